Context: an optimization exercise on an open-source flow, tuned for small area. The choices shown serve that exercise and are no tape-out recipe.
Only simulation tests tie the RTL to the original design; equivalence was not proved.
The runs stand in the order in which they began. Some may have run side by side, so a run need not build on the results above it, and the first need not be the original design.
Some runs may be left out. An edit can pass the tests and still lose a function that they never use.
Power is estimated from default activity; no workload was simulated.

$ cat flow/run.sh
#!/bin/bash
# synth_recipe.tcl (not shown) runs the flow's synth.tcl, then flattens the netlist and writes it again
# the make line also repeats each setting of config.mk as NAME=value (left out here)
make -C /OpenROAD-flow-scripts/flow DESIGN_CONFIG=/design/flow/config.mk WORK_HOME=/design/flow/orfs CLKGATE_MAP_FILE= SYNTH_SCRIPT=/design/flow/synth_recipe.tcl finish
$ cat flow/config.mk
export PLATFORM = sky130hd
export DESIGN_NAME = QA
export DESIGN_NICKNAME = QA
export VERILOG_FILES = /design/flow/design.v
export SDC_FILE = /design/flow/constraint.sdc
export NUM_CORES = 4
export LEC_CHECK = 0
export CAP_MARGIN = 20
export CORE_MARGIN = 2
export CORE_UTILIZATION = 40
export SLEW_MARGIN = 20
$ cat flow/design.v
`timescale 1ns / 1ps
module multiply(
    input wire [31:0] in0,
    input wire [2:0] c,
    output wire [31:0] out0
    );
    wire [1:0] i, j, k; 
    assign i = (c[2])? 2'd1 : 2'd0;  
    assign j = (c[1])? 2'd2 : 2'd0;  
    assign k = (c[0])? 2'd3 : 2'd0;  
    wire [31:0] w0, w1, w2, w3, w4;
    r_shift s0(.in0(in0),   .step(i),   .out0(w0));
    r_shift s1(.in0(in0),   .step(j),   .out0(w1));
    r_shift s3(.in0(in0),   .step(k),   .out0(w2));
    assign w3 = w0 + w1;
    assign w4 = w2 + w3;
    assign out0 = w4;
endmodule
module r_shift(
    input wire [31:0] in0,
    input wire [1:0] step,
    output wire [31:0] out0
    );
    assign out0 =
        (step == 2'd0)                      ? 32'd0 :
        (step == 2'd1) && (in0[31] == 1'b1) ? (in0 >> step)|32'h8000_0000 :
        (step == 2'd2) && (in0[31] == 1'b1) ? (in0 >> step)|32'hc000_0000 :
        (step == 2'd3) && (in0[31] == 1'b1) ? (in0 >> step)|32'he000_0000 :
        (in0 >> step) ;
endmodule
module lsfr_16bit(
    input wire  [15:0] in0,
    output wire [15:0] out0
    );
    wire w0;
    assign w0 = in0[15] ^ in0[13] ^ in0[12] ^ in0[10];
    assign out0 = {in0[14:0],w0};
endmodule
module lsfr_12bit(
    input wire  [11:0] in0,
    output wire [11:0] out0
    );
    wire w0;
    assign w0 = in0[11] ^ in0[10] ^ in0[9] ^ in0[3];
    assign out0 = {in0[10:0],w0};
endmodule
module lsfr_32bit(
    input wire  [31:0] in0,
    output wire [31:0] out0
    );
    wire w0, temp0;
    assign w0 = in0[31] ^~ in0[21] ^~ in0[1] ^~ in0[0];
    assign out0 = {in0[30:0],w0};
endmodule
`timescale 1ns / 1ps
module mux4to1_32bit(
    input   wire [31:0] in0, in1, in2, in3,
    input   wire [1:0] sel,
    output  wire [31:0] out0
    );
    assign  out0 =  (sel==2'd0)? in0:
                    (sel==2'd1)? in1:
                    (sel==2'd2)? in2:
                                 in3;
endmodule
`timescale 1ns / 1ps
module QA(
    input wire clk, rst,
    input wire [31:0] Q0_A, Q1_A, Q2_A, Q3_A,
    input wire [31:0] Q0_B, Q1_B, Q2_B, Q3_B,
    input wire [31:0] R,
    input wire [1:0] A_A, Amax_A, A_B, Amax_B,
    input wire [2:0] alpha, gamma,
    output reg [31:0] Qnew_A,Qnew_B
    );
    reg [31:0] Q0_reg0_A, Q1_reg0_A, Q2_reg0_A, Q3_reg0_A;
    reg [31:0] Q0_reg1_A, Q1_reg1_A, Q2_reg1_A, Q3_reg1_A;
    reg [1:0] Amax_reg0_A, A_reg0_A;
    reg [31:0] Q0_reg0_B, Q1_reg0_B, Q2_reg0_B, Q3_reg0_B;
    reg [31:0] Q0_reg1_B, Q1_reg1_B, Q2_reg1_B, Q3_reg1_B;
    reg [1:0] Amax_reg0_B, A_reg0_B;
    reg [31:0] R_reg0_A, R_reg0_B;
    always @(posedge clk) begin 
        Q0_reg0_A <= Q0_A;
        Q1_reg0_A <= Q1_A;
        Q2_reg0_A <= Q2_A;
        Q3_reg0_A <= Q3_A;
        Q0_reg1_A <= Q0_reg0_A;
        Q1_reg1_A <= Q1_reg0_A;
        Q2_reg1_A <= Q2_reg0_A;
        Q3_reg1_A <= Q3_reg0_A;
        Amax_reg0_A <= Amax_A;
        A_reg0_A <= A_A;
        R_reg0_A <= R;
        Q0_reg0_B <= Q0_B;
        Q1_reg0_B <= Q1_B;
        Q2_reg0_B <= Q2_B;
        Q3_reg0_B <= Q3_B;
        Q0_reg1_B <= Q0_reg0_B;
        Q1_reg1_B <= Q1_reg0_B;
        Q2_reg1_B <= Q2_reg0_B;
        Q3_reg1_B <= Q3_reg0_B;
        Amax_reg0_B <= Amax_B;
        A_reg0_B <= A_B;
        R_reg0_B <= R;
    end
    wire [31:0] Qmax_A;
    mux4to1_32bit max0_A( .in0(Q0_reg0_A),   .in1(Q1_reg0_A),   .in2(Q2_reg0_A),   .in3(Q3_reg0_A),
                       .sel(Amax_reg0_A),  .out0(Qmax_A)
                        );
    wire [31:0] Qsel_A;
    mux4to1_32bit mux0_A( .in0(Q0_reg1_A),   .in1(Q1_reg1_A),   .in2(Q2_reg1_A),   .in3(Q3_reg1_A),
                       .sel(A_reg0_A),    .out0(Qsel_A)
                        );
    wire [31:0] Qmax_B;
    mux4to1_32bit max0_B( .in0(Q0_reg0_B),   .in1(Q1_reg0_B),   .in2(Q2_reg0_B),   .in3(Q3_reg0_B),
                       .sel(Amax_reg0_B),  .out0(Qmax_B)
                        );
    wire [31:0] Qsel_B;
    mux4to1_32bit mux0_B( .in0(Q0_reg1_B),   .in1(Q1_reg1_B),   .in2(Q2_reg1_B),   .in3(Q3_reg1_B),
                       .sel(A_reg0_B),    .out0(Qsel_B)
                        );
    reg [31:0] Qsel_reg0_A, Qsel_reg1_A, Qsel_reg2_A, Qsel_reg3_A;  
    always @(posedge clk) begin
        Qsel_reg0_A <= Qsel_A;
        Qsel_reg1_A <= Qsel_reg0_A;
        Qsel_reg2_A <= Qsel_reg1_A;
        Qsel_reg3_A <= Qsel_reg2_A;
    end              
    reg [31:0] Qsel_reg0_B, Qsel_reg1_B, Qsel_reg2_B, Qsel_reg3_B;  
    always @(posedge clk) begin
        Qsel_reg0_B <= Qsel_B;
        Qsel_reg1_B <= Qsel_reg0_B;
        Qsel_reg2_B <= Qsel_reg1_B;
        Qsel_reg3_B <= Qsel_reg2_B;
    end
    wire [31:0] Gm_A, Gm_B;
    reg [31:0] Gm_reg0_A, Gm_reg0_B;
    multiply mul0_A(.in0(Qmax_A), .c(gamma), .out0(Gm_A));
    multiply mul0_B(.in0(Qmax_B), .c(gamma), .out0(Gm_B));
    always @(posedge clk) begin
        Gm_reg0_A <= Gm_A;
        Gm_reg0_B <= Gm_B;
    end
    wire [31:0] RQ_A, RQg_A, Ap_A;
    reg [31:0] Ap_reg0_A;
    wire [31:0] RQ_B, RQg_B, Ap_B;
    reg [31:0] Ap_reg0_B;
    assign RQ_A  = R_reg0_A - Qsel_reg1_A;
    assign RQg_A = RQ_A + Gm_reg0_A;
    assign RQ_B  = R_reg0_B - Qsel_reg1_B;
    assign RQg_B = RQ_B + Gm_reg0_B;
    reg [31:0] RQg_reg0_A, RQg_reg0_B;
    always @(posedge clk) begin
        RQg_reg0_A <= RQg_A;
        RQg_reg0_B <= RQg_B;
    end
    multiply mul1_A(.in0(RQg_reg0_A), .c(alpha), .out0(Ap_A));
    multiply mul1_B(.in0(RQg_reg0_B), .c(alpha), .out0(Ap_B));
    always @(posedge clk) begin
        Ap_reg0_A <= Ap_A;
        Ap_reg0_B <= Ap_B;
    end
    wire [31:0] Qnew_temp0_A, Qnew_temp0_B;
    assign Qnew_temp0_A = Ap_reg0_A + Qsel_reg3_A;
    assign Qnew_temp0_B = Ap_reg0_B + Qsel_reg3_B;
    always @(posedge clk) begin
        Qnew_A <= Qnew_temp0_A;
        Qnew_B <= Qnew_temp0_B;
    end
endmodule
$ cat flow/constraint.sdc
create_clock -name core_clock -period 6.0 [get_ports {clk}]
set_input_delay 1.2000 -clock core_clock [delete_from_list [all_inputs] [get_ports {clk}]]
set_output_delay 1.2000 -clock core_clock [all_outputs]
set_load 0.01 [all_outputs]
==> results.ini, run 1 <==
[status]
status = no timing/DRC/antenna violations

[yosys]
ys_seq_elements = 1062
synth_ff_type = dfxtp_1
synth.top_cell.area_share_pct = 49.60
synth.avg_cell_area_sq_um = 11.04
synth_cells = 3883
synth-seq-area-share_pct = 49.60
synthArstFlopShare_pct = 0
syn_area_sq_um = 42860
ys_types = 64
synth_edf_count = 0
netlist_top_cells_area = dfxtp_1, fa_1, ha_1
synth_top_cell_by_area = dfxtp_1
syn-num-nets = 4624
yosys_warnings = 1

[power]
comb_power_share_pct = 40.5
power_leakage_nw = 23.83
powerDensity_nw_per_um2 = 519.0
power.total_mw = 27.00
p_int_mw = 17.64
power.share.sequential_pct = 33.6
p_sw_mw = 9.358
p_sw_share_pct = 34.66
clkPwrFrac_pct = 25.9
peakVddDrop_mv = 0.2544

[clock_tree]
insertion_delay_ns = 0.70
cts.sink_count = 1062
root_buffer = clkbuf_16
cts_max_level = 3
cts.clk_slew.worst_paths_ns = 0.07
cts_buffer_depth = 3
cts_resized = 0
cts_tree = yes
cts_made_buffers = 107
hold_buffers = 0
post_cts_buffers = 0

[setup_path]
cp.arrival_ns = 5.54
critPathCaptureType = register
critPathRequiredTime_ns = 6.60
regToRegSetupSlack_ns = 1.07
startpoint_type = register
crit_start = Amax_reg0_B[1]
cp_max_fo = 12
crit_type = register to register
r2r-start = Amax_reg0_B[1]

[global_routing]
grt_pass1_vias = 26510
grt_max_degree = 62
grt_pass1_wl_mm = 147.1
grt_overflow_total = 0
track_usage_pct = 17.21
antenna_found_initial = 12

[placed_design]
place_congestion = 0.8592
io_buffer_count = 366
place_hpwl_mm = 75.78
pre_cts_ws_ns = 0.3727
dpl_cell_area_sq_um = 48170

[route]
ant_nets = 0
wl_mm = 95.41
firstDrtPassIters = 5
drt_iter0_drc = 957
via_per_inst = 4.586
vias = 26620
drc = 0
wl_per_cell_microns = 16.44

[timing]
tightest_slew_ns = 0.8196
fin_tns_setup_ns = 0
whs_ns = 0.3024
clock_skew_ns = 0.03350
min_period_ns = 4.935
finalHoldViolCount = 0
setup_violations = 0
worst_slack_ns = 1.065
clock.fmax_mhz = 202.6
rsz0062_at_grt = false
min_period_over_period_pct = 82.25
maxSlewHeadroom_pct = 45.36
drv_slew = 0

[finish]
area_delta_synth_final_pct = 21.37
final_common_cell = dfxtp_1
nNetsFinal = 5048
design_area_sq_um = 52020
final_cell_mix = dfxtp_1, inv_1, nand2_1
drive_gt1_share_pct = 8.458
fill_cells = 9705

[floorplan]
initial_core_util_pct = 40.21
rows = 120
die-width_microns = 331.4
fp.dieH_microns = 331.4
coreArea_sq_um = 106600
dieArea_sq_um = 109800
io_pins = 368

[min_path]
worstHoldStart = Qsel_reg2_B[17]
hp-class = register to register

[job]
drv_cap = 0

[cell type report]
cell class                 count  area [sq um]  share of cell area [%]
clock buffer                 139          2988                   5.743
inverter                     506          1899                   3.651
tap                         1403          1755                   3.374
sequential                  1062         21270                   40.88
multi-input combinational   2242         19430                   37.35
timing repair buffer         388          3836                   7.374
antenna                        2         5.005                0.009620
clock inverter                61         843.3                   1.621
[synth_stat cells (14+ instances only)]
cell,number
fa_1,192
a21oi_1,219
o21ai_0,111
o31ai_1,14
nand2_1,442
nor2b_1,25
nand2b_1,34
a21o_1,114
a211oi_1,18
and3_1,25
o21bai_1,33
xor2_1,66
a31oi_1,19
nor3_1,25
inv_1,506
dfxtp_1,1062
clkbuf_1,56
nor2_1,123
buf_1,17
o21a_1,24
mux4_2,126
nand4_1,23
o211ai_1,16
ha_1,245
nand3_1,37
xnor2_1,156
and2_1,42
[cell families after synthesis]
logic type | share of synthesized area, %
flip-flops | 49.60
multiplexers | 6.690
buffers and inverters | 5.070
AO/OA/AOI/OAI | 9.504
AND/OR/NAND/NOR | 8.480
adder cells (fa/ha/maj) | 16.12
XOR/XNOR | 4.536
[power groups by stage]
stage	registers, mW	clock network, mW	logic [mW]
after detailed placement	9.23	0	10.9
after floorplan	9.12	0	8.21
final	9.06	7.00	10.9
after global placement	9.20	0	10.8
after global routing	9.19	7.48	12.4
after CTS	9.08	7.20	11.0
[path summary, 6_finish.rpt]
path | end | depth (start not counted)
max | Gm_reg0_B[21] | 15
min | Qsel_reg3_B[17] | 0
max reg2reg | Gm_reg0_B[21] | 15
min reg2reg | Qsel_reg3_B[17] | 0
[worst max-delay path, cell delays in order (launching register included)]
cell	delay, ns
dfxtp_1	0.74
mux4_2	0.44
and2_1	0.20
fa_1	0.43
ha_1	0.25
fa_1	0.46
a21oi_1	0.19
o21ai_0	0.15
nand3_1	0.13
a31oi_1	0.11
o21a_1	0.25
o21ai_0	0.21
a21oi_1	0.13
o41ai_2	0.40
or4b_2	0.64
o211ai_1	0.12
[layer usage]
metal	part of all wire (%)	up-vias	track usage [%]
li1	-	13720	-
met1	49	12260	24.26
met2	45	522	27.38
met3	4.3	105	2.771
met4	1.9	8	4.780
met5	0.055	-	0
[through the flow]
stage | util, % | cells
after detailed placement | 45.18 | 5600
after floorplan | - | 3883
after global routing | 48.80 | 5801
final | 48.80 | 5803
after global placement | 45.18 | 5600
after CTS | 48.78 | 5800
==> run 2, diff against run 1 <==
==> flow/design.v (replaced) <==
`timescale 1ns / 1ps
module QA(
    input wire clk, rst,
    input wire [31:0] Q0_A, Q1_A, Q2_A, Q3_A,
    input wire [31:0] Q0_B, Q1_B, Q2_B, Q3_B,
    input wire [31:0] R,
    input wire [1:0] A_A, Amax_A, A_B, Amax_B,
    input wire [2:0] alpha, gamma,
    output wire [31:0] Qnew_A, Qnew_B
    );
    qa_agent agA(.clk(clk), .Q0(Q0_A), .Q1(Q1_A), .Q2(Q2_A), .Q3(Q3_A),
                 .A(A_A), .Amax(Amax_A), .R(R), .alpha(alpha), .gamma(gamma),
                 .Qnew(Qnew_A));
    qa_agent agB(.clk(clk), .Q0(Q0_B), .Q1(Q1_B), .Q2(Q2_B), .Q3(Q3_B),
                 .A(A_B), .Amax(Amax_B), .R(R), .alpha(alpha), .gamma(gamma),
                 .Qnew(Qnew_B));
endmodule
module qa_agent(
    input wire clk,
    input wire [31:0] Q0, Q1, Q2, Q3,
    input wire [1:0] A, Amax,
    input wire [31:0] R,
    input wire [2:0] alpha, gamma,
    output reg [31:0] Qnew
    );
    reg [31:0] q0, q1, q2, q3;
    reg [31:0] qsel1, qsel2, qsel3, qsel4;
    reg [1:0]  amax1;
    reg [31:1] td3, td4;
    reg [31:0] res5;
    wire [31:0] qsel = (A == 2'd0) ? q0 : (A == 2'd1) ? q1 : (A == 2'd2) ? q2 : q3;
    wire [31:0] qmax = (amax1 == 2'd0) ? q0 : (amax1 == 2'd1) ? q1 : (amax1 == 2'd2) ? q2 : q3;
    wire [31:0] gq = (gamma[2] ? {qmax[31], qmax[31:1]} : 32'd0)
                   + (gamma[1] ? {{2{qmax[31]}}, qmax[31:2]} : 32'd0)
                   + (gamma[0] ? {{3{qmax[31]}}, qmax[31:3]} : 32'd0);
    wire [31:0] td = R - qsel2 + gq;
    wire [31:0] at = (alpha[2] ? {td4[31], td4[31:1]} : 32'd0)
                   + (alpha[1] ? {{2{td4[31]}}, td4[31:2]} : 32'd0)
                   + (alpha[0] ? {{3{td4[31]}}, td4[31:3]} : 32'd0);
    always @(posedge clk) begin
        q0 <= Q0; q1 <= Q1; q2 <= Q2; q3 <= Q3;
        qsel1 <= qsel;
        qsel2 <= qsel1;
        amax1 <= Amax;
        td3   <= td[31:1];
        qsel3 <= qsel2;
        td4   <= td3;
        qsel4 <= qsel3;
        res5  <= qsel4 + at;
        Qnew  <= res5;
    end
endmodule
==> results.ini, run 2 <==
[route]
firstDrtPassIters = 5  ; unchanged
ant_nets = 0  ; unchanged
wl_per_cell_microns = 17.73  ; was 16.44 microns
wl_mm = 79.91  ; was 95.41 mm
drc = 0  ; unchanged
vias = 20550  ; was 26,620
drt_iter0_drc = 1072  ; was 957
via_per_inst = 4.560  ; was 4.586

[yosys]
synth_cells = 2863  ; was 3,883
yosys_warnings = 1  ; unchanged
synth-seq-area-share_pct = 45.43  ; was 49.60%
netlist_top_cells_area = dfxtp_1, fa_1, mux4_2  ; was dfxtp_1, fa_1, ha_1
synth_top_cell_by_area = dfxtp_1  ; unchanged
ys_seq_elements = 768  ; was 1,062
synth.top_cell.area_share_pct = 45.43  ; was 49.60%
ys_types = 66  ; was 64
synth_commonest_cells = dfxtp_1, inv_1, fa_1  ; was dfxtp_1, inv_1, nand2_1
syn_area_sq_um = 33840  ; was 42,860 sq um
synth.most_common_cell = dfxtp_1  ; unchanged
synth_edf_count = 0  ; unchanged
synthArstFlopShare_pct = 0  ; unchanged
synth.avg_cell_area_sq_um = 11.82  ; was 11.04 sq um
syn-num-nets = 3599  ; was 4,624
synth_ff_type = dfxtp_1  ; unchanged

[finish]
multi_input_area_sq_um = 16580  ; was 19,430 sq um
final_cell_mix = dfxtp_1, inv_1, clkdlybuf4s50_1  ; was dfxtp_1, inv_1, nand2_1
final_common_cell = dfxtp_1  ; unchanged
fill_cells = 7366  ; was 9,705
design_area_sq_um = 41940  ; was 52,020 sq um
area.sequential_sq_um = 15380  ; was 21,270 sq um
drive_gt1_share_pct = 10.28  ; was 8.458%
nNetsFinal = 4039  ; was 5,048
area_delta_synth_final_pct = 23.92  ; was 21.37%

[clock_tree]
cts_resized = 0  ; unchanged
cts_made_buffers = 82  ; was 107
insertion_delay_ns = 0.63  ; was 0.70 ns
post_cts_buffers = 0  ; unchanged
cts.sink_count = 768  ; was 1,062
cts_max_level = 3  ; unchanged
hold_buffers = 0  ; unchanged
root_buffer = clkbuf_16  ; unchanged
cts.clk_slew.worst_paths_ns = 0.06  ; was 0.07 ns
cts_buffer_depth = 3  ; unchanged
cts_tree = yes  ; unchanged

[power]
power.share.sequential_pct = 28.6  ; was 33.6%
powerDensity_nw_per_um2 = 583.9  ; was 519.0 nW/um^2
p_sw_share_pct = 37.63  ; was 34.66%
peakVddDrop_mv = 0.2379  ; was 0.2544 mV
p_int_mw = 15.27  ; was 17.64 mW
power.total_mw = 24.49  ; was 27.00 mW
p_sw_mw = 9.214  ; was 9.358 mW
clkPwrFrac_pct = 20.9  ; was 25.9%
power_leakage_nw = 18.75  ; was 23.83 nW
comb_power_share_pct = 50.5  ; was 40.5%

[placed_design]
pre_cts_ws_ns = -0.03971  ; was 0.3727 ns
place_hpwl_mm = 65.15  ; was 75.78 mm
dpl_cell_area_sq_um = 39140  ; was 48,170 sq um
place_congestion = 0.8548  ; was 0.8592
io_buffer_count = 366  ; unchanged

[global_routing]
grt_pass1_wl_mm = 123.2  ; was 147.1 mm
grt_max_degree = 59  ; was 62
grt_overflow_total = 0  ; unchanged
track_usage_pct = 18.79  ; was 17.21%
grt_pass1_vias = 21240  ; was 26,510
antenna_found_initial = 10  ; was 12

[floorplan]
initial_core_util_pct = 40.44  ; was 40.21%
dieArea_sq_um = 86950  ; was 109,800 sq um
fp.dieH_microns = 294.9  ; was 331.4 microns
io_pins = 368  ; unchanged
die-width_microns = 294.9  ; was 331.4 microns
rows = 106  ; was 120
coreArea_sq_um = 83690  ; was 106,600 sq um

[min_path]
hp-class = register to register  ; unchanged

[setup_path]
crit_end = agA.td3[30]  ; was Gm_reg0_B[21]
critPathRequiredTime_ns = 6.48  ; was 6.60 ns
cp.arrival_ns = 6.03  ; was 5.54 ns
r2r-start = agA.amax1[0]  ; was Amax_reg0_B[1]
regToRegSetupSlack_ns = 0.45  ; was 1.07 ns
crit_start = agA.amax1[0]  ; was Amax_reg0_B[1]
startpoint_type = register  ; unchanged
crit_type = register to register  ; unchanged
worstRegToRegCells = 17  ; was 15
cp_max_fo = 10  ; was 12
critPathCaptureType = register  ; unchanged
reg2reg_to = agA.td3[30]  ; was Gm_reg0_B[21]

[job]
drv_cap = 0  ; unchanged

[timing]
setup_violations = 0  ; unchanged
drv_slew = 0  ; unchanged
fin_tns_setup_ns = 0  ; unchanged
rsz0062_at_grt = false  ; unchanged
clock.fmax_mhz = 180.2  ; was 202.6 MHz
tightest_slew_ns = 0.6928  ; was 0.8196 ns
min_period_over_period_pct = 92.48  ; was 82.25%
finalHoldViolCount = 0  ; unchanged
min_period_ns = 5.549  ; was 4.935 ns
worst_slack_ns = 0.4510  ; was 1.065 ns
clock_skew_ns = 0.01948  ; was 0.03350 ns
maxSlewHeadroom_pct = 53.81  ; was 45.36%

[status]
status = no timing/DRC/antenna violations  ; unchanged

[run 2: cell types whose count changed in the layout (fill, tap and decap cells not counted), moves of 69 or more]
cell     change
a21o_1      -69
a21oi_1    -125
and2_1      +96
dfxtp_1    -292
fa_1       +116
ha_1       -121
inv_1       -74
nand2_1    -170
[run 2: cells by family (layout without fill, tap and decap cells)]
kind of cell / after synthesis / in the layout / share of synthesized area (%)
and+or+nand+nor: 599 / 599 / 8.448
xor gates and xnor gates: 120 / 120 / 3.105
other: 0 / 7 / 0
buffers and inverters: 503 / 1005 / 5.582
muxes: 127 / 127 / 8.340
adders and majority gates: 432 / 432 / 22.80
AOI/OAI and AO/OA: 314 / 314 / 6.292
DFF: 768 / 768 / 45.43
[run 2: layout make-up]
cell class / instances / share of cell area (%)
Multi-Input combinational cell: 1592 / 39.53
Sequential cell: 768 / 36.67
Timing Repair Buffer: 427 / 9.881
Clock buffer: 114 / 5.713
Inverter: 432 / 3.867
Tap cell: 1134 / 3.383
Clock inverter: 32 / 0.9129
Antenna cell: 7 / 0.04177
[run 2: worst min-delay path by stage]
stage,endpoint,cells past startpoint,startpoint
finish,agB.qsel2[21],0,agB.qsel1[21]
global route,agA.qsel2[1],0,agA.qsel1[1]
CTS,agA.qsel2[16],0,agA.qsel1[16]
detailed placement,agA.qsel2[2],0,agA.qsel1[2]
global placement,agA.qsel2[22],0,agA.qsel1[22]
floorplan,agA.Qnew[0],0,agA.res5[0]
[run 2: power by group through the flow]
| stage | combinational [mW] | sequential (mW) | clock, mW |
|---|---|---|---|
| after floorplan | 9.04 | 7.02 | 0 |
| after global placement | 12.3 | 7.13 | 0 |
| after detailed placement | 12.4 | 7.14 | 0 |
| after CTS | 12.5 | 7.03 | 5.26 |
| after global routing | 14.0 | 7.15 | 5.47 |
| final | 12.4 | 7.01 | 5.11 |
[run 2: metrics by stage]
stage | util, % | hold WS [ns] | std cells
6_report | 50.11 | 0.3204 | 4506
5_1_grt | 50.11 | 0.3273 | 4504
4_1_cts | 50.09 | 0.3196 | 4499
3_5_place_dp | 46.77 | 0.3121 | 4353
3_3_place_gp | 46.77 | 0.3103 | 4353
2_1_floorplan | - | 0.3096 | 2863
[run 2: metal layers]
layer / part of all wire [%] / up-vias / global-route usage (%)
met5: 0.038 / - / 0
met4: 2.5 / 6 / 6.757
met3: 5.0 / 118 / 3.273
met2: 45 / 477 / 28.98
met1: 48 / 9777 / 26.55
li1: - / 10170 / -
[run 2: worst max-delay path, stage by stage, from the launching register on]
cell and delay, ns:
dfxtp_2 0.53, buf_4 0.24, mux4_2 0.57, and2_1 0.19, fa_1 0.45, fa_1 0.49
inv_1 0.05, fa_1 0.52, inv_1 0.06, ha_1 0.28, a211oi_1 0.25, o21bai_1 0.18
o2111a_1 0.32, o21ai_0 0.39, nand4_1 0.21, a31o_2 0.27, a21oi_1 0.22, o311ai_0 0.16
==> run 3, diff against run 2 <==
--- a/flow/design.v
+++ b/flow/design.v
@@ -30,13 +30,22 @@
     reg [31:0] res5;
     wire [31:0] qsel = (A == 2'd0) ? q0 : (A == 2'd1) ? q1 : (A == 2'd2) ? q2 : q3;
     wire [31:0] qmax = (amax1 == 2'd0) ? q0 : (amax1 == 2'd1) ? q1 : (amax1 == 2'd2) ? q2 : q3;
-    wire [31:0] gq = (gamma[2] ? {qmax[31], qmax[31:1]} : 32'd0)
-                   + (gamma[1] ? {{2{qmax[31]}}, qmax[31:2]} : 32'd0)
-                   + (gamma[0] ? {{3{qmax[31]}}, qmax[31:3]} : 32'd0);
-    wire [31:0] td = R - qsel2 + gq;
-    wire [31:0] at = (alpha[2] ? {td4[31], td4[31:1]} : 32'd0)
-                   + (alpha[1] ? {{2{td4[31]}}, td4[31:2]} : 32'd0)
-                   + (alpha[0] ? {{3{td4[31]}}, td4[31:3]} : 32'd0);
+    wire [31:0] gp1, gp0;
+    wire [1:0]  gb;
+    mul_pp mg(.x(qmax), .c(gamma), .pp1(gp1), .pp0(gp0), .b(gb));
+    wire [31:0] s1, c1, s2, c2;
+    csa3 r1(.x(R), .y(~qsel2), .z(gp0), .s(s1), .c(c1));
+    csa3 r2(.x(gp1), .y(s1), .z({c1[30:0], 1'b1}), .s(s2), .c(c2));
+    wire [31:0] td;
+    cpa ad(.a(s2), .b({c2[30:0], gb[0]}), .ci(gb[1]), .s(td));
+    wire [31:0] tdx = {td4, 1'b0};   
+    wire [31:0] ap1, ap0;
+    wire [1:0]  ab;
+    mul_pp ma(.x(tdx), .c(alpha), .pp1(ap1), .pp0(ap0), .b(ab));
+    wire [31:0] s3, c3;
+    csa3 r3(.x(qsel4), .y(ap1), .z(ap0), .s(s3), .c(c3));
+    wire [31:0] res;
+    cpa ar(.a(s3), .b({c3[30:0], ab[0]}), .ci(ab[1]), .s(res));
     always @(posedge clk) begin
         q0 <= Q0; q1 <= Q1; q2 <= Q2; q3 <= Q3;
         qsel1 <= qsel;
@@ -46,7 +55,65 @@
         qsel3 <= qsel2;
         td4   <= td3;
         qsel4 <= qsel3;
-        res5  <= qsel4 + at;
+        res5  <= res;
         Qnew  <= res5;
     end
 endmodule
+module mul_pp(
+    input wire [31:0] x,
+    input wire [2:0] c,
+    output wire [31:0] pp1, pp0,
+    output wire [1:0] b
+    );
+    wire d1one = c[2] ^ c[1];
+    wire d1two = c[2] & c[1];
+    wire one = c[0];
+    wire two = c[1] & ~c[0];
+    wire neg = c[1];
+    wire [31:0] h  = {{3{x[31]}}, x[31:3]};
+    wire [31:0] h2 = {{2{x[31]}}, x[31:3], 1'b0};
+    wire [31:0] xs1 = {x[31], x[31:2], 1'b0};
+    wire [31:0] xs0 = {x[31:2], 2'b00};
+    assign pp1 = ({32{d1one}} & xs1) | ({32{d1two}} & xs0);
+    assign pp0 = (({32{one}} & h) | ({32{two}} & h2)) ^ {32{neg}};
+    assign b = {c[2] & x[1], c[1] & ~x[2]};
+endmodule
+module csa3(
+    input wire [31:0] x, y, z,
+    output wire [31:0] s, c
+    );
+    assign s = x ^ y ^ z;
+    assign c = (x & y) | (x & z) | (y & z);
+endmodule
+module cpa(
+    input wire [31:0] a, b,
+    input wire ci,
+    output wire [31:0] s
+    );
+    wire [31:0] p0 = a ^ b;
+    wire [31:0] g0 = {a[31:1] & b[31:1], (a[0] & b[0]) | (p0[0] & ci)};
+    wire [31:0] g1, p1, g2, p2, g3, p3, g4, p4, g5, p5;
+    sk_level #(.L(0)) l0(.gi(g0), .pi(p0), .go(g1), .po(p1));
+    sk_level #(.L(1)) l1(.gi(g1), .pi(p1), .go(g2), .po(p2));
+    sk_level #(.L(2)) l2(.gi(g2), .pi(p2), .go(g3), .po(p3));
+    sk_level #(.L(3)) l3(.gi(g3), .pi(p3), .go(g4), .po(p4));
+    sk_level #(.L(4)) l4(.gi(g4), .pi(p4), .go(g5), .po(p5));
+    assign s = p0 ^ {g5[30:0], ci};
+endmodule
+module sk_level #(parameter L = 0) (
+    input wire [31:0] gi, pi,
+    output wire [31:0] go, po
+    );
+    genvar i;
+    generate
+        for (i = 0; i < 32; i = i + 1) begin : bt
+            if (((i >> L) & 1) == 1) begin : m
+                assign go[i] = gi[i] | (pi[i] & gi[((i >> L) << L) - 1]);
+                assign po[i] = pi[i] & pi[((i >> L) << L) - 1];
+            end else begin : k
+                assign go[i] = gi[i];
+                assign po[i] = pi[i];
+            end
+        end
+    endgenerate
+endmodule
==> results.ini, run 3 <==
[status]
status = no timing/DRC/antenna violations  ; unchanged

[route]
via_per_inst = 4.705  ; was 4.560
wl_per_cell_microns = 19.04  ; was 17.73 microns
drc = 0  ; unchanged
drt_iter0_drc = 1111  ; was 1,072
firstDrtPassIters = 5  ; unchanged
wl_mm = 78.38  ; was 79.91 mm
vias = 19370  ; was 20,550
ant_nets = 0  ; unchanged

[yosys]
synth.top_cell.area_share_pct = 48.46  ; was 45.43%
syn_area_sq_um = 31730  ; was 33,840 sq um
synth_cells = 2612  ; was 2,863
synth_ff_type = dfxtp_1  ; unchanged
synth_top_cell_by_area = dfxtp_1  ; unchanged
synth.most_common_cell = dfxtp_1  ; unchanged
synth_commonest_cells = dfxtp_1, inv_1, fa_1  ; unchanged
synth-seq-area-share_pct = 48.46  ; was 45.43%
synthArstFlopShare_pct = 0  ; unchanged
netlist_top_cells_area = dfxtp_1, fa_1, mux4_2  ; unchanged
synth_edf_count = 0  ; unchanged
synth.avg_cell_area_sq_um = 12.15  ; was 11.82 sq um
yosys_warnings = 1  ; unchanged
syn-num-nets = 3242  ; was 3,599
ys_types = 60  ; was 66
ys_seq_elements = 768  ; unchanged

[setup_path]
startpoint_type = register  ; unchanged
worstRegToRegCells = 17  ; unchanged
cp_max_fo = 14  ; was 10
critPathCaptureType = register  ; unchanged
cp.arrival_ns = 5.67  ; was 6.03 ns
critPathRequiredTime_ns = 6.50  ; was 6.48 ns
reg2reg_to = agA.td3[31]  ; was agA.td3[30]
r2r-start = agA.amax1[0]  ; unchanged
regToRegSetupSlack_ns = 0.83  ; was 0.45 ns
crit_end = agA.td3[31]  ; was agA.td3[30]
crit_start = agA.amax1[0]  ; unchanged
crit_type = register to register  ; unchanged

[timing]
min_period_over_period_pct = 86.19  ; was 92.48%
clock_skew_ns = 0.02515  ; was 0.01948 ns
rsz0062_at_grt = false  ; unchanged
clock.fmax_mhz = 193.4  ; was 180.2 MHz
finalHoldViolCount = 0  ; unchanged
fin_tns_setup_ns = 0  ; unchanged
maxSlewHeadroom_pct = 49.23  ; was 53.81%
min_period_ns = 5.172  ; was 5.549 ns
worst_slack_ns = 0.8283  ; was 0.4510 ns
setup_violations = 0  ; unchanged
tightest_slew_ns = 0.7615  ; was 0.6928 ns
drv_slew = 0  ; unchanged

[clock_tree]
cts_made_buffers = 80  ; was 82
cts_tree = yes  ; unchanged
cts.clk_slew.worst_paths_ns = 0.07  ; was 0.06 ns
cts.sink_count = 768  ; unchanged
cts_max_level = 3  ; unchanged
cts_buffer_depth = 3  ; unchanged
cts_resized = 0  ; unchanged
root_buffer = clkbuf_16  ; unchanged
hold_buffers = 0  ; unchanged
post_cts_buffers = 0  ; unchanged
insertion_delay_ns = 0.62  ; was 0.63 ns

[global_routing]
grt_pass1_wl_mm = 119.2  ; was 123.2 mm
grt_overflow_total = 0  ; unchanged
antenna_found_initial = 12  ; was 10
grt_max_degree = 61  ; was 59
track_usage_pct = 19.23  ; was 18.79%
grt_pass1_vias = 19990  ; was 21,240

[placed_design]
place_hpwl_mm = 63.36  ; was 65.15 mm
dp.cells = 3960  ; was 4,353
place_congestion = 0.8768  ; was 0.8548
io_buffer_count = 366  ; unchanged
pre_cts_ws_ns = 0.3633  ; was -0.03971 ns

[floorplan]
coreArea_sq_um = 78740  ; was 83,690 sq um
die-width_microns = 285.6  ; was 294.9 microns
fp.dieH_microns = 285.6  ; was 294.9 microns
io_pins = 368  ; unchanged
rows = 103  ; was 106
initial_core_util_pct = 40.29  ; was 40.44%
dieArea_sq_um = 81580  ; was 86,950 sq um

[power]
power_leakage_nw = 16.94  ; was 18.75 nW
powerDensity_nw_per_um2 = 506.6  ; was 583.9 nW/um^2
power.total_mw = 19.95  ; was 24.49 mW
peakVddDrop_mv = 0.2212  ; was 0.2379 mV

[finish]
drive_gt1_share_pct = 11.23  ; was 10.28%
final_cells = 4117  ; was 4,506
nNetsFinal = 3622  ; was 4,039
area_delta_synth_final_pct = 24.10  ; was 23.92%
final_cell_mix = dfxtp_1, clkdlybuf4s50_1, inv_1  ; was dfxtp_1, inv_1, clkdlybuf4s50_1
final_common_cell = dfxtp_1  ; unchanged

[min_path]
hp-class = register to register  ; unchanged
worstHoldStart = agA.td3[19]  ; was agB.qsel1[21]
min_path_cells = 0  ; unchanged

[job]
drv_cap = 0  ; unchanged

[run 3: critical path: stages (launching register included)]
cell,delay [ns]
dfxtp_2,0.68
buf_4,0.27
mux4_2,0.59
nand2_1,0.12
o21ai_0,0.11
fa_1,0.51
inv_1,0.05
fa_1,0.49
inv_1,0.04
ha_1,0.31
a21oi_1,0.19
o21ai_0,0.15
a221oi_2,0.34
o211ai_1,0.24
a41oi_2,0.33
o21ai_2,0.15
o41ai_2,0.26
xnor2_1,0.22
[run 3: metrics by stage]
stage / utilization, % / hold slack, ns / cell area (sq um)
2_1_floorplan: - / 0.3096 / 31730
3_3_place_gp: 46.47 / 0.3116 / 36590
3_5_place_dp: 46.47 / 0.3121 / 36590
4_1_cts: 49.97 / 0.3160 / 39340
5_1_grt: 50.00 / 0.3253 / 39370
6_report: 50.00 / 0.3180 / 39370
[run 3: how the worst min path moves through the flow]
stage | end | slack [ns]
floorplan | agA.Qnew[0] | 0.31
global placement | agB.qsel2[29] | 0.31
detailed placement | agA.qsel2[7] | 0.31
CTS | agA.td4[19] | 0.32
global route | agB.qsel2[21] | 0.33
finish | agA.td4[19] | 0.32
[run 3: layout make-up]
type / instances / area [sq um]
Inverter: 331 / 1242
Tap cell: 1050 / 1314
Clock inverter: 37 / 503.0
Fill cell: 6849 / 39370
Timing Repair Buffer: 403 / 3946
Clock buffer: 108 / 2248
Multi-Input combinational cell: 1408 / 14710
Antenna cell: 12 / 30.03
Sequential cell: 768 / 15380
[run 3: kinds of logic after synthesis]
logic type,count (synthesis),synth area share (%)
XOR/XNOR,162,4.472
buffers and inverters,436,5.182
AND/OR/NAND/NOR,313,4.807
multiplexers,152,9.780
AO/OA/AOI/OAI,455,9.615
adder cells (fa/ha/maj),326,17.68
flip-flops,768,48.46
[run 3: where the power goes]
part	internal, mW	switching [mW]
Clock	3.04	2.02
Sequential	6.43	0.639
Combinational	3.77	4.04
[run 3: metal layers]
layer / vias to the layer above / routed length (microns) / global-route usage (%)
li1: 9562 / - / -
met1: 9183 / 38240 / 27.86
met2: 500 / 34160 / 28.88
met3: 123 / 3433 / 2.943
met4: 2 / 2541 / 7.696
met5: - / 13 / 0
==> run 4, diff against run 3 <==
--- a/flow/config.mk
+++ b/flow/config.mk
@@ -8,4 +8,6 @@
 export CAP_MARGIN = 20
 export CORE_MARGIN = 2
 export CORE_UTILIZATION = 40
+export CTS_BUF_LIST = sky130_fd_sc_hd__clkbuf_4
+export CTS_CLUSTER_SIZE = 30
 export SLEW_MARGIN = 20
==> results.ini, run 4 <==
[status]
status = no timing/DRC/antenna violations  ; unchanged

[min_path]
worstHoldStart = agB.qsel1[14]  ; was agA.td3[19]
min_path_cells = 0  ; unchanged
hp-class = register to register  ; unchanged
min_to = agB.qsel2[14]  ; was agA.td4[19]

[yosys]
syn-num-nets = 3242  ; unchanged
ys_types = 60  ; unchanged
syn_area_sq_um = 31730  ; unchanged
synth_commonest_cells = dfxtp_1, inv_1, fa_1  ; unchanged
synth.top_cell.area_share_pct = 48.46  ; unchanged
synth-seq-area-share_pct = 48.46  ; unchanged
synth_compound_area_share_pct = 9.615  ; unchanged
synth.avg_cell_area_sq_um = 12.15  ; unchanged
synth_cells = 2612  ; unchanged
yosys_warnings = 1  ; unchanged
synth_top_family_by_area = adder cells  ; unchanged
synth_xor_xnor_area_share_pct = 4.472  ; unchanged
netlist_top_cells_area = dfxtp_1, fa_1, mux4_2  ; unchanged
synth_edf_count = 0  ; unchanged
synth_ff_type = dfxtp_1  ; unchanged
synth.most_common_cell = dfxtp_1  ; unchanged
synthMuxAreaShare_pct = 9.780  ; unchanged
synth-simple-area-share_pct = 4.807  ; unchanged
ys_seq_elements = 768  ; unchanged
synthArstFlopShare_pct = 0  ; unchanged
synth_top_cell_by_area = dfxtp_1  ; unchanged
synth_adder_area_share_pct = 17.68  ; unchanged

[finish]
final_common_cell = dfxtp_1  ; unchanged
area_delta_synth_final_pct = 23.04  ; was 24.10%
final_cells = 4304  ; was 4,117
drive_gt1_share_pct = 15.55  ; was 11.23%
final_cell_mix = dfxtp_1, clkdlybuf4s50_1, inv_1  ; unchanged
finish.utilization_pct = 49.57  ; was 50.00%
nNetsFinal = 3732  ; was 3,622
design_area_sq_um = 39040  ; was 39,370 sq um

[timing]
setup_violations = 0  ; unchanged
clock_skew_ns = 0.08979  ; was 0.02515 ns
drv_slew = 0  ; unchanged
clock.fmax_mhz = 190.7  ; was 193.4 MHz
fin_tns_setup_ns = 0  ; unchanged
finalHoldViolCount = 0  ; unchanged
rsz0062_at_grt = false  ; unchanged
min_period_over_period_pct = 87.42  ; was 86.19%
tightest_slew_ns = 0.7672  ; was 0.7615 ns
min_period_ns = 5.245  ; was 5.172 ns
maxSlewHeadroom_pct = 48.85  ; was 49.23%

[job]
drv_cap = 0  ; unchanged

[global_routing]
grt_max_degree = 61  ; unchanged
grt_pass1_wl_mm = 121.1  ; was 119.2 mm
antenna_found_initial = 13  ; was 12
track_usage_pct = 19.63  ; was 19.23%
grt_overflow_total = 0  ; unchanged
grt_pass1_vias = 20980  ; was 19,990

[clock_tree]
post_cts_buffers = 0  ; unchanged
cts.sink_count = 768  ; unchanged
cts_buffer_depth = 3  ; unchanged
insertion_delay_ns = 1.01  ; was 0.62 ns
hold_buffers = 0  ; unchanged
cts_made_buffers = 190  ; was 80
cts_tree = yes  ; unchanged
cts_resized = 0  ; unchanged
root_buffer = clkbuf_4  ; was clkbuf_16
cts_max_level = 4  ; was 3
cts.clk_slew.worst_paths_ns = 0.06  ; was 0.07 ns

[setup_path]
regToRegSetupSlack_ns = 0.76  ; was 0.83 ns
cp.arrival_ns = 6.08  ; was 5.67 ns
r2r-start = agA.amax1[0]  ; unchanged
critPathCaptureType = register  ; unchanged
critPathRequiredTime_ns = 6.83  ; was 6.50 ns
cp_max_fo = 14  ; unchanged
crit_type = register to register  ; unchanged
startpoint_type = register  ; unchanged
reg2reg_to = agA.td3[31]  ; unchanged
worstRegToRegCells = 17  ; unchanged

[floorplan]
dieArea_sq_um = 81580  ; unchanged
fp.dieH_microns = 285.6  ; unchanged
initial_core_util_pct = 40.29  ; unchanged
die-width_microns = 285.6  ; unchanged
rows = 103  ; unchanged
io_pins = 368  ; unchanged
coreArea_sq_um = 78740  ; unchanged

[route]
vias = 20100  ; was 19,370
firstDrtPassIters = 7  ; was 5
via_per_inst = 4.670  ; was 4.705
wl_per_cell_microns = 18.45  ; was 19.04 microns
drt_iter0_drc = 1197  ; was 1,111
wl_mm = 79.41  ; was 78.38 mm
drc = 0  ; unchanged
ant_nets = 0  ; unchanged

[placed_design]
dpl_cell_area_sq_um = 36590  ; unchanged
io_buffer_count = 366  ; unchanged
place_hpwl_mm = 63.36  ; unchanged
dp.cells = 3960  ; unchanged
place_congestion = 0.8768  ; unchanged

[power]
p_sw_mw = 6.698  ; was 6.702 mW
comb_power_share_pct = 40.8  ; was 39.2%
clkPwrFrac_pct = 22.3  ; was 25.4%
powerDensity_nw_per_um2 = 490.3  ; was 506.6 nW/um^2
p_sw_share_pct = 35.00  ; was 33.60%
power.share.sequential_pct = 36.9  ; was 35.4%
power.total_mw = 19.14  ; was 19.95 mW
peakVddDrop_mv = 0.1690  ; was 0.2212 mV
power_leakage_nw = 17.02  ; was 16.94 nW
p_int_mw = 12.44  ; was 13.24 mW

[run 4: changes by cell type in the layout (fill, tap and decap cells not counted), moves of 5 or more]
cell / previous run / this run
clkbuf_4: 0 / 269
clkinv_1: 0 / 40
clkbuf_16: 81 / 0
clkbuf_1: 15 / 0
bufinv_16: 9 / 4
clkbuf_8: 12 / 0
[run 4: worst max path at each step]
stage,cells after the start,from,to
5_1_grt,16,agA.amax1[0],agA.td3[31]
3_3_place_gp,14,R[0],agA.td3[31]
4_1_cts,17,agA.amax1[0],agA.td3[31]
2_1_floorplan,17,gamma[0],agB.td3[19]
6_report,17,agA.amax1[0],agA.td3[31]
3_5_place_dp,15,alpha[2],agB.res5[29]
[run 4: kinds of logic after synthesis]
| group | count (synthesis) |
|---|---|
| AO/OA/AOI/OAI | 455 |
| XOR/XNOR | 162 |
| adder cells (fa/ha/maj) | 326 |
| buffers and inverters | 436 |
| flip-flops | 768 |
| multiplexers | 152 |
| AND/OR/NAND/NOR | 313 |
[run 4: layout make-up]
cell class              instances  area (sq um)
repair buffers                403          3946
well taps                    1050          1314
fillers                      7033         39710
flip-flops and latches        768         15380
clock inverters                62         391.6
multi-input cells            1408         14710
diodes                         13         32.53
inverters                     331          1242
clock buffers                 269          2019
[run 4: critical path, stage by stage (launching register included)]
cell,delay [ns]
dfxtp_2,0.69
buf_4,0.27
mux4_2,0.60
nand2_1,0.12
o21ai_0,0.11
fa_1,0.51
inv_1,0.05
fa_1,0.49
inv_1,0.04
ha_1,0.31
a21oi_1,0.19
o21ai_0,0.15
a221oi_2,0.33
o211ai_1,0.24
a41oi_2,0.33
o21ai_2,0.15
o41ai_2,0.26
xnor2_1,0.22
[run 4: layer usage]
layer	share of wire (%)	vias up	wire, microns	global-route usage, %
li1	-	9890	-	-
met4	3.0	2	2374	8.809
met1	48	9503	38070	27.46
met5	0.014	-	11	0
met2	44	586	35090	29.33
met3	4.9	118	3870	4.099
[run 4: power groups by stage]
| stage | Clock [mW] | Sequential, mW | Combinational, mW |
|---|---|---|---|
| after floorplan | 0 | 7.04 | 5.59 |
| after global placement | 0 | 7.16 | 7.68 |
| after detailed placement | 0 | 7.20 | 7.84 |
| after CTS | 4.44 | 7.08 | 7.89 |
| after global routing | 4.71 | 7.20 | 8.85 |
| final | 4.26 | 7.07 | 7.81 |
[run 4: stage by stage]
| stage | worst slack [ns] | hold WS (ns) |
|---|---|---|
| 6_report | 0.7550 | 0.2575 |
| 5_1_grt | 0.3971 | 0.2622 |
| 4_1_cts | 0.6994 | 0.2399 |
| 3_5_place_dp | 0.3633 | 0.3121 |
| 3_3_place_gp | 0.4173 | 0.3116 |
| 2_1_floorplan | 0.7763 | 0.3096 |
==> run 5, diff against run 4 <==
==> flow/flow/run.sh (new file) <==
#!/bin/bash
# The standard flow, with 1x buffers on the ports and a clock tree without dummy loads.
set -euo pipefail
bash standard.sh synth > synth.log 2>&1
bash standard.sh \
  "BUFFER_PORTS_ARGS=-buffer_cell sky130_fd_sc_hd__buf_1" \
  "CTS_ARGS=-sink_clustering_enable -repair_clock_nets -dont_use_dummy_load" \
  finish > finish.log 2>&1
==> flow/standard.sh (new file) <==
#!/bin/bash
# synth_recipe.tcl (not shown) runs the flow's synth.tcl, then flattens the netlist and writes it again
# the make line also repeats each setting of config.mk as NAME=value (left out here)
make -C /OpenROAD-flow-scripts/flow DESIGN_CONFIG=/design/flow/config.mk WORK_HOME=/design/flow/orfs CLKGATE_MAP_FILE= SYNTH_SCRIPT=/design/flow/synth_recipe.tcl "${@:-finish}"
--- a/flow/config.mk
+++ b/flow/config.mk
@@ -8,6 +8,4 @@
 export CAP_MARGIN = 20
 export CORE_MARGIN = 2
 export CORE_UTILIZATION = 40
-export CTS_BUF_LIST = sky130_fd_sc_hd__clkbuf_4
-export CTS_CLUSTER_SIZE = 30
 export SLEW_MARGIN = 20
removed: flow/run.sh
==> results.ini, run 5 <==
[yosys]
synth_compound_area_share_pct = 9.615  ; unchanged
synth_xor_xnor_area_share_pct = 4.472  ; unchanged
synth.avg_cell_area_sq_um = 12.15  ; unchanged
synth.most_common_cell = dfxtp_1  ; unchanged
synth_ff_type = dfxtp_1  ; unchanged
ys_types = 60  ; unchanged
synth-simple-area-share_pct = 4.807  ; unchanged
synth_adder_area_share_pct = 17.68  ; unchanged
synth_commonest_cells = dfxtp_1, inv_1, fa_1  ; unchanged
synth_top_family_by_area = adder cells  ; unchanged
netlist_top_cells_area = dfxtp_1, fa_1, mux4_2  ; unchanged
synth_cells = 2612  ; unchanged
syn-num-nets = 3242  ; unchanged
syn_area_sq_um = 31730  ; unchanged
ys_seq_elements = 768  ; unchanged
synth_edf_count = 0  ; unchanged
synthMuxAreaShare_pct = 9.780  ; unchanged
yosys_warnings = 1  ; unchanged
synth-seq-area-share_pct = 48.46  ; unchanged
synthArstFlopShare_pct = 0  ; unchanged
synth_top_cell_by_area = dfxtp_1  ; unchanged
synth.top_cell.area_share_pct = 48.46  ; unchanged

[power]
power_leakage_nw = 15.60  ; was 17.02 nW
peakVddDrop_mv = 0.2403  ; was 0.1690 mV
powerDensity_nw_per_um2 = 508.7  ; was 490.3 nW/um^2

[timing]
maxSlewHeadroom_pct = 33.66  ; was 48.85%
finalHoldViolCount = 0  ; unchanged
setup_violations = 0  ; unchanged
min_period_ns = 5.294  ; was 5.245 ns
clock_skew_ns = 0.04849  ; was 0.08979 ns
min_period_over_period_pct = 88.23  ; was 87.42%
fin_tns_setup_ns = 0  ; unchanged
drv_slew = 0  ; unchanged
tightest_slew_ns = 0.9951  ; was 0.7672 ns
rsz0062_at_grt = false  ; unchanged
clock.fmax_mhz = 188.9  ; was 190.7 MHz

[setup_path]
cp.arrival_ns = 5.75  ; was 6.08 ns
crit_path_top_delay_cell = dfxtp_2  ; unchanged
regToRegSetupSlack_ns = 0.71  ; was 0.76 ns
critPathCaptureType = register  ; unchanged
slowest_delay_ns = 0.66  ; was 0.69 ns
crit_type = register to register  ; unchanged
startpoint_type = register  ; unchanged
critPathMostFrequentCell = a21oi_1
cp_max_fo = 15  ; was 14
crit_path_cell_trace = buf_4, mux4_2, nand2_1, nor2_1, a21oi_1, fa_1, fa_1, inv_1, ha_1, o21ai_0, a21oi_1, a21boi_2, o21ai_0, a21oi_1, nor2b_1, o21a_1, nor2_1, xnor2_1  ; was buf_4, mux4_2, nand2_1, o21ai_0, fa_1, inv_1, fa_1, inv_1, ha_1, a21oi_1, o21ai_0, a221oi_2, o211ai_1, a41oi_2, o21ai_2, o41ai_2, xnor2_1
critPathRequiredTime_ns = 6.45  ; was 6.83 ns

[placed_design]
dp.cells = 3962  ; was 3,960
place_hpwl_mm = 62.68  ; was 63.36 mm
place_congestion = 0.8541  ; was 0.8768
io_buffer_count = 366  ; unchanged

[clock_tree]
post_cts_buffers = 0  ; unchanged
root_buffer = clkbuf_16  ; was clkbuf_4
cts_max_level = 3  ; was 4
cts_buffer_depth = 3  ; unchanged
cts.sink_count = 768  ; unchanged
cts_made_buffers = 79  ; was 190
hold_buffers = 0  ; unchanged
cts_tree = yes  ; unchanged
cts.clk_slew.worst_paths_ns = 0.06  ; about the same
cts_resized = 0  ; unchanged
insertion_delay_ns = 0.60  ; was 1.01 ns

[global_routing]
track_usage_pct = 18.85  ; was 19.63%
antenna_found_initial = 9  ; was 13
grt_pass1_wl_mm = 117.7  ; was 121.1 mm
grt_overflow_total = 0  ; unchanged
grt_pass1_vias = 20030  ; was 20,980
grt_max_degree = 77  ; was 61

[floorplan]
rows = 103  ; unchanged
io_pins = 368  ; unchanged
initial_core_util_pct = 40.29  ; unchanged
dieArea_sq_um = 81580  ; unchanged
coreArea_sq_um = 78740  ; unchanged
die-width_microns = 285.6  ; unchanged
fp.dieH_microns = 285.6  ; unchanged

[finish]
area_delta_synth_final_pct = 14.50  ; was 23.04%
drive_gt1_share_pct = 9.896  ; was 15.55%
final_cell_mix = dfxtp_1, buf_1, inv_1  ; was dfxtp_1, clkdlybuf4s50_1, inv_1
final_common_cell = dfxtp_1  ; unchanged
final_cells = 4043  ; was 4,304
fill_cells = 7133  ; was 7,033
nNetsFinal = 3623  ; was 3,732

[route]
firstDrtPassIters = 6  ; was 7
via_per_inst = 4.820  ; was 4.670
wl_per_cell_microns = 19.10  ; was 18.45 microns
drt_iter0_drc = 1451  ; was 1,197
ant_nets = 0  ; unchanged
vias = 19490  ; was 20,100
drc = 0  ; unchanged
wl_mm = 77.23  ; was 79.41 mm

[job]
drv_cap = 0  ; unchanged

[min_path]
hp-class = register to register  ; unchanged

[status]
status = no timing/DRC/antenna violations  ; unchanged

run 5: area by class of cell:
cell class	count	area [sq um]	share of cell area [%]
inverter	331	1242	3.420
antenna	2	5.005	0.01378
multi-input combinational	1408	14710	40.50
tap	1050	1314	3.616
clock buffer	79	1977	5.442
sequential	768	15380	42.33
timing repair buffer	405	1699	4.677
run 5: metrics by stage:
stage | utilization, % | setup slack [ns] | hold WS [ns] | total power [mW] | cell area (sq um)
final | 46.13 | 0.7063 | 0.3018 | 18.48 | 36330
after global routing | 46.13 | 0.3806 | 0.3095 | 19.96 | 36320
after CTS | 46.13 | 0.7132 | 0.3041 | 18.70 | 36320
after detailed placement | 43.62 | 0.4550 | 0.3121 | 14.60 | 34350
after global placement | 43.62 | 0.5006 | 0.3107 | 14.39 | 34350
after floorplan | - | 0.7763 | 0.3096 | 12.63 | 31730
run 5: worst paths after layout:
kind | cells past startpoint | from | to
worst max register to register | 18 | agB.amax1[0] | agB.td3[15]
worst min-delay path | 0 | agA.qsel1[14] | agA.qsel2[14]
worst min register to register | 0 | agA.qsel1[14] | agA.qsel2[14]
worst max-delay path | 18 | agB.amax1[0] | agB.td3[15]
run 5: cells by family after synthesis:
family / Yosys count
simple gates: 313
compound gates: 455
buf+inv: 436
flops: 768
mux: 152
fa+ha+maj: 326
xor+xnor: 162
run 5: power by group:
| part | switching (mW) | internal (mW) | total [mW] |
|---|---|---|---|
| clock network | 1.72 | 2.30 | 4.02 |
| registers | 0.645 | 6.43 | 7.08 |
| logic | 4.03 | 3.35 | 7.38 |
run 5: metal layers:
layer	part of all wire, %	global-route usage (%)	routed length [microns]	vias up
met5	0.084	0	65	-
met4	3.3	7.068	2533	10
met3	5.7	3.102	4380	114
met2	43	28.53	33550	587
met1	48	27.16	36700	9297
li1	-	-	-	9479
run 5: critical path, delay by kind of cell, from the launching register on:
| family | cells | cell delay (ns) |
|---|---|---|
| mux | 1 | 0.64 |
| compound gates | 7 | 1.46 |
| buf+inv | 2 | 0.33 |
| flops | 1 | 0.66 |
| fa+ha+maj | 3 | 1.34 |
| xor+xnor | 1 | 0.31 |
| simple gates | 4 | 0.38 |
==> run 6, diff against run 5 <==
==> flow/flow/run.sh (replaced) <==
#!/bin/bash
# The standard flow, with 1x buffers on the ports and a clock tree of larger
# sink clusters without dummy loads.
set -euo pipefail
bash standard.sh synth > synth.log 2>&1
bash standard.sh \
  "BUFFER_PORTS_ARGS=-buffer_cell sky130_fd_sc_hd__buf_1" \
  "CTS_ARGS=-sink_clustering_enable -repair_clock_nets -dont_use_dummy_load -buf_list sky130_fd_sc_hd__clkbuf_8 -sink_clustering_size 18 -sink_clustering_max_diameter 50" \
  finish > finish.log 2>&1
==> results.ini, run 6 <==
[status]
status = no timing/DRC/antenna violations  ; unchanged

[yosys]
ys_types = 60  ; unchanged
synth_top_cell_by_area = dfxtp_1  ; unchanged
synthArstFlopShare_pct = 0  ; unchanged
synth-seq-area-share_pct = 48.46  ; unchanged
synth.top_cell.area_share_pct = 48.46  ; unchanged
synth_cells = 2612  ; unchanged
syn-num-nets = 3242  ; unchanged
ys_seq_elements = 768  ; unchanged
yosys_warnings = 1  ; unchanged
synth_edf_count = 0  ; unchanged
netlist_top_cells_area = dfxtp_1, fa_1, mux4_2  ; unchanged
synth.avg_cell_area_sq_um = 12.15  ; unchanged
synth_commonest_cells = dfxtp_1, inv_1, fa_1  ; unchanged
synth.most_common_cell = dfxtp_1  ; unchanged
syn_area_sq_um = 31730  ; unchanged
synth_ff_type = dfxtp_1  ; unchanged

[floorplan]
fp.dieH_microns = 285.6  ; unchanged
dieArea_sq_um = 81580  ; unchanged
rows = 103  ; unchanged
initial_core_util_pct = 40.29  ; unchanged
io_pins = 368  ; unchanged
coreArea_sq_um = 78740  ; unchanged
die-width_microns = 285.6  ; unchanged

[finish]
nNetsFinal = 3616  ; was 3,623
design_area_sq_um = 35350  ; was 36,330 sq um
drive_gt1_share_pct = 9.685  ; was 9.896%
final_common_cell = dfxtp_1  ; unchanged
area_delta_synth_final_pct = 11.41  ; was 14.50%
finish.utilization_pct = 44.89  ; was 46.13%
multi_input_area_sq_um = 14710  ; unchanged
final_cell_mix = dfxtp_1, buf_1, inv_1  ; unchanged
area.sequential_sq_um = 15380  ; unchanged
fill_cells = 7243  ; was 7,133

[global_routing]
grt_max_degree = 77  ; unchanged
grt_pass1_vias = 19940  ; was 20,030
antenna_found_initial = 11  ; was 9
grt_overflow_total = 0  ; unchanged
grt_pass1_wl_mm = 117.4  ; was 117.7 mm
track_usage_pct = 18.82  ; was 18.85%

[clock_tree]
insertion_delay_ns = 0.68  ; was 0.60 ns
cts_tree = yes  ; unchanged
post_cts_buffers = 0  ; unchanged
cts_buffer_depth = 3  ; unchanged
root_buffer = clkbuf_8  ; was clkbuf_16
cts_resized = 0  ; unchanged
cts_made_buffers = 72  ; was 79
hold_buffers = 0  ; unchanged
cts_max_level = 3  ; unchanged
cts.clk_slew.worst_paths_ns = 0.10  ; was 0.06 ns
cts.sink_count = 768  ; unchanged

[placed_design]
place_congestion = 0.8541  ; unchanged
place_hpwl_mm = 62.68  ; unchanged
dpl_cell_area_sq_um = 34350  ; unchanged
pre_cts_ws_ns = 0.4550  ; unchanged
io_buffer_count = 366  ; unchanged

[timing]
setup_violations = 0  ; unchanged
clock.fmax_mhz = 188.6  ; was 188.9 MHz
rsz0062_at_grt = false  ; unchanged
finalHoldViolCount = 0  ; unchanged
maxSlewHeadroom_pct = 33.64  ; was 33.66%
drv_slew = 0  ; unchanged
tightest_slew_ns = 0.9954  ; was 0.9951 ns
min_period_ns = 5.302  ; was 5.294 ns
whs_ns = 0.2620  ; was 0.3018 ns
worst_slack_ns = 0.6978  ; was 0.7063 ns
min_period_over_period_pct = 88.37  ; was 88.23%
clock_skew_ns = 0.08907  ; was 0.04849 ns
fin_tns_setup_ns = 0  ; unchanged

[power]
powerDensity_nw_per_um2 = 482.5  ; was 508.7 nW/um^2
power_leakage_nw = 15.15  ; was 15.60 nW
peakVddDrop_mv = 0.1797  ; was 0.2403 mV

[route]
ant_nets = 0  ; unchanged
firstDrtPassIters = 6  ; unchanged
vias = 19280  ; was 19,490
via_per_inst = 4.774  ; was 4.820
wl_per_cell_microns = 19.02  ; was 19.10 microns
drt_iter0_drc = 1492  ; was 1,451
drc = 0  ; unchanged
wl_mm = 76.81  ; was 77.23 mm

[setup_path]
critPathCaptureType = register  ; unchanged
critPathRequiredTime_ns = 6.54  ; was 6.45 ns
crit_type = register to register  ; unchanged
cp_max_fo = 16  ; was 15
regToRegSetupSlack_ns = 0.70  ; was 0.71 ns
startpoint_type = register  ; unchanged
cp.arrival_ns = 5.84  ; was 5.75 ns

[min_path]
hp-class = register to register  ; unchanged

[job]
drv_cap = 0  ; unchanged

[run 6: cell counts after synthesis]
No cell type changed its count.
[run 6: metrics by stage]
| step | power [mW] | cells |
|---|---|---|
| global placement | 14.39 | 3962 |
| finish | 17.06 | 4038 |
| CTS | 17.26 | 4034 |
| detailed placement | 14.60 | 3962 |
| global route | 18.54 | 4037 |
| floorplan | 12.63 | 2612 |
[run 6: path summary, 6_finish.rpt]
kind,start,to,depth (start not counted)
setup / recovery,agA.amax1[0],agA.td3[30],17
hold / removal,agB.qsel1[25],agB.qsel2[25],0
setup reg to reg,agA.amax1[0],agA.td3[30],17
hold reg to reg,agB.qsel1[25],agB.qsel2[25],0
[run 6: final cells by class]
class	instances	share of cell area, %
sequential	768	43.50
multi-input combinational	1408	41.62
timing repair buffer	405	4.807
tap	1050	3.717
inverter	331	3.515
clock buffer	72	2.804
antenna	4	0.02832
[run 6: kinds of logic (layout without fill, tap and decap cells)]
group                      after synthesis  after routing  synth area share, %
DFF                                    768            768                48.46
other                                    0              4                    0
adders and majority gates              326            326                17.68
muxes                                  152            152                9.780
AOI/OAI and AO/OA                      455            455                9.615
buffers and inverters                  436            808                5.182
xor gates and xnor gates               162            162                4.472
and+or+nand+nor                        313            313                4.807
[run 6: critical path, stage by stage, from the launching register on]
cell,delay (ns)
dfxtp_2,0.72
mux4_2,0.71
nand2_1,0.11
nor2_1,0.04
a21oi_1,0.36
fa_1,0.53
fa_1,0.57
inv_1,0.06
ha_1,0.29
a211oi_1,0.29
o211ai_1,0.24
nand4_1,0.14
o211ai_1,0.18
a41oi_2,0.34
o21ai_2,0.15
o21a_1,0.21
nor2_1,0.11
xnor2_1,0.12
[run 6: power breakdown]
group          switching, mW  total [mW]  internal, mW
sequential             0.641        7.06          6.42
clock                   1.54        2.61          1.07
combinational           4.03        7.38          3.35
total                   6.21        17.1          10.8
[run 6: routing by layer]
| metal | track usage [%] | up-vias | part of all wire (%) |
|---|---|---|---|
| met5 | 0 | - | 0.085 |
| met4 | 6.780 | 10 | 3.0 |
| met3 | 3.214 | 101 | 5.2 |
| met2 | 28.39 | 524 | 43 |
| met1 | 27.24 | 9190 | 48 |
| li1 | - | 9452 | - |
==> run 7, diff against run 6 <==
==> flow/flow/run.sh (replaced) <==
#!/bin/bash
# The standard flow, with 1x buffers on the ports and a clock tree of larger
# sink clusters without dummy loads.
set -euo pipefail
bash standard.sh synth > synth.log 2>&1
bash standard.sh \
  "BUFFER_PORTS_ARGS=-buffer_cell sky130_fd_sc_hd__buf_1" \
  "CTS_ARGS=-sink_clustering_enable -repair_clock_nets -dont_use_dummy_load -buf_list sky130_fd_sc_hd__clkbuf_16 -sink_clustering_size 32 -sink_clustering_max_diameter 60" \
  finish > finish.log 2>&1
==> results.ini, run 7 <==
[status]
status = no timing/DRC/antenna violations  ; unchanged

[setup_path]
crit_start = agB.amax1[0]  ; was agA.amax1[0]
cp_max_fo = 15  ; was 16
startpoint_type = register  ; unchanged
cp.arrival_ns = 5.78  ; was 5.84 ns
critPathCaptureType = register  ; unchanged
crit_type = register to register  ; unchanged
critPathRequiredTime_ns = 6.44  ; was 6.54 ns
r2r-start = agB.amax1[0]  ; was agA.amax1[0]

[yosys]
synth_edf_count = 0  ; unchanged
synth_cells = 2612  ; unchanged
synth.top_cell.area_share_pct = 48.46  ; unchanged
synth.most_common_cell = dfxtp_1  ; unchanged
synth.avg_cell_area_sq_um = 12.15  ; unchanged
ys_seq_elements = 768  ; unchanged
ys_types = 60  ; unchanged
synth_top_cell_by_area = dfxtp_1  ; unchanged
yosys_warnings = 1  ; unchanged
synthArstFlopShare_pct = 0  ; unchanged
netlist_top_cells_area = dfxtp_1, fa_1, mux4_2  ; unchanged
synth-seq-area-share_pct = 48.46  ; unchanged
syn_area_sq_um = 31730  ; unchanged
synth_commonest_cells = dfxtp_1, inv_1, fa_1  ; unchanged
synth_ff_type = dfxtp_1  ; unchanged
syn-num-nets = 3242  ; unchanged

[power]
power.total_mw = 17.33  ; was 17.06 mW
power_leakage_nw = 15.18  ; was 15.15 nW
peakVddDrop_mv = 0.2756  ; was 0.1797 mV
powerDensity_nw_per_um2 = 488.3  ; was 482.5 nW/um^2

[placed_design]
dp.cells = 3962  ; unchanged
place_congestion = 0.8541  ; unchanged
place_hpwl_mm = 62.68  ; unchanged
io_buffer_count = 366  ; unchanged

[finish]
nNetsFinal = 3589  ; was 3,616
final_cells = 4011  ; was 4,038
final_cell_mix = dfxtp_1, buf_1, inv_1  ; unchanged
final_common_cell = dfxtp_1  ; unchanged
drive_gt1_share_pct = 8.860  ; was 9.685%
area_delta_synth_final_pct = 11.83  ; was 11.41%

[clock_tree]
cts_max_level = 2  ; was 3
post_cts_buffers = 0  ; unchanged
hold_buffers = 0  ; unchanged
root_buffer = clkbuf_16  ; was clkbuf_8
cts_resized = 0  ; unchanged
cts.clk_slew.worst_paths_ns = 0.11  ; was 0.10 ns
cts_made_buffers = 45  ; was 72
cts_buffer_depth = 3  ; unchanged
cts.sink_count = 768  ; unchanged
insertion_delay_ns = 0.62  ; was 0.68 ns
cts_tree = yes  ; unchanged

[timing]
finalHoldViolCount = 0  ; unchanged
drv_slew = 0  ; unchanged
min_period_over_period_pct = 88.99  ; was 88.37%
rsz0062_at_grt = false  ; unchanged
clock_skew_ns = 0.07699  ; was 0.08907 ns
setup_violations = 0  ; unchanged
whs_ns = 0.2621  ; was 0.2620 ns
fin_tns_setup_ns = 0  ; unchanged
tightest_slew_ns = 0.9733  ; was 0.9954 ns
min_period_ns = 5.339  ; was 5.302 ns
clock.fmax_mhz = 187.3  ; was 188.6 MHz
maxSlewHeadroom_pct = 35.11  ; was 33.64%

[route]
wl_per_cell_microns = 19.09  ; was 19.02 microns
via_per_inst = 4.789  ; was 4.774
drc = 0  ; unchanged
drt_iter0_drc = 1541  ; was 1,492
wl_mm = 76.56  ; was 76.81 mm
ant_nets = 0  ; unchanged
vias = 19210  ; was 19,280
firstDrtPassIters = 6  ; unchanged

[job]
drv_cap = 0  ; unchanged

[min_path]
worstHoldStart = agA.td3[20]  ; was agB.qsel1[25]
hp-class = register to register  ; unchanged

[floorplan]
rows = 103  ; unchanged
io_pins = 368  ; unchanged
fp.dieH_microns = 285.6  ; unchanged
dieArea_sq_um = 81580  ; unchanged
coreArea_sq_um = 78740  ; unchanged
initial_core_util_pct = 40.29  ; unchanged
die-width_microns = 285.6  ; unchanged

[global_routing]
grt_overflow_total = 0  ; unchanged
antenna_found_initial = 9  ; was 11
grt_pass1_vias = 19640  ; was 19,940
track_usage_pct = 18.65  ; was 18.82%
grt_max_degree = 77  ; unchanged
grt_pass1_wl_mm = 116.7  ; was 117.4 mm

-- run 7: cell types whose count changed in the layout (fill, tap and decap cells not counted) --
cell	before	now
clkbuf_16	0	45
clkbuf_8	72	0
-- run 7: final cells by class --
type	instances	area (sq um)
well taps	1050	1314
clock buffers	45	1126
repair buffers	405	1699
diodes	4	10.01
flip-flops and latches	768	15380
inverters	331	1242
fillers	7211	43260
multi-input cells	1408	14710
-- run 7: power by group --
group          internal, mW  leakage, nW  switching, mW
registers              6.42         6.48          0.643
clock network          1.33        0.555           1.54
logic                  3.35         8.15           4.04
total                  11.1         15.2           6.22
-- run 7: worst paths after layout --
kind	to	slack, ns	cells past startpoint
worst max-delay path	agB.td3[15]	0.66	18
worst min-delay path	agA.td4[20]	0.26	0
worst max register to register	agB.td3[15]	0.66	18
worst min register to register	agA.td4[20]	0.26	0
-- run 7: cells by family after synthesis --
kind of cell               after synthesis  share of synthesized area (%)
DFF                                    768                          48.46
AOI/OAI and AO/OA                      455                          9.615
muxes                                  152                          9.780
adders and majority gates              326                          17.68
buffers and inverters                  436                          5.182
xor gates and xnor gates               162                          4.472
and+or+nand+nor                        313                          4.807
-- run 7: per-stage QoR --
step	cell area (sq um)	util, %	worst slack (ns)
5_1_grt	35480	45.05	0.3679
2_1_floorplan	31730	-	0.7763
6_report	35480	45.06	0.6607
3_3_place_gp	34350	43.62	0.5006
3_5_place_dp	34350	43.62	0.4550
4_1_cts	35470	45.05	0.6868
-- run 7: per-layer routing --
layer / track usage [%] / wire length, microns
met2: 28.64 / 33650
met1: 27.45 / 37340
met5: 0 / 65
met3: 2.560 / 3389
met4: 5.458 / 2110
-- run 7: worst max-delay path, stage by stage (launching register included) --
cell and delay (ns):
dfxtp_2 0.67, buf_4 0.29, mux4_2 0.64, nand2_1 0.12
nor2_1 0.05, a21oi_1 0.22, fa_1 0.50, fa_1 0.53
inv_1 0.04, ha_1 0.31, o21ai_0 0.09, a21oi_1 0.25
a21boi_2 0.11, o21ai_0 0.44, a21oi_1 0.19, nor2b_1 0.17
o21a_1 0.13, nor2_1 0.05, xnor2_1 0.36
==> run 8, diff against run 7 <==
--- a/flow/design.v
+++ b/flow/design.v
@@ -26,7 +26,7 @@
     reg [31:0] q0, q1, q2, q3;
     reg [31:0] qsel1, qsel2, qsel3, qsel4;
     reg [1:0]  amax1;
-    reg [31:1] td3, td4;
+    reg [31:1] tdn3, tdn4;    
     reg [31:0] res5;
     wire [31:0] qsel = (A == 2'd0) ? q0 : (A == 2'd1) ? q1 : (A == 2'd2) ? q2 : q3;
     wire [31:0] qmax = (amax1 == 2'd0) ? q0 : (amax1 == 2'd1) ? q1 : (amax1 == 2'd2) ? q2 : q3;
@@ -34,11 +34,11 @@
     wire [1:0]  gb;
     mul_pp mg(.x(qmax), .c(gamma), .pp1(gp1), .pp0(gp0), .b(gb));
     wire [31:0] s1, c1, s2, c2;
-    csa3 r1(.x(R), .y(~qsel2), .z(gp0), .s(s1), .c(c1));
-    csa3 r2(.x(gp1), .y(s1), .z({c1[30:0], 1'b1}), .s(s2), .c(c2));
-    wire [31:0] td;
-    cpa ad(.a(s2), .b({c2[30:0], gb[0]}), .ci(gb[1]), .s(td));
-    wire [31:0] tdx = {td4, 1'b0};   
+    csa3 r1(.x(~R), .y(qsel2), .z(~gp0), .s(s1), .c(c1));
+    csa3 r2(.x(~gp1), .y(s1), .z({c1[30:0], 1'b0}), .s(s2), .c(c2));
+    wire [31:0] tdn;
+    cpa ad(.a(s2), .b({c2[30:0], ~gb[0]}), .ci(~gb[1]), .s(tdn));
+    wire [31:0] tdx = {~tdn4, 1'b0};   
     wire [31:0] ap1, ap0;
     wire [1:0]  ab;
     mul_pp ma(.x(tdx), .c(alpha), .pp1(ap1), .pp0(ap0), .b(ab));
@@ -51,9 +51,9 @@
         qsel1 <= qsel;
         qsel2 <= qsel1;
         amax1 <= Amax;
-        td3   <= td[31:1];
+        tdn3  <= tdn[31:1];
         qsel3 <= qsel2;
-        td4   <= td3;
+        tdn4  <= tdn3;
         qsel4 <= qsel3;
         res5  <= res;
         Qnew  <= res5;
==> flow/flow/run.sh (replaced) <==
#!/bin/bash
# The standard flow, with 1x buffers on the ports and a clock tree of larger
# sink clusters without dummy loads.
set -euo pipefail
bash standard.sh synth > synth.log 2>&1
bash standard.sh \
  "BUFFER_PORTS_ARGS=-buffer_cell sky130_fd_sc_hd__buf_1" \
  "CTS_ARGS=-sink_clustering_enable -repair_clock_nets -dont_use_dummy_load -buf_list sky130_fd_sc_hd__clkbuf_8 -sink_clustering_size 22 -sink_clustering_max_diameter 45" \
  finish > finish.log 2>&1
==> results.ini, run 8 <==
[status]
status = no timing/DRC/antenna violations  ; unchanged

[floorplan]
initial_core_util_pct = 40.54  ; was 40.29%
fp.dieH_microns = 281.9  ; was 285.6 microns
coreArea_sq_um = 76200  ; was 78,740 sq um
die-width_microns = 281.9  ; was 285.6 microns
dieArea_sq_um = 79480  ; was 81,580 sq um
io_pins = 368  ; unchanged
rows = 101  ; was 103

[route]
wl_mm = 74.54  ; was 76.56 mm
firstDrtPassIters = 5  ; was 6
drc = 0  ; unchanged
drt_iter0_drc = 1143  ; was 1,541
ant_nets = 0  ; unchanged
vias = 18250  ; was 19,210
via_per_inst = 4.807  ; was 4.789
wl_per_cell_microns = 19.63  ; was 19.09 microns

[yosys]
synth_ff_type = dfxtp_1  ; unchanged
synth_commonest_cells = dfxtp_1, fa_1, inv_1  ; was dfxtp_1, inv_1, fa_1
synthArstFlopShare_pct = 0  ; unchanged
synth_xor_xnor_area_share_pct = 6.237  ; was 4.472%
synth-seq-area-share_pct = 49.76  ; was 48.46%
synth.most_common_cell = dfxtp_1  ; unchanged
ys_types = 57  ; was 60
synth_top_cell_by_area = dfxtp_1  ; unchanged
ys_seq_elements = 768  ; unchanged
netlist_top_cells_area = dfxtp_1, fa_1, mux4_2  ; unchanged
syn-num-nets = 3016  ; was 3,242
synth_compound_area_share_pct = 9.533  ; was 9.615%
synth-simple-area-share_pct = 3.491  ; was 4.807%
synth.top_cell.area_share_pct = 49.76  ; was 48.46%
synth_cells = 2386  ; was 2,612
synth_adder_area_share_pct = 18.16  ; was 17.68%
synthMuxAreaShare_pct = 9.258  ; was 9.780%
synth_edf_count = 0  ; unchanged
syn_area_sq_um = 30900  ; was 31,730 sq um
synth.avg_cell_area_sq_um = 12.95  ; was 12.15 sq um
yosys_warnings = 1  ; unchanged
synth_top_family_by_area = adder cells  ; unchanged

[setup_path]
regToRegSetupSlack_ns = 0.66  ; about the same
cp_max_fo = 12  ; was 15
slowest_delay_ns = 0.67  ; about the same
crit_path_cell_trace = buf_4, mux4_2, xor2_1, nand2_1, o21ai_0, fa_1, fa_1, inv_1, ha_1, o21ai_0, a21oi_1, o2111ai_2, a21o_1, a2111o_1, a21oi_1, nor3_1, a311o_1  ; was buf_4, mux4_2, nand2_1, nor2_1, a21oi_1, fa_1, fa_1, inv_1, ha_1, o21ai_0, a21oi_1, a21boi_2, o21ai_0, a21oi_1, nor2b_1, o21a_1, nor2_1, xnor2_1
cp.arrival_ns = 5.85  ; was 5.78 ns
critPathRequiredTime_ns = 6.51  ; was 6.44 ns
critPathCaptureType = register  ; unchanged
critPathBufInv = 2  ; unchanged
path_delay_family = compound AO/OA/AOI/OAI gates  ; unchanged
crit_type = register to register  ; unchanged
startpoint_type = register  ; unchanged
crit_path_top_delay_cell = dfxtp_2  ; unchanged

[timing]
maxSlewHeadroom_pct = 33.89  ; was 35.11%
rsz0062_at_grt = false  ; unchanged
clock.fmax_mhz = 187.4  ; was 187.3 MHz
drv_slew = 0  ; unchanged
setup_violations = 0  ; unchanged
fin_tns_setup_ns = 0  ; unchanged
clock_skew_ns = 0.1270  ; was 0.07699 ns
min_period_ns = 5.337  ; was 5.339 ns
tightest_slew_ns = 0.9916  ; was 0.9733 ns
min_period_over_period_pct = 88.95  ; was 88.99%
finalHoldViolCount = 0  ; unchanged

[global_routing]
track_usage_pct = 18.83  ; was 18.65%
grt_pass1_vias = 19060  ; was 19,640
grt_max_degree = 70  ; was 77
antenna_found_initial = 12  ; was 9
grt_pass1_wl_mm = 112.9  ; was 116.7 mm
grt_overflow_total = 0  ; unchanged

[finish]
final_cell_mix = dfxtp_1, buf_1, fa_1  ; was dfxtp_1, buf_1, inv_1
nNetsFinal = 3396  ; was 3,589
area.sequential_sq_um = 15380  ; unchanged
finish.utilization_pct = 45.37  ; was 45.06%
drive_gt1_share_pct = 9.334  ; was 8.860%
final_cells = 3797  ; was 4,011
multi_input_area_sq_um = 14430  ; was 14,710 sq um
final_common_cell = dfxtp_1  ; unchanged
area_delta_synth_final_pct = 11.90  ; was 11.83%
fill_cells = 6878  ; was 7,211

[placed_design]
io_buffer_count = 366  ; unchanged
place_congestion = 0.8725  ; was 0.8541
dp.cells = 3720  ; was 3,962
place_hpwl_mm = 61.11  ; was 62.68 mm

[clock_tree]
cts_made_buffers = 74  ; was 45
root_buffer = clkbuf_8  ; was clkbuf_16
cts_buffer_depth = 3  ; unchanged
cts.clk_slew.worst_paths_ns = 0.11  ; about the same
hold_buffers = 0  ; unchanged
post_cts_buffers = 0  ; unchanged
cts_max_level = 3  ; was 2
insertion_delay_ns = 0.72  ; was 0.62 ns
cts_resized = 0  ; unchanged
cts_tree = yes  ; unchanged
cts.sink_count = 768  ; unchanged

[min_path]
hp-class = register to register  ; unchanged

[power]
power_leakage_nw = 14.28  ; was 15.18 nW
peakVddDrop_mv = 0.2007  ; was 0.2756 mV
powerDensity_nw_per_um2 = 500.2  ; was 488.3 nW/um^2

[job]
drv_cap = 0  ; unchanged

==> run 8: metrics by stage <==
step	hold slack, ns	area [sq um]	setup slack [ns]	total power, mW
floorplan	0.3096	30900	0.6050	12.80
global placement	0.3122	33550	0.4543	14.67
detailed placement	0.3121	33550	0.3827	14.82
CTS	0.2626	34560	0.6393	17.48
global route	0.2558	34570	0.3191	18.78
finish	0.2607	34570	0.6631	17.29
==> run 8: final cells by class <==
type,instances,area share [%]
sequential,768,44.48
multi-input combinational,1327,41.74
timing repair buffer,396,4.922
tap,1030,3.728
clock buffer,74,2.946
inverter,199,2.161
antenna,3,0.02171
==> run 8: worst register-to-register path, cell delays in order, from the launching register on <==
cell and delay [ns]:
dfxtp_2 0.67, buf_4 0.31, mux4_2 0.62, xor2_1 0.18, nand2_1 0.08, o21ai_0 0.10, fa_1 0.47, fa_1 0.52
inv_1 0.04, ha_1 0.31, o21ai_0 0.11, a21oi_1 0.22, o2111ai_2 0.22, a21o_1 0.26, a2111o_1 0.46, a21oi_1 0.23
nor3_1 0.09, a311o_1 0.33
==> run 8: cells by family (layout without fill, tap and decap cells) <==
logic type | Yosys count | count (layout)
adder cells (fa/ha/maj) | 326 | 326
AND/OR/NAND/NOR | 227 | 227
XOR/XNOR | 220 | 220
other | 0 | 3
buffers and inverters | 291 | 669
multiplexers | 128 | 128
AO/OA/AOI/OAI | 426 | 426
flip-flops | 768 | 768
==> run 8: path summary, 6_finish.rpt <==
kind | from | endpoint | depth (start not counted)
min | agB.qsel3[26] | agB.qsel4[26] | 0
min reg2reg | agB.qsel3[26] | agB.qsel4[26] | 0
max | agB.amax1[0] | agB.tdn3[31] | 17
max reg2reg | agB.amax1[0] | agB.tdn3[31] | 17
==> run 8: per-layer routing <==
layer	vias up	wire length, microns	global-route usage, %
li1	8879	-	-
met1	8749	35170	26.56
met2	488	32880	28.75
met3	124	3951	3.422
met4	14	2455	7.338
met5	-	86	0
==> run 8: power breakdown <==
| group | internal [mW] | leakage, nW | switching, mW |
|---|---|---|---|
| Combinational | 3.48 | 7.27 | 4.09 |
| Clock | 1.09 | 0.532 | 1.53 |
| Sequential | 6.44 | 6.48 | 0.658 |
==> run 9, diff against run 8 <==
--- a/flow/config.mk
+++ b/flow/config.mk
@@ -7,5 +7,5 @@
 export LEC_CHECK = 0
 export CAP_MARGIN = 20
 export CORE_MARGIN = 2
-export CORE_UTILIZATION = 40
+export CORE_UTILIZATION = 65
 export SLEW_MARGIN = 20
==> results.ini, run 9 <==
[route]
ant_nets = 0  ; unchanged
firstDrtPassIters = 6  ; was 5
drc = 0  ; unchanged
vias = 18680  ; was 18,250
wl_per_cell_microns = 20.73  ; was 19.63 microns
drt_iter0_drc = 1431  ; was 1,143
wl_mm = 69.60  ; was 74.54 mm
via_per_inst = 5.564  ; was 4.807

[yosys]
synth_adder_area_share_pct = 18.16  ; unchanged
synth_commonest_cells = dfxtp_1, fa_1, inv_1  ; unchanged
synthArstFlopShare_pct = 0  ; unchanged
netlist_top_cells_area = dfxtp_1, fa_1, mux4_2  ; unchanged
synth_edf_count = 0  ; unchanged
synth_top_cell_by_area = dfxtp_1  ; unchanged
synth_cells = 2386  ; unchanged
synth_top_family_by_area = adder cells  ; unchanged
synth_compound_area_share_pct = 9.533  ; unchanged
ys_types = 57  ; unchanged
synth.top_cell.area_share_pct = 49.76  ; unchanged
synth.avg_cell_area_sq_um = 12.95  ; unchanged
synth-simple-area-share_pct = 3.491  ; unchanged
synthMuxAreaShare_pct = 9.258  ; unchanged
synth_ff_type = dfxtp_1  ; unchanged
syn-num-nets = 3016  ; unchanged
ys_seq_elements = 768  ; unchanged
synth_xor_xnor_area_share_pct = 6.237  ; unchanged
synth.most_common_cell = dfxtp_1  ; unchanged
synth-seq-area-share_pct = 49.76  ; unchanged
yosys_warnings = 1  ; unchanged
syn_area_sq_um = 30900  ; unchanged

[clock_tree]
cts_resized = 0  ; unchanged
cts.sink_count = 768  ; unchanged
cts.clk_slew.worst_paths_ns = 0.11  ; about the same
cts_max_level = 2  ; was 3
root_buffer = clkbuf_8  ; unchanged
cts_buffer_depth = 3  ; unchanged
cts_made_buffers = 56  ; was 74
cts_tree = yes  ; unchanged
post_cts_buffers = 0  ; unchanged
hold_buffers = 0  ; unchanged
insertion_delay_ns = 0.70  ; was 0.72 ns

[timing]
min_period_over_period_pct = 89.40  ; was 88.95%
tightest_slew_ns = 0.9918  ; was 0.9916 ns
rsz0062_at_grt = false  ; unchanged
min_period_ns = 5.364  ; was 5.337 ns
fin_tns_setup_ns = 0  ; unchanged
drv_slew = 0  ; unchanged
clock_skew_ns = 0.09094  ; was 0.1270 ns
setup_violations = 0  ; unchanged
clock.fmax_mhz = 186.4  ; was 187.4 MHz
worst_slack_ns = 0.6358  ; was 0.6631 ns
maxSlewHeadroom_pct = 33.88  ; was 33.89%
finalHoldViolCount = 0  ; unchanged

[finish]
area_delta_synth_final_pct = 9.302  ; was 11.90%
final_cells = 3357  ; was 3,797
design_area_sq_um = 33770  ; was 34,570 sq um
final_cell_mix = dfxtp_1, buf_1, fa_1  ; unchanged
finish.utilization_pct = 72.23  ; was 45.37%
nNetsFinal = 3378  ; was 3,396
final_common_cell = dfxtp_1  ; unchanged
drive_gt1_share_pct = 8.667  ; was 9.334%

[floorplan]
rows = 79  ; was 101
io_pins = 368  ; unchanged
dieArea_sq_um = 49290  ; was 79,480 sq um
die-width_microns = 222.0  ; was 281.9 microns
fp.dieH_microns = 222.0  ; was 281.9 microns
coreArea_sq_um = 46750  ; was 76,200 sq um
initial_core_util_pct = 66.08  ; was 40.54%

[placed_design]
place_congestion = 0.9279  ; was 0.8725
place_hpwl_mm = 56.79  ; was 61.11 mm
io_buffer_count = 366  ; unchanged
dpl_cell_area_sq_um = 32990  ; was 33,550 sq um
pre_cts_ws_ns = 0.4156  ; was 0.3827 ns
dp.cells = 3297  ; was 3,720

[setup_path]
r2r-start = agA.amax1[0]  ; was agB.amax1[0]
crit_end = agA.tdn3[31]  ; was agB.tdn3[31]
cp_max_fo = 16  ; was 12
reg2reg_to = agA.tdn3[31]  ; was agB.tdn3[31]
slowest_delay_ns = 0.70  ; was 0.67 ns
crit_path_cell_trace = buf_4, mux4_2, xor2_1, nand2_1, o21ai_0, fa_1, fa_1, inv_1, ha_1, a21o_1, a21oi_1, nor2b_1, or3_1, o211ai_2, a21oi_2, or2_1, a311o_1  ; was buf_4, mux4_2, xor2_1, nand2_1, o21ai_0, fa_1, fa_1, inv_1, ha_1, o21ai_0, a21oi_1, o2111ai_2, a21o_1, a2111o_1, a21oi_1, nor3_1, a311o_1
critPathCaptureType = register  ; unchanged
crit_type = register to register  ; unchanged
crit_start = agA.amax1[0]  ; was agB.amax1[0]
regToRegSetupSlack_ns = 0.64  ; was 0.66 ns
critPathMostFrequentCell = fa_1
crit_path_top_delay_cell = dfxtp_2  ; unchanged
critPathRequiredTime_ns = 6.52  ; was 6.51 ns
worstRegToRegCells = 17  ; unchanged
startpoint_type = register  ; unchanged
cp.arrival_ns = 5.88  ; was 5.85 ns

[global_routing]
antenna_found_initial = 5  ; was 12
grt_overflow_total = 0  ; unchanged
track_usage_pct = 28.36  ; was 18.83%
grt_max_degree = 64  ; was 70
grt_pass1_wl_mm = 106.0  ; was 112.9 mm
grt_pass1_vias = 18640  ; was 19,060

[min_path]
hp-class = register to register  ; unchanged

[power]
peakVddDrop_mv = 0.2921  ; was 0.2007 mV
power_leakage_nw = 14.13  ; was 14.28 nW
powerDensity_nw_per_um2 = 499.4  ; was 500.2 nW/um^2

[status]
status = no timing/DRC/antenna violations  ; unchanged

[job]
drv_cap = 0  ; unchanged

[run 9: final cells by class]
| class | count | area [sq um] |
|---|---|---|
| antenna | 4 | 10.01 |
| clock buffer | 56 | 770.7 |
| fill | 3161 | 12980 |
| inverter | 199 | 747.0 |
| multi-input combinational | 1327 | 14430 |
| sequential | 768 | 15380 |
| tap | 607 | 759.5 |
| timing repair buffer | 396 | 1674 |
[run 9: where the power goes]
group	internal [mW]	switching [mW]	leakage, nW	total, mW
logic	3.50	4.10	7.25	7.60
registers	6.43	0.607	6.48	7.04
clock network	0.831	1.40	0.403	2.23
total	10.8	6.10	14.1	16.9
[run 9: cells by family (layout without fill, tap and decap cells)]
| logic type | Yosys count | count (layout) |
|---|---|---|
| buffers and inverters | 291 | 651 |
| other | 0 | 4 |
| and+or+nand+nor | 227 | 227 |
| xor gates and xnor gates | 220 | 220 |
| muxes | 128 | 128 |
| adders and majority gates | 326 | 326 |
| AOI/OAI and AO/OA | 426 | 426 |
| DFF | 768 | 768 |
[run 9: worst min-delay path by stage]
| stage | startpoint | to | slack, ns | cells after the start |
|---|---|---|---|---|
| final | agB.res5[18] | agB.Qnew[18] | 0.28 | 0 |
| after global routing | agB.res5[18] | agB.Qnew[18] | 0.28 | 0 |
| after CTS | agB.res5[14] | agB.Qnew[14] | 0.29 | 0 |
| after detailed placement | agA.res5[11] | agA.Qnew[11] | 0.31 | 0 |
| after global placement | agA.res5[5] | agA.Qnew[5] | 0.31 | 0 |
| after floorplan | agA.res5[0] | agA.Qnew[0] | 0.31 | 0 |
[run 9: per-stage QoR]
| step | hold WS, ns | power [mW] |
|---|---|---|
| floorplan | 0.3096 | 12.80 |
| global placement | 0.3096 | 14.39 |
| detailed placement | 0.3121 | 14.70 |
| CTS | 0.2854 | 16.90 |
| global route | 0.2801 | 18.17 |
| finish | 0.2784 | 16.86 |
[run 9: per-layer routing]
metal,share of wire (%),vias up,GRT usage [%]
met5,0,-,0
met4,3.4,0,10.64
met3,6.4,112,4.320
met2,43,793,41.21
met1,47,8921,43.29
li1,-,8852,-
[run 9: worst max-delay path: cells and delay by family (launching register included)]
family | cells | cell delay [ns]
fa+ha+maj | 3 | 1.32
flops | 1 | 0.70
simple gates | 4 | 0.81
xor+xnor | 1 | 0.17
buf+inv | 2 | 0.38
mux | 1 | 0.61
compound gates | 6 | 1.21
==> run 10, diff against run 9 <==
==> flow/flow/run.sh (replaced) <==
#!/bin/bash
# The standard flow, with 1x buffers on the ports and a clock tree of larger
# sink clusters without dummy loads.
set -euo pipefail
bash standard.sh synth > synth.log 2>&1
bash standard.sh \
  "BUFFER_PORTS_ARGS=-buffer_cell sky130_fd_sc_hd__buf_1" \
  "CTS_ARGS=-sink_clustering_enable -repair_clock_nets -dont_use_dummy_load -buf_list sky130_fd_sc_hd__clkbuf_16 -sink_clustering_size 36 -sink_clustering_max_diameter 50" \
  finish > finish.log 2>&1
==> results.ini, run 10 <==
[power]
comb_power_share_pct = 43.5  ; was 45.0%
p_int_mw = 11.29  ; was 10.76 mW
power.share.sequential_pct = 40.3  ; was 41.7%
p_sw_mw = 6.208  ; was 6.102 mW
powerDensity_nw_per_um2 = 512.5  ; was 499.4 nW/um^2
p_sw_share_pct = 35.47  ; was 36.18%
peakVddDrop_mv = 0.3196  ; was 0.2921 mV
power.total_mw = 17.50  ; was 16.86 mW
power_leakage_nw = 14.30  ; was 14.13 nW
clkPwrFrac_pct = 16.2  ; was 13.2%

[finish]
drive_gt1_share_pct = 8.333  ; was 8.667%
final_common_cell = dfxtp_1  ; unchanged
nNetsFinal = 3368  ; was 3,378
design_area_sq_um = 34150  ; was 33,770 sq um
final_cell_mix = dfxtp_1, buf_1, fa_1  ; unchanged
finish.utilization_pct = 73.04  ; was 72.23%
area_delta_synth_final_pct = 10.53  ; was 9.302%

[timing]
setup_violations = 0  ; unchanged
min_period_over_period_pct = 88.92  ; was 89.40%
worst_slack_ns = 0.6648  ; was 0.6358 ns
tightest_slew_ns = 0.9879  ; was 0.9918 ns
clock.fmax_mhz = 187.4  ; was 186.4 MHz
drv_slew = 0  ; unchanged
fin_tns_setup_ns = 0  ; unchanged
maxSlewHeadroom_pct = 34.14  ; was 33.88%
min_period_ns = 5.335  ; was 5.364 ns
finalHoldViolCount = 0  ; unchanged
rsz0062_at_grt = false  ; unchanged
clock_skew_ns = 0.07775  ; was 0.09094 ns

[setup_path]
startpoint_type = register  ; unchanged
path_delay_family = adder cells  ; unchanged
cp.arrival_ns = 5.80  ; was 5.88 ns
crit_path_top_delay_cell = dfxtp_2  ; unchanged
worstRegToRegCells = 17  ; unchanged
r2r-start = agA.amax1[0]  ; unchanged
regToRegSetupSlack_ns = 0.66  ; was 0.64 ns
crit_path_cell_trace = buf_4, mux4_2, xor2_1, nand2_1, o21ai_0, fa_1, fa_1, inv_1, ha_1, a21o_1, a21oi_1, nor2b_1, or3_1, o211ai_2, a21oi_2, or2_1, a311o_1  ; unchanged
crit_type = register to register  ; unchanged
crit_cells = 17  ; unchanged
critPathCaptureType = register  ; unchanged
cp_max_fo = 16  ; unchanged
slowest_delay_ns = 0.69  ; was 0.70 ns
critPathMostFrequentCell = fa_1  ; unchanged
critPathRequiredTime_ns = 6.46  ; was 6.52 ns
critPathBufInv = 2  ; unchanged
reg2reg_to = agA.tdn3[31]  ; unchanged

[yosys]
synth_top_family_by_area = adder cells  ; unchanged
synth_top_cell_by_area = dfxtp_1  ; unchanged
synth-seq-area-share_pct = 49.76  ; unchanged
synth_edf_count = 0  ; unchanged
syn-num-nets = 3016  ; unchanged
synth.most_common_cell = dfxtp_1  ; unchanged
synth_xor_xnor_area_share_pct = 6.237  ; unchanged
ys_seq_elements = 768  ; unchanged
synth_adder_area_share_pct = 18.16  ; unchanged
yosys_warnings = 1  ; unchanged
synth_compound_area_share_pct = 9.533  ; unchanged
synth-simple-area-share_pct = 3.491  ; unchanged
syn_area_sq_um = 30900  ; unchanged
synth_ff_type = dfxtp_1  ; unchanged
synth_cells = 2386  ; unchanged
synth_commonest_cells = dfxtp_1, fa_1, inv_1  ; unchanged
synth.top_cell.area_share_pct = 49.76  ; unchanged
netlist_top_cells_area = dfxtp_1, fa_1, mux4_2  ; unchanged
ys_types = 57  ; unchanged
synthArstFlopShare_pct = 0  ; unchanged
synthMuxAreaShare_pct = 9.258  ; unchanged
synth.avg_cell_area_sq_um = 12.95  ; unchanged

[global_routing]
grt_overflow_total = 0  ; unchanged
track_usage_pct = 28.87  ; was 28.36%
grt_pass1_vias = 18710  ; was 18,640
grt_max_degree = 64  ; unchanged
grt_pass1_wl_mm = 108.1  ; was 106.0 mm
antenna_found_initial = 4  ; was 5

[clock_tree]
cts_tree = yes  ; unchanged
cts_made_buffers = 46  ; was 56
cts_buffer_depth = 3  ; unchanged
cts.sink_count = 768  ; unchanged
root_buffer = clkbuf_16  ; was clkbuf_8
hold_buffers = 0  ; unchanged
cts_max_level = 2  ; unchanged
insertion_delay_ns = 0.61  ; was 0.70 ns
cts.clk_slew.worst_paths_ns = 0.10  ; was 0.11 ns
cts_resized = 0  ; unchanged
post_cts_buffers = 0  ; unchanged

[floorplan]
die-width_microns = 222.0  ; unchanged
io_pins = 368  ; unchanged
dieArea_sq_um = 49290  ; unchanged
initial_core_util_pct = 66.08  ; unchanged
rows = 79  ; unchanged
fp.dieH_microns = 222.0  ; unchanged
coreArea_sq_um = 46750  ; unchanged

[min_path]
hp-class = register to register  ; unchanged
worstHoldStart = agB.tdn3[21]  ; was agB.res5[18]
min_path_cells = 0  ; unchanged
min_to = agB.tdn4[21]  ; was agB.Qnew[18]

[placed_design]
dpl_cell_area_sq_um = 32990  ; unchanged
place_congestion = 0.9279  ; unchanged
place_hpwl_mm = 56.79  ; unchanged
pre_cts_ws_ns = 0.4156  ; unchanged
io_buffer_count = 366  ; unchanged

[route]
drt_iter0_drc = 1437  ; was 1,431
drc = 0  ; unchanged
via_per_inst = 5.589  ; was 5.564
ant_nets = 0  ; unchanged
firstDrtPassIters = 7  ; was 6
wl_per_cell_microns = 21.16  ; was 20.73 microns
vias = 18700  ; was 18,680
wl_mm = 70.80  ; was 69.60 mm

[job]
drv_cap = 0  ; unchanged

[status]
status = no timing/DRC/antenna violations  ; unchanged

run 10: final cells by class:
class	instances	area, sq um
diodes	3	7.507
well taps	607	759.5
fillers	3088	12610
flip-flops and latches	768	15380
multi-input cells	1327	14430
clock buffers	46	1151
inverters	199	747.0
repair buffers	396	1674
run 10: cell families after synthesis:
| kind of cell | count (synthesis) |
|---|---|
| AND/OR/NAND/NOR | 227 |
| AO/OA/AOI/OAI | 426 |
| XOR/XNOR | 220 |
| flip-flops | 768 |
| adder cells (fa/ha/maj) | 326 |
| buffers and inverters | 291 |
| multiplexers | 128 |
run 10: worst max-delay path by stage:
stage	startpoint	end
floorplan	gamma[0]	agB.tdn3[31]
global placement	gamma[1]	agB.tdn3[31]
detailed placement	gamma[1]	agB.tdn3[31]
CTS	agA.amax1[0]	agA.tdn3[31]
global route	agB.amax1[0]	agB.tdn3[31]
finish	agA.amax1[0]	agA.tdn3[31]
run 10: layer usage:
| metal | track usage (%) | part of all wire [%] | wire (microns) | vias up |
|---|---|---|---|---|
| met1 | 44.28 | 47 | 33500 | 8984 |
| met5 | 0 | 0 | 0 | - |
| met2 | 43.30 | 43 | 30730 | 778 |
| met3 | 4.029 | 6.4 | 4528 | 94 |
| met4 | 7.999 | 2.9 | 2039 | 0 |
| li1 | - | - | - | 8844 |
run 10: power groups by stage:
stage	registers (mW)	logic, mW	clock network [mW]
final	7.05	7.61	2.84
after detailed placement	7.15	7.54	0
after global placement	7.10	7.29	0
after CTS	7.04	7.60	2.89
after floorplan	7.05	5.74	0
after global routing	7.16	8.55	3.07
run 10: per-stage QoR:
step                      instances  hold WS, ns
after floorplan                2386       0.3096
after global placement         3297       0.3096
after detailed placement       3297       0.3121
after CTS                      3343       0.2713
after global routing           3346       0.2687
final                          3346       0.2691
==> run 11, diff against run 10 <==
==> flow/flow/run.sh (replaced) <==
#!/bin/bash
# The standard flow, with 1x buffers on the ports and a clock tree of larger
# sink clusters without dummy loads.
set -euo pipefail
bash standard.sh synth > synth.log 2>&1
bash standard.sh \
  "BUFFER_PORTS_ARGS=-buffer_cell sky130_fd_sc_hd__buf_1" \
  "CTS_ARGS=-sink_clustering_enable -repair_clock_nets -dont_use_dummy_load -buf_list sky130_fd_sc_hd__clkbuf_4 -sink_clustering_size 12 -sink_clustering_max_diameter 30" \
  finish > finish.log 2>&1
==> results.ini, run 11 <==
[status]
status = no timing/DRC/antenna violations  ; unchanged

[timing]
clock.fmax_mhz = 187.0  ; was 187.4 MHz
tightest_slew_ns = 0.9896  ; was 0.9879 ns
min_period_ns = 5.346  ; was 5.335 ns
rsz0062_at_grt = false  ; unchanged
min_period_over_period_pct = 89.10  ; was 88.92%
fin_tns_setup_ns = 0  ; unchanged
drv_slew = 0  ; unchanged
whs_ns = 0.2579  ; was 0.2691 ns
setup_violations = 0  ; unchanged
clock_skew_ns = 0.08655  ; was 0.07775 ns
finalHoldViolCount = 0  ; unchanged
maxSlewHeadroom_pct = 34.03  ; was 34.14%

[clock_tree]
cts_max_level = 3  ; was 2
cts_tree = yes  ; unchanged
root_buffer = clkbuf_4  ; was clkbuf_16
cts_buffer_depth = 3  ; unchanged
hold_buffers = 0  ; unchanged
cts.clk_slew.worst_paths_ns = 0.11  ; was 0.10 ns
cts.sink_count = 768  ; unchanged
insertion_delay_ns = 0.84  ; was 0.61 ns
post_cts_buffers = 0  ; unchanged
cts_made_buffers = 100  ; was 46
cts_resized = 0  ; unchanged

[finish]
final_cells = 3400  ; was 3,346
drive_gt1_share_pct = 10.11  ; was 8.333%
area_delta_synth_final_pct = 9.229  ; was 10.53%
final_common_cell = dfxtp_1  ; unchanged
nNetsFinal = 3422  ; was 3,368
final_cell_mix = dfxtp_1, buf_1, fa_1  ; unchanged

[setup_path]
worstRegToRegCells = 17  ; unchanged
cp_max_fo = 16  ; unchanged
path_delay_family = compound AO/OA/AOI/OAI gates  ; was adder cells
crit_path_top_delay_cell = dfxtp_2  ; unchanged
regToRegSetupSlack_ns = 0.65  ; was 0.66 ns
crit_cells = 17  ; unchanged
reg2reg_to = agB.tdn3[31]  ; was agA.tdn3[31]
critPathRequiredTime_ns = 6.64  ; was 6.46 ns
startpoint_type = register  ; unchanged
critPathCaptureType = register  ; unchanged
slowest_delay_ns = 0.71  ; was 0.69 ns
r2r-start = agB.amax1[0]  ; was agA.amax1[0]
crit_type = register to register  ; unchanged
crit_path_cell_trace = buf_12, mux4_2, xor2_1, nand2_1, o21ai_0, fa_1, fa_1, inv_1, ha_1, a21o_1, a21o_1, a221oi_1, nand2b_1, a2111o_1, a21oi_1, or2_1, a311o_1  ; was buf_4, mux4_2, xor2_1, nand2_1, o21ai_0, fa_1, fa_1, inv_1, ha_1, a21o_1, a21oi_1, nor2b_1, or3_1, o211ai_2, a21oi_2, or2_1, a311o_1
cp.arrival_ns = 5.98  ; was 5.80 ns
critPathBufInv = 2  ; unchanged

[yosys]
synth_adder_area_share_pct = 18.16  ; unchanged
synth.top_cell.area_share_pct = 49.76  ; unchanged
synth_compound_area_share_pct = 9.533  ; unchanged
synth_edf_count = 0  ; unchanged
synth-simple-area-share_pct = 3.491  ; unchanged
synth.most_common_cell = dfxtp_1  ; unchanged
syn_area_sq_um = 30900  ; unchanged
synth-seq-area-share_pct = 49.76  ; unchanged
synth_cells = 2386  ; unchanged
synthMuxAreaShare_pct = 9.258  ; unchanged
ys_types = 57  ; unchanged
synth_top_family_by_area = adder cells  ; unchanged
syn-num-nets = 3016  ; unchanged
synth.avg_cell_area_sq_um = 12.95  ; unchanged
netlist_top_cells_area = dfxtp_1, fa_1, mux4_2  ; unchanged
synth_top_cell_by_area = dfxtp_1  ; unchanged
synthArstFlopShare_pct = 0  ; unchanged
synth_xor_xnor_area_share_pct = 6.237  ; unchanged
ys_seq_elements = 768  ; unchanged
synth_ff_type = dfxtp_1  ; unchanged
yosys_warnings = 1  ; unchanged
synth_commonest_cells = dfxtp_1, fa_1, inv_1  ; unchanged

[route]
met2_length_mm = 29.55  ; was 30.73 mm
vias = 18800  ; was 18,700
drt_iter0_drc = 1585  ; was 1,437
wl_met3_mm = 4.780  ; was 4.528 mm
firstDrtPassIters = 5  ; was 7
ant_nets = 0  ; unchanged
wl_mm = 69.71  ; was 70.80 mm
via_per_inst = 5.529  ; was 5.589
drc = 0  ; unchanged
wl_per_cell_microns = 20.50  ; was 21.16 microns
wl_met1_mm = 32.92  ; was 33.50 mm
highest_layer = met4  ; unchanged

[power]
peakVddDrop_mv = 0.2439  ; was 0.3196 mV
power_leakage_nw = 14.19  ; was 14.30 nW
powerDensity_nw_per_um2 = 498.5  ; was 512.5 nW/um^2
power.total_mw = 16.82  ; was 17.50 mW

[global_routing]
grt_max_degree = 64  ; unchanged
grt_pass1_vias = 18940  ; was 18,710
antenna_found_initial = 4  ; unchanged
track_usage_pct = 28.55  ; was 28.87%
grt_overflow_total = 0  ; unchanged
grt_pass1_wl_mm = 106.5  ; was 108.1 mm

[min_path]
worstHoldStart = agA.qsel3[7]  ; was agB.tdn3[21]
hp-class = register to register  ; unchanged
min_to = agA.qsel4[7]  ; was agB.tdn4[21]
min_path_cells = 0  ; unchanged

[placed_design]
place_congestion = 0.9279  ; unchanged
place_hpwl_mm = 56.79  ; unchanged
dp.cells = 3297  ; unchanged
io_buffer_count = 366  ; unchanged

[floorplan]
coreArea_sq_um = 46750  ; unchanged
initial_core_util_pct = 66.08  ; unchanged
rows = 79  ; unchanged
dieArea_sq_um = 49290  ; unchanged
io_pins = 368  ; unchanged
fp.dieH_microns = 222.0  ; unchanged
die-width_microns = 222.0  ; unchanged

[job]
drv_cap = 0  ; unchanged

## run 11: changes by cell type in the layout (fill, tap and decap cells not counted), sizes merged
cell	previous run	this run
clkbuf	52	106
## run 11: where the power goes
part           switching [mW]  internal, mW  total [mW]
combinational            4.10          3.50        7.59
sequential              0.603          6.43        7.03
clock                    1.43         0.760        2.19
## run 11: cell families after synthesis
| family | count (synthesis) |
|---|---|
| DFF | 768 |
| AOI/OAI and AO/OA | 426 |
| adders and majority gates | 326 |
| buffers and inverters | 291 |
| and+or+nand+nor | 227 |
| xor gates and xnor gates | 220 |
| muxes | 128 |
## run 11: area by class of cell
class	instances	area, sq um
Multi-Input combinational cell	1327	14430
Antenna cell	3	7.507
Sequential cell	768	15380
Clock buffer	100	750.7
Timing Repair Buffer	396	1674
Tap cell	607	759.5
Fill cell	3196	13010
Inverter	199	747.0
## run 11: through the flow
| stage | util [%] | worst slack, ns | cell area, sq um |
|---|---|---|---|
| after floorplan | - | 0.6050 | 30900 |
| after CTS | 72.17 | 0.6711 | 33740 |
| after global routing | 72.18 | 0.3384 | 33750 |
| final | 72.18 | 0.6538 | 33750 |
| after detailed placement | 70.56 | 0.4156 | 32990 |
| after global placement | 70.56 | 0.4340 | 32990 |
## run 11: worst register-to-register path, stage by stage, from the launching register on
cell and delay (ns):
dfxtp_2 0.71, buf_12 0.26, mux4_2 0.62, xor2_1 0.18, nand2_1 0.07, o21ai_0 0.13
fa_1 0.43, fa_1 0.54, inv_1 0.04, ha_1 0.34, a21o_1 0.21, a21o_1 0.19
a221oi_1 0.36, nand2b_1 0.19, a2111o_1 0.18, a21oi_1 0.10, or2_1 0.28, a311o_1 0.32
## run 11: worst max path at each step
stage | start | to | slack [ns]
finish | agB.amax1[0] | agB.tdn3[31] | 0.65
global route | agB.amax1[0] | agB.tdn3[31] | 0.34
CTS | agB.amax1[0] | agB.tdn3[31] | 0.67
detailed placement | gamma[1] | agB.tdn3[31] | 0.42
global placement | gamma[1] | agB.tdn3[31] | 0.43
floorplan | gamma[0] | agB.tdn3[31] | 0.61
## run 11: metal layers
layer	vias to the layer above	GRT usage (%)
met5	-	0
met4	0	11.55
met3	109	5.235
met2	805	41.22
met1	8912	42.87
li1	8971	-
==> run 12, diff against run 11 <==
==> flow/flow/run.sh (replaced) <==
#!/bin/bash
# The standard flow, with 1x buffers on the ports and a clock tree of larger
# sink clusters without dummy loads.
set -euo pipefail
bash standard.sh synth > synth.log 2>&1
bash standard.sh \
  "BUFFER_PORTS_ARGS=-buffer_cell sky130_fd_sc_hd__buf_1" \
  "CTS_ARGS=-sink_clustering_enable -repair_clock_nets -dont_use_dummy_load -buf_list {sky130_fd_sc_hd__clkbuf_4 sky130_fd_sc_hd__clkbuf_8} -sink_clustering_size 14 -sink_clustering_max_diameter 32" \
  finish > finish.log 2>&1
==> results.ini, run 12 <==
[status]
status = no timing/DRC/antenna violations  ; unchanged

[global_routing]
grt_pass1_vias = 19170  ; was 18,940
grt_overflow_total = 0  ; unchanged
grt_max_degree = 64  ; unchanged
antenna_found_initial = 6  ; was 4
grt_pass1_wl_mm = 108.4  ; was 106.5 mm
track_usage_pct = 29.07  ; was 28.55%

[yosys]
synth-seq-area-share_pct = 49.76  ; unchanged
ys_seq_elements = 768  ; unchanged
synthArstFlopShare_pct = 0  ; unchanged
syn_area_sq_um = 30900  ; unchanged
synth.avg_cell_area_sq_um = 12.95  ; unchanged
synth_ff_type = dfxtp_1  ; unchanged
synth_edf_count = 0  ; unchanged
synth_top_cell_by_area = dfxtp_1  ; unchanged
syn-num-nets = 3016  ; unchanged
netlist_top_cells_area = dfxtp_1, fa_1, mux4_2  ; unchanged
ys_types = 57  ; unchanged
yosys_warnings = 1  ; unchanged
synth.most_common_cell = dfxtp_1  ; unchanged
synth_cells = 2386  ; unchanged
synth.top_cell.area_share_pct = 49.76  ; unchanged
synth_commonest_cells = dfxtp_1, fa_1, inv_1  ; unchanged

[power]
clkPwrFrac_pct = 16.7  ; was 13.0%
power.share.sequential_pct = 40.1  ; was 41.8%
powerDensity_nw_per_um2 = 512.3  ; was 498.5 nW/um^2
p_sw_mw = 6.245  ; was 6.134 mW
p_int_mw = 11.33  ; was 10.69 mW
comb_power_share_pct = 43.3  ; was 45.1%
peakVddDrop_mv = 0.2682  ; was 0.2439 mV
p_sw_share_pct = 35.53  ; was 36.46%
power_leakage_nw = 14.42  ; was 14.19 nW

[setup_path]
critPathRequiredTime_ns = 6.54  ; was 6.64 ns
startpoint_type = register  ; unchanged
cp_max_fo = 16  ; unchanged
critPathCaptureType = register  ; unchanged
cp.arrival_ns = 5.82  ; was 5.98 ns
crit_type = register to register  ; unchanged

[clock_tree]
cts.sink_count = 768  ; unchanged
insertion_delay_ns = 0.67  ; was 0.84 ns
cts.clk_slew.worst_paths_ns = 0.08  ; was 0.11 ns
cts_max_level = 3  ; unchanged
cts_tree = yes  ; unchanged
cts_resized = 0  ; unchanged
hold_buffers = 0  ; unchanged
cts_made_buffers = 95  ; was 100
post_cts_buffers = 0  ; unchanged
cts_buffer_depth = 3  ; unchanged
root_buffer = clkbuf_8  ; was clkbuf_4

[route]
ant_nets = 0  ; unchanged
drt_iter0_drc = 1410  ; was 1,585
firstDrtPassIters = 5  ; unchanged
drc = 0  ; unchanged
vias = 18940  ; was 18,800
wl_per_cell_microns = 20.84  ; was 20.50 microns
via_per_inst = 5.574  ; was 5.529
wl_mm = 70.81  ; was 69.71 mm

[floorplan]
dieArea_sq_um = 49290  ; unchanged
io_pins = 368  ; unchanged
die-width_microns = 222.0  ; unchanged
fp.dieH_microns = 222.0  ; unchanged
coreArea_sq_um = 46750  ; unchanged
initial_core_util_pct = 66.08  ; unchanged
rows = 79  ; unchanged

[timing]
fin_tns_setup_ns = 0  ; unchanged
tightest_slew_ns = 0.9834  ; was 0.9896 ns
min_period_ns = 5.285  ; was 5.346 ns
min_period_over_period_pct = 88.09  ; was 89.10%
clock.fmax_mhz = 189.2  ; was 187.0 MHz
maxSlewHeadroom_pct = 34.44  ; was 34.03%
finalHoldViolCount = 0  ; unchanged
setup_violations = 0  ; unchanged
clock_skew_ns = 0.07717  ; was 0.08655 ns
drv_slew = 0  ; unchanged
rsz0062_at_grt = false  ; unchanged

[finish]
final_cell_mix = dfxtp_1, buf_1, fa_1  ; unchanged
final_common_cell = dfxtp_1  ; unchanged
area_delta_synth_final_pct = 11.05  ; was 9.229%
drive_gt1_share_pct = 9.946  ; was 10.11%
design_area_sq_um = 34310  ; was 33,750 sq um
fill_cells = 3069  ; was 3,196
nNetsFinal = 3417  ; was 3,422

[min_path]
hp-class = register to register  ; unchanged

[placed_design]
dpl_cell_area_sq_um = 32990  ; unchanged
place_congestion = 0.9279  ; unchanged
place_hpwl_mm = 56.79  ; unchanged
io_buffer_count = 366  ; unchanged

[job]
drv_cap = 0  ; unchanged

## run 12: cell count changes in the layout (fill, tap and decap cells not counted), sizes merged
| cell | before | now |
|---|---|---|
| clkbuf | 106 | 101 |
| diode | 3 | 5 |
## run 12: cells by family after synthesis
logic type	share of synthesized area [%]
fa+ha+maj	18.16
simple gates	3.491
mux	9.258
flops	49.76
xor+xnor	6.237
buf+inv	3.560
compound gates	9.533
## run 12: layout make-up
cell class	instances	area (sq um)	share of cell area, %
diodes	5	12.51	0.03647
clock buffers	95	1308	3.811
inverters	199	747.0	2.177
multi-input cells	1327	14430	42.06
flip-flops and latches	768	15380	44.82
well taps	607	759.5	2.214
repair buffers	396	1674	4.879
## run 12: path summary, 6_finish.rpt
path	endpoint	depth (start not counted)	startpoint	slack [ns]
worst min register to register	agA.qsel4[7]	0	agA.qsel3[7]	0.28
worst max register to register	agA.tdn3[31]	17	agA.amax1[0]	0.71
worst max-delay path	agA.tdn3[31]	17	agA.amax1[0]	0.71
worst min-delay path	agA.qsel4[7]	0	agA.qsel3[7]	0.28
## run 12: power groups by stage
| stage | registers [mW] | clock network (mW) | logic [mW] |
|---|---|---|---|
| 5_1_grt | 7.15 | 3.21 | 8.55 |
| 4_1_cts | 7.04 | 3.00 | 7.59 |
| 3_5_place_dp | 7.15 | 0 | 7.54 |
| 6_report | 7.05 | 2.93 | 7.60 |
| 2_1_floorplan | 7.05 | 0 | 5.74 |
| 3_3_place_gp | 7.10 | 0 | 7.29 |
## run 12: worst max-delay path, cell delays in order (launching register included)
cell and delay [ns]:
dfxtp_2 0.68, buf_4 0.34, mux4_2 0.61, xor2_1 0.17, nand2_1 0.07, o21ai_0 0.14, fa_1 0.42, fa_1 0.55
inv_1 0.04, ha_1 0.34, a21o_1 0.21, a21oi_1 0.21, nor2b_1 0.07, or3_1 0.42, o211ai_2 0.24, a21oi_2 0.09
or2_1 0.25, a311o_1 0.31
## run 12: metrics by stage
step / hold WS [ns] / std cells / setup slack [ns] / utilization, % / power, mW
2_1_floorplan: 0.3096 / 2386 / 0.6050 / - / 12.80
3_3_place_gp: 0.3096 / 3297 / 0.4340 / 70.56 / 14.39
3_5_place_dp: 0.3121 / 3297 / 0.4156 / 70.56 / 14.70
4_1_cts: 0.2787 / 3392 / 0.7192 / 73.36 / 17.63
5_1_grt: 0.2796 / 3397 / 0.4051 / 73.38 / 18.92
6_report: 0.2751 / 3397 / 0.7146 / 73.38 / 17.58
## run 12: per-layer routing
layer | track usage [%] | routed length, microns
met1 | 43.46 | 32980
met2 | 42.49 | 30720
met4 | 11.40 | 2114
met3 | 5.142 | 4995
met5 | 0 | 0
==> run 13, diff against run 12 <==
==> flow/flow/run.sh (replaced) <==
#!/bin/bash
# The standard flow, with 1x buffers on the ports and a clock tree of larger
# sink clusters without dummy loads.
set -euo pipefail
bash standard.sh synth > synth.log 2>&1
bash standard.sh \
  "BUFFER_PORTS_ARGS=-buffer_cell sky130_fd_sc_hd__buf_1" \
  "CTS_ARGS=-sink_clustering_enable -repair_clock_nets -dont_use_dummy_load -buf_list sky130_fd_sc_hd__clkbuf_4 -sink_clustering_size 12 -sink_clustering_max_diameter 30" \
  finish > finish.log 2>&1
--- a/flow/config.mk
+++ b/flow/config.mk
@@ -7,5 +7,5 @@
 export LEC_CHECK = 0
 export CAP_MARGIN = 20
 export CORE_MARGIN = 2
-export CORE_UTILIZATION = 65
+export CORE_UTILIZATION = 55
 export SLEW_MARGIN = 20
==> results.ini, run 13 <==
[status]
status = no timing/DRC/antenna violations  ; unchanged

[placed_design]
dpl_cell_area_sq_um = 33180  ; was 32,990 sq um
io_buffer_count = 366  ; unchanged
place_hpwl_mm = 58.25  ; was 56.79 mm
dp.cells = 3440  ; was 3,297
pre_cts_ws_ns = 0.5185  ; was 0.4156 ns
place_congestion = 0.8854  ; was 0.9279

[yosys]
synth_commonest_cells = dfxtp_1, fa_1, inv_1  ; unchanged
synth_cells = 2386  ; unchanged
synthArstFlopShare_pct = 0  ; unchanged
synth.avg_cell_area_sq_um = 12.95  ; unchanged
synth_top_cell_by_area = dfxtp_1  ; unchanged
ys_seq_elements = 768  ; unchanged
syn-num-nets = 3016  ; unchanged
synth_ff_type = dfxtp_1  ; unchanged
yosys_warnings = 1  ; unchanged
synth-seq-area-share_pct = 49.76  ; unchanged
netlist_top_cells_area = dfxtp_1, fa_1, mux4_2  ; unchanged
synth.most_common_cell = dfxtp_1  ; unchanged
ys_types = 57  ; unchanged
syn_area_sq_um = 30900  ; unchanged
synth_edf_count = 0  ; unchanged
synth.top_cell.area_share_pct = 49.76  ; unchanged

[global_routing]
grt_max_degree = 70  ; was 64
grt_overflow_total = 0  ; unchanged
track_usage_pct = 24.65  ; was 29.07%
grt_pass1_vias = 18410  ; was 19,170
antenna_found_initial = 12  ; was 6
grt_pass1_wl_mm = 106.2  ; was 108.4 mm

[finish]
area_delta_synth_final_pct = 10.03  ; was 11.05%
drive_gt1_share_pct = 10.43  ; was 9.946%
final_cell_mix = dfxtp_1, buf_1, fa_1  ; unchanged
final_cells = 3551  ; was 3,397
finish.utilization_pct = 61.47  ; was 73.38%
design_area_sq_um = 34000  ; was 34,310 sq um
nNetsFinal = 3431  ; was 3,417
final_common_cell = dfxtp_1  ; unchanged

[route]
wl_mm = 70.92  ; was 70.81 mm
drt_iter0_drc = 1181  ; was 1,410
firstDrtPassIters = 5  ; unchanged
ant_nets = 0  ; unchanged
wl_per_cell_microns = 19.97  ; was 20.84 microns
drc = 0  ; unchanged
vias = 18420  ; was 18,940
via_per_inst = 5.188  ; was 5.574

[clock_tree]
cts_max_level = 3  ; unchanged
post_cts_buffers = 0  ; unchanged
cts.clk_slew.worst_paths_ns = 0.08  ; about the same
cts_resized = 0  ; unchanged
cts_tree = yes  ; unchanged
hold_buffers = 0  ; unchanged
insertion_delay_ns = 0.88  ; was 0.67 ns
cts.sink_count = 768  ; unchanged
cts_buffer_depth = 3  ; unchanged
cts_made_buffers = 107  ; was 95
root_buffer = clkbuf_4  ; was clkbuf_8

[job]
drv_cap = 0  ; unchanged

[floorplan]
coreArea_sq_um = 55310  ; was 46,750 sq um
dieArea_sq_um = 58090  ; was 49,290 sq um
fp.dieH_microns = 241.0  ; was 222.0 microns
die-width_microns = 241.0  ; was 222.0 microns
initial_core_util_pct = 55.86  ; was 66.08%
rows = 86  ; was 79
io_pins = 368  ; unchanged

[min_path]
worstHoldStart = agB.qsel1[19]  ; was agA.qsel3[7]
min_path_cells = 0  ; unchanged
hp-class = register to register  ; unchanged
min_to = agB.qsel2[19]  ; was agA.qsel4[7]

[setup_path]
r2r-start = agB.amax1[0]  ; was agA.amax1[0]
crit_path_cell_trace = buf_4, buf_4, mux4_2, xor2_1, a21oi_1, fa_1, fa_1, ha_1, a21o_1, a21oi_1, nor2b_1, a221oi_1, a21oi_1, or2_1, a311o_1  ; was buf_4, mux4_2, xor2_1, nand2_1, o21ai_0, fa_1, fa_1, inv_1, ha_1, a21o_1, a21oi_1, nor2b_1, or3_1, o211ai_2, a21oi_2, or2_1, a311o_1
reg2reg_to = agB.tdn3[31]  ; was agA.tdn3[31]
worstRegToRegCells = 15  ; was 17
cp.arrival_ns = 5.89  ; was 5.82 ns
crit_type = register to register  ; unchanged
cp_max_fo = 15  ; was 16
regToRegSetupSlack_ns = 0.75  ; was 0.71 ns
startpoint_type = register  ; unchanged
critPathBufInv = 2  ; unchanged
slowest_delay_ns = 0.70  ; was 0.68 ns
path_delay_family = compound AO/OA/AOI/OAI gates  ; was adder cells
critPathRequiredTime_ns = 6.64  ; was 6.54 ns
critPathCaptureType = register  ; unchanged
critPathMostFrequentCell = a21oi_1  ; was fa_1
crit_path_top_delay_cell = dfxtp_2  ; unchanged

[power]
power_leakage_nw = 14.24  ; was 14.42 nW
p_sw_mw = 6.081  ; was 6.245 mW
power.share.sequential_pct = 41.8  ; was 40.1%
peakVddDrop_mv = 0.2474  ; was 0.2682 mV
p_sw_share_pct = 36.11  ; was 35.53%
comb_power_share_pct = 44.7  ; was 43.3%
power.total_mw = 16.84  ; was 17.58 mW
p_int_mw = 10.76  ; was 11.33 mW
powerDensity_nw_per_um2 = 495.4  ; was 512.3 nW/um^2
clkPwrFrac_pct = 13.5  ; was 16.7%

[timing]
min_period_ns = 5.249  ; was 5.285 ns
clock.fmax_mhz = 190.5  ; was 189.2 MHz
whs_ns = 0.2533  ; was 0.2751 ns
fin_tns_setup_ns = 0  ; unchanged
tightest_slew_ns = 0.9561  ; was 0.9834 ns
rsz0062_at_grt = false  ; unchanged
clock_skew_ns = 0.1633  ; was 0.07717 ns
setup_violations = 0  ; unchanged
maxSlewHeadroom_pct = 36.26  ; was 34.44%
worst_slack_ns = 0.7506  ; was 0.7146 ns
min_period_over_period_pct = 87.49  ; was 88.09%
drv_slew = 0  ; unchanged
finalHoldViolCount = 0  ; unchanged

run 13: cells by family after synthesis:
logic type                 count (synthesis)  synth area share (%)
xor gates and xnor gates                 220                 6.237
muxes                                    128                 9.258
and+or+nand+nor                          227                 3.491
DFF                                      768                 49.76
buffers and inverters                    291                 3.560
adders and majority gates                326                 18.16
AOI/OAI and AO/OA                        426                 9.533
run 13: worst max path at each step:
| stage | to | startpoint | cells after the start | slack, ns |
|---|---|---|---|---|
| final | agB.tdn3[31] | agB.amax1[0] | 15 | 0.75 |
| after detailed placement | agB.tdn3[31] | gamma[1] | 17 | 0.52 |
| after global routing | agB.tdn3[31] | agB.amax1[0] | 17 | 0.45 |
| after floorplan | agB.tdn3[31] | gamma[0] | 18 | 0.61 |
| after global placement | agB.tdn3[31] | gamma[1] | 17 | 0.56 |
| after CTS | agB.tdn3[31] | agB.amax1[0] | 15 | 0.75 |
run 13: power groups by stage:
stage,sequential [mW],combinational (mW),clock [mW]
4_1_cts,7.04,7.57,2.38
6_report,7.04,7.53,2.27
5_1_grt,7.18,8.55,2.56
3_5_place_dp,7.17,7.53,0
3_3_place_gp,7.13,7.36,0
2_1_floorplan,7.05,5.74,0
run 13: cell type report:
cell class	count	area, sq um
diodes	4	10.01
repair buffers	398	1690
inverters	199	747.0
well taps	748	935.9
multi-input cells	1327	14430
clock buffers	107	803.3
fillers	4565	21310
flip-flops and latches	768	15380
run 13: metal layers:
metal	routed length [microns]	share of wire, %	global-route usage [%]
met4	1921	2.7	8.268
met1	35110	50	37.73
met3	4842	6.8	5.936
met2	28920	41	34.16
met5	129	0.18	0
==> run 14, diff against run 13 <==
--- a/flow/config.mk
+++ b/flow/config.mk
@@ -7,5 +7,5 @@
 export LEC_CHECK = 0
 export CAP_MARGIN = 20
 export CORE_MARGIN = 2
-export CORE_UTILIZATION = 55
+export CORE_UTILIZATION = 60
 export SLEW_MARGIN = 20
==> results.ini, run 14 <==
[timing]
drv_slew = 0  ; unchanged
maxSlewHeadroom_pct = 39.33  ; was 36.26%
setup_violations = 0  ; unchanged
fin_tns_setup_ns = 0  ; unchanged
finalHoldViolCount = 0  ; unchanged
min_period_over_period_pct = 91.61  ; was 87.49%
tightest_slew_ns = 0.9101  ; was 0.9561 ns
clock.fmax_mhz = 181.9  ; was 190.5 MHz
rsz0062_at_grt = false  ; unchanged
min_period_ns = 5.496  ; was 5.249 ns
clock_skew_ns = 0.1057  ; was 0.1633 ns

[power]
power.total_mw = 16.80  ; was 16.84 mW
p_sw_mw = 6.073  ; was 6.081 mW
p_int_mw = 10.72  ; was 10.76 mW
clkPwrFrac_pct = 13.3  ; was 13.5%
powerDensity_nw_per_um2 = 496.5  ; was 495.4 nW/um^2
power_leakage_nw = 14.19  ; was 14.24 nW
p_sw_share_pct = 36.16  ; was 36.11%
peakVddDrop_mv = 0.2123  ; was 0.2474 mV
comb_power_share_pct = 44.7  ; about the same
power.share.sequential_pct = 42.0  ; was 41.8%

[global_routing]
antenna_found_initial = 4  ; was 12
grt_pass1_wl_mm = 106.5  ; was 106.2 mm
grt_overflow_total = 0  ; unchanged
grt_max_degree = 61  ; was 70
grt_pass1_vias = 18830  ; was 18,410
track_usage_pct = 26.65  ; was 24.65%

[setup_path]
crit_path_top_delay_cell = dfxtp_2  ; unchanged
cp.arrival_ns = 6.17  ; was 5.89 ns
slowest_delay_ns = 0.77  ; was 0.70 ns
regToRegSetupSlack_ns = 0.50  ; was 0.75 ns
critPathRequiredTime_ns = 6.67  ; was 6.64 ns
crit_path_cell_trace = buf_4, mux4_2, xor2_1, a21oi_1, fa_1, fa_1, ha_1, a21o_1, a21o_1, a21oi_1, nor2b_1, a221oi_1, a21oi_1, or2_1, a311o_1  ; was buf_4, buf_4, mux4_2, xor2_1, a21oi_1, fa_1, fa_1, ha_1, a21o_1, a21oi_1, nor2b_1, a221oi_1, a21oi_1, or2_1, a311o_1
startpoint_type = register  ; unchanged
critPathMostFrequentCell = a21oi_1  ; unchanged
cp_max_fo = 17  ; was 15
worstRegToRegCells = 15  ; unchanged
critPathCaptureType = register  ; unchanged
crit_type = register to register  ; unchanged

[yosys]
synth-simple-area-share_pct = 3.491  ; unchanged
netlist_top_cells_area = dfxtp_1, fa_1, mux4_2  ; unchanged
synth_cells = 2386  ; unchanged
synth_ff_type = dfxtp_1  ; unchanged
syn_area_sq_um = 30900  ; unchanged
synth_adder_area_share_pct = 18.16  ; unchanged
synth.most_common_cell = dfxtp_1  ; unchanged
yosys_warnings = 1  ; unchanged
synthArstFlopShare_pct = 0  ; unchanged
synth_compound_area_share_pct = 9.533  ; unchanged
synth_top_family_by_area = adder cells  ; unchanged
ys_seq_elements = 768  ; unchanged
synth.top_cell.area_share_pct = 49.76  ; unchanged
synth.avg_cell_area_sq_um = 12.95  ; unchanged
synth_edf_count = 0  ; unchanged
synth_commonest_cells = dfxtp_1, fa_1, inv_1  ; unchanged
synth-seq-area-share_pct = 49.76  ; unchanged
synthMuxAreaShare_pct = 9.258  ; unchanged
synth_top_cell_by_area = dfxtp_1  ; unchanged
synth_xor_xnor_area_share_pct = 6.237  ; unchanged
syn-num-nets = 3016  ; unchanged
ys_types = 57  ; unchanged

[clock_tree]
cts_buffer_depth = 3  ; unchanged
cts_max_level = 3  ; unchanged
cts_made_buffers = 104  ; was 107
root_buffer = clkbuf_4  ; unchanged
hold_buffers = 0  ; unchanged
cts.clk_slew.worst_paths_ns = 0.12  ; was 0.08 ns
cts.sink_count = 768  ; unchanged
cts_resized = 0  ; unchanged
insertion_delay_ns = 0.88  ; about the same
post_cts_buffers = 0  ; unchanged
cts_tree = yes  ; unchanged

[finish]
nNetsFinal = 3423  ; was 3,431
area_delta_synth_final_pct = 9.484  ; was 10.03%
drive_gt1_share_pct = 10.21  ; was 10.43%
final_common_cell = dfxtp_1  ; unchanged
final_cell_mix = dfxtp_1, buf_1, fa_1  ; unchanged
fill_cells = 3903  ; was 4,565
final_cells = 3475  ; was 3,551

[placed_design]
io_buffer_count = 366  ; unchanged
place_hpwl_mm = 57.33  ; was 58.25 mm
place_congestion = 0.9087  ; was 0.8854
dp.cells = 3367  ; was 3,440

[route]
vias = 18780  ; was 18,420
ant_nets = 0  ; unchanged
wl_mm = 70.34  ; was 70.92 mm
drt_iter0_drc = 1177  ; was 1,181
firstDrtPassIters = 5  ; unchanged
via_per_inst = 5.405  ; was 5.188
drc = 0  ; unchanged
wl_per_cell_microns = 20.24  ; was 19.97 microns

[floorplan]
io_pins = 368  ; unchanged
rows = 83  ; was 86
dieArea_sq_um = 53320  ; was 58,090 sq um
coreArea_sq_um = 51090  ; was 55,310 sq um
initial_core_util_pct = 60.47  ; was 55.86%
die-width_microns = 230.9  ; was 241.0 microns
fp.dieH_microns = 230.9  ; was 241.0 microns

[status]
status = no timing/DRC/antenna violations  ; unchanged

[job]
drv_cap = 0  ; unchanged

[min_path]
min_path_cells = 0  ; unchanged
hp-class = register to register  ; unchanged

[run 14: final timing paths]
| check | start | to |
|---|---|---|
| worst max-delay path | agB.amax1[0] | agB.tdn3[31] |
| worst min-delay path | agA.qsel3[5] | agA.qsel4[5] |
| worst max register to register | agB.amax1[0] | agB.tdn3[31] |
| worst min register to register | agA.qsel3[5] | agA.qsel4[5] |
[run 14: critical path, delay by kind of cell (launching register included)]
| kind | cells | cell delay [ns] |
|---|---|---|
| AOI/OAI and AO/OA | 7 | 1.74 |
| xor gates and xnor gates | 1 | 0.17 |
| adders and majority gates | 3 | 1.31 |
| buffers and inverters | 1 | 0.35 |
| DFF | 1 | 0.77 |
| muxes | 1 | 0.61 |
| and+or+nand+nor | 2 | 0.35 |
[run 14: kinds of logic after synthesis]
kind of cell | Yosys count
flops | 768
compound gates | 426
fa+ha+maj | 326
buf+inv | 291
simple gates | 227
xor+xnor | 220
mux | 128
[run 14: area by class of cell]
type | instances | area, sq um | share of cell area (%)
well taps | 680 | 850.8 | 2.515
inverters | 199 | 747.0 | 2.208
flip-flops and latches | 768 | 15380 | 45.46
clock buffers | 104 | 780.7 | 2.308
repair buffers | 393 | 1629 | 4.816
multi-input cells | 1327 | 14430 | 42.66
diodes | 4 | 10.01 | 0.02959
[run 14: power by group through the flow]
stage	clock network (mW)	logic (mW)	registers (mW)
floorplan	0	5.74	7.05
global placement	0	7.28	7.13
detailed placement	0	7.48	7.18
CTS	2.31	7.52	7.05
global route	2.51	8.50	7.17
finish	2.23	7.51	7.06
[run 14: through the flow]
stage,worst slack [ns],util (%),hold WS [ns],instance area (sq um)
after floorplan,0.6050,-,0.3096,30900
after global placement,0.4911,64.66,0.3098,33040
after detailed placement,0.4446,64.66,0.3121,33040
after CTS,0.5279,66.18,0.2660,33820
after global routing,0.1788,66.20,0.2557,33820
final,0.5036,66.20,0.2623,33830
[run 14: routing by layer]
metal,global-route usage (%),part of all wire (%),up-vias
li1,-,-,8988
met2,37.30,41,770
met1,40.42,48,8907
met3,5.250,7.1,114
met5,0,0.020,-
met4,11.27,3.7,2

separate check: timing with driven ports:
How much do the figures lean on ideal ports? The routed layouts below were timed once more, with nothing changed but the port constraints.
Step 1: set_driving_cell puts a clkbuf_16 on clk and a buf_2 on each other input, an assumption about the parent block.
Step 2 also shifts input and output timing later by t, the mid clock arrival at the registers, as if the neighbouring blocks saw the same clock.
Slacks: ideal ports / drivers / drivers and shift; pairs: ideal ports / drivers.
run | t, ns | setup WS [ns] | pins driven straight from the clock port
run 1 | 0.746 | 1.065 / 1.065 / 0.500 | 1
run 2 | 0.682 | 0.451 / 0.451 / -0.048 | 1
run 3 | 0.671 | 0.828 / 0.828 / 0.381 | 1
run 4 | 1.029 | 0.755 / 0.755 / 0.368 | 1
run 5 | 0.639 | 0.706 / 0.706 / 0.386 | 1
run 6 | 0.689 | 0.698 / 0.698 / 0.403 | 1
run 7 | 0.646 | 0.661 / 0.661 / 0.346 | 1
run 8 | 0.713 | 0.663 / 0.663 / 0.241 | 1
run 9 | 0.700 | 0.636 / 0.636 / 0.352 | 1
run 10 | 0.633 | 0.665 / 0.665 / 0.334 | 1
run 11 | 0.848 | 0.654 / 0.654 / 0.313 | 1
run 12 | 0.680 | 0.715 / 0.715 / 0.316 | 1
run 13 | 0.854 | 0.751 / 0.751 / 0.413 | 1
run 14 | 0.872 | 0.504 / 0.504 / 0.383 | 1
Met with ideal ports but missed after step 2: setup timing in run 2. For run 1, which loses most, drivers alone change the setup slack by 0.000 ns; drivers and shift together by -0.565 ns.
